Source: an optimization exercise on an open RTL-to-GDS flow (aim: small area). Production flows keep margins and buffers that such runs may drop.
Function was checked by simulation only, so behaviour that the tests miss may differ from the original.
The runs stand in the order in which they began. Some may have run side by side, so a run need not build on the results above it, and the first need not be the original design.
Not every run is shown, and edits may drop behaviour that the tests do not exercise.
Power is estimated from default activity; no workload was simulated. The flow treats the clock pin as an ideal source, which a real chip does not have.

### constraint.sdc
create_clock -name core_clock -period 12.0 [get_ports {clk}]
set_input_delay 2.4000 -clock core_clock [delete_from_list [all_inputs] [get_ports {clk}]]
set_output_delay 2.4000 -clock core_clock [all_outputs]
set_load 0.01 [all_outputs]
### run.sh
#!/bin/bash
# synth_recipe.tcl (not shown) runs the flow's synth.tcl, then flattens the netlist and writes it again
# the make line also repeats each setting of config.mk as NAME=value (left out here)
make -C /OpenROAD-flow-scripts/flow DESIGN_CONFIG=/design/flow/config.mk WORK_HOME=/design/flow/orfs CLKGATE_MAP_FILE= SYNTH_SCRIPT=/design/flow/synth_recipe.tcl finish
### config.mk
export PLATFORM = sky130hd
export DESIGN_NAME = Uart8_Matrix10
export DESIGN_NICKNAME = Uart8_Matrix10
export VERILOG_FILES = /design/flow/design.v
export SDC_FILE = /design/flow/constraint.sdc
export NUM_CORES = 4
export LEC_CHECK = 0
export CAP_MARGIN = 20
export CORE_MARGIN = 2
export CORE_UTILIZATION = 45
export PLACE_DENSITY = 0.6
export SLEW_MARGIN = 20
### design.v
`timescale 1ns / 1ps
`timescale 1ns / 1ps
module Uart8Receiver (
    input  wire       clk,
    input  wire       rst,
    input  wire       tick,
    input  wire       in,
    output reg  [7:0] data,
    output reg        done,
    output reg        busy,
    output reg        err
);
    localparam [1:0] IDLE = 2'd0;
    localparam [1:0] DATA_BITS = 2'd1;
    localparam [1:0] STOP_BIT = 2'd2;
    reg [1:0] state;
    reg [2:0] inputSw;
    reg [6:0] cnt;    
    wire sampledBit = (inputSw[2] & inputSw[1]) |
                      (inputSw[1] & inputSw[0]) |
                      (inputSw[2] & inputSw[0]);
    always @(posedge clk) begin
        if (rst) begin
            state <= IDLE;
            inputSw <= 3'b111;
            done <= 1'b0;
            busy <= 1'b0;
            err <= 1'b0;
        end else if (tick) begin
            inputSw <= {inputSw[1:0], in};
            done <= 1'b0;
            case (state)
                IDLE: begin
                    if (!sampledBit) begin
                        if (cnt[2:0] == 3'd7) begin
                            state <= DATA_BITS;
                            busy <= 1'b1;
                            cnt <= 7'd0;
                        end else begin
                            cnt <= cnt + 7'd1;
                        end
                    end else begin
                        cnt <= 7'd0;
                    end
                end
                DATA_BITS: begin
                    if (cnt[3:0] == 4'hF)
                        data <= {sampledBit, data[7:1]};
                    if (cnt == 7'h7F)
                        state <= STOP_BIT;
                    cnt <= cnt + 7'd1;
                end
                default: begin  
                    if (cnt[3:0] == 4'hF) begin
                        state <= IDLE;
                        if (sampledBit) begin
                            done <= 1'b1;
                            busy <= 1'b0;
                        end else begin
                            err <= 1'b1;
                        end
                    end
                    cnt <= cnt + 7'd1;
                end
            endcase
        end
    end
endmodule
`timescale 1ns / 1ps
`timescale 1ns / 1ps
module Uart8_Matrix10 (
    input wire clk,
    input wire rst,
    input wire rx,
    input wire rxEn,
    output wire [7:0] out,
    output wire rxDone,
    output wire rxBusy,
    output wire rxErr,
    output wire tx,
    input wire txEn,
    output wire txDone,
    output wire txBusy,
    output reg [7:0] led
);
    localparam [2:0] RX_A = 3'd0, RX_B = 3'd1, WAIT = 3'd2, SUM = 3'd3, TX = 3'd4;
    reg [6:0] bc;
    always @(posedge clk) begin
        if (rst) bc <= 7'd0;
        else bc <= bc + 7'd1;
    end
    wire rxTick = (bc[2:0] == 3'd3);
    wire bitEnd = (bc == 7'd127);
    wire [7:0] rxData;
    Uart8Receiver rxInst (
        .clk(clk),
        .rst(rst),
        .tick(rxTick),
        .in(rx),
        .data(rxData),
        .done(rxDone),
        .busy(rxBusy),
        .err(rxErr)
    );
    wire rxRise = rxDone & (bc[2:0] == 3'd4);
    assign out = rxRise ? rxData : led;
    always @(posedge clk) begin
        if (rst) led <= 8'd0;
        else if (rxRise) led <= rxData;
    end
    reg [3:0] m, k;
    reg [2:0] ph;
    wire revEnd = (m == 4'd9) & (k == 4'd9);
    always @(posedge clk) begin
        if (rst) begin
            m <= 4'd0;
            k <= 4'd0;
            ph <= 3'd0;
        end else begin
        if (k == 4'd9) begin
            k <= 4'd0;
            m <= (m == 4'd9) ? 4'd0 : m + 4'd1;
        end else begin
            k <= k + 4'd1;
        end
        if (revEnd) ph <= ph + 3'd1;
        end
    end
    reg [2:0] st;
    reg pend;             
    reg [3:0] hi, lo;     
    reg [3:0] tbit;       
    reg [7:0] acc;
    wire wrA = (st == RX_A) & pend & (m == hi) & (k == lo);
    wire wrB = (st == RX_B) & pend & (m == lo) & (k == hi) & (ph == 3'd7);
    reg [799:0] ringA;
    reg [799:0] ringB;
    always @(posedge clk) begin
        ringA <= {wrA ? led : ringA[7:0], ringA[799:8]};
        ringB <= {wrB ? led : {ringB[6:0], ringB[7]}, ringB[799:8]};
    end
    wire [3:0] dd = lo - hi;
    wire wrap = lo < hi;
    wire [3:0] d = wrap ? dd + 4'd10 : dd;
    reg bbit;
    always @(*) begin
        case (d)
            4'd0: bbit = ringB[7];
            4'd1: bbit = ringB[87];
            4'd2: bbit = ringB[167];
            4'd3: bbit = ringB[247];
            4'd4: bbit = ringB[327];
            4'd5: bbit = ringB[407];
            4'd6: bbit = ringB[487];
            4'd7: bbit = ringB[567];
            4'd8: bbit = ringB[647];
            default: bbit = ringB[727];
        endcase
    end
    wire [2:0] pp = ph + {2'd0, wrap};    
    wire [7:0] term = ringA[7:0] & {8{bbit}};
    wire [7:0] base = (k != 4'd0) ? acc : (pp == 3'd0) ? 8'd0 : {acc[6:0], 1'b0};
    wire lastElem = (hi == 4'd9) & (lo == 4'd9);
    always @(posedge clk) begin
        if (rst) begin
            st <= RX_A;
            pend <= 1'b0;
            hi <= 4'd0;
            lo <= 4'd0;
        end else begin
            if (rxRise) pend <= 1'b1;
            case (st)
                RX_A, RX_B: begin
                    if (wrA | wrB) begin
                        pend <= 1'b0;
                        if (lo == 4'd9) begin
                            lo <= 4'd0;
                            hi <= (hi == 4'd9) ? 4'd0 : hi + 4'd1;
                        end else begin
                            lo <= lo + 4'd1;
                        end
                        if (lastElem) st <= st + 3'd1;
                    end
                end
                WAIT: begin
                    if (revEnd & (pp == 3'd7)) st <= SUM;
                end
                SUM: begin
                    if (m == hi) acc <= base + term;
                    if (revEnd & (pp == 3'd7)) begin
                        st <= TX;
                        tbit <= 4'd15;
                    end
                end
                default: begin  
                    if (bitEnd) begin
                        tbit <= tbit + 4'd1;
                        if (tbit != 4'd0 && tbit != 4'd15) acc <= {1'b0, acc[7:1]};
                        if (tbit == 4'd9) begin
                            if (lo == 4'd9) begin
                                lo <= 4'd0;
                                hi <= (hi == 4'd9) ? 4'd0 : hi + 4'd1;
                            end else begin
                                lo <= lo + 4'd1;
                            end
                            st <= lastElem ? RX_A : WAIT;
                        end
                    end
                end
            endcase
        end
    end
    assign txBusy = (st == TX) & (tbit != 4'd9);
    assign txDone = (st == TX) & (tbit == 4'd9);
    assign tx = (st != TX) | (tbit == 4'd9) | (tbit == 4'd15) | ((tbit != 4'd0) & acc[0]);
endmodule
==> reports/metrics.cfg, run 1 <==
[status]
outcome=timing/DRC/antenna clean

[clocking]
cts_sinks=1673
postCtsSetupBuffers=0
cts_tree=done
holdBufCountCts=0
root_buffer=clkbuf_16
numCtsBuffers=147
cts_resized=0
htreeDepth=4
path_clk_slew_ns=0.06
clk_latency_ns=0.71
cts_max_path_buffers=3

[worst_setup_path]
worstSetupPathType=reg2reg
worst-endpoint-arrival_ns=5.87
crit_fanout=10
cp.required_ns=12.46
cp-end-kind=register
start_kind=register

[timing]
tns_ns=0
skew_ns=0.0392
setup_violations=0
finalCritPeriodShare=0.451
tightest_slew_ns=0.846
fmax_mhz=185
finalHoldViolations=0
slew_viol_final=0
period_needed_ns=5.41
rsz0062_at_grt=false
slew_headroom=0.436

[grt]
grt_max_degree=53
grt.total_usage=0.108
grt_pass1_vias=14700
grt_first_pass_wirelength_um=74100
antenna_found_initial=2
grt_overflow=0

[finish]
syn2layout_area_growth_pct=17.7
fin_nets=2297
final_common_cell=dfxtp_1
layout_common_cells=dfxtp_1, clkbuf_16, nor2_1
drive_gt1_frac=0.120

[floorplan]
io-pin-count=27
die_y_um=290
num_rows=104
die_area_mm2=0.0842
core_mm2=0.0808
die_w_um=290
initial_core_util=0.456

[hold_path]
hp-class=reg2reg

[drt]
drt_iter0_markers=611
drt-pass1-iter-count=5
wirelength_um=43900
final_antenna_net_count=0
wl_per_cell_um=12.8
viasPerCell=4.09
vias=14000
drc=0

[run]
cap_violations=0

[synth]
syn_area_mm2=0.0368
synth_cell_types=70
syn_area_per_cell_um2=17.5
async_flop_share=0
netlist_instances=2105
synth_nets=2144
post-synth-top-area-fraction=0.895
synth_ff_type=dfxtp_1
yosysSeqAreaShare=0.917
ys_ff_latch=1673
synthTopCellsByArea=dfxtp_1, edfxtp_1, ha_1
ys.warnings.count=2
synth_edf_count=27
yosys.area.top_type=dfxtp_1

[place]
hpwl_um=22500
place_congestion=0.805
io_buffer_count=24

[worst max-delay path, stage by stage (launching register included)]
cell	delay, ns
dfxtp_1	0.51
inv_1	0.09
ha_1	0.22
fa_1	0.70
inv_2	0.17
ha_1	0.32
a21oi_1	0.05
a221o_1	0.42
nor4_1	0.43
nor4_2	0.14
mux2i_4	0.30
nor2b_1	0.10
ha_1	0.30
a21o_1	0.18
a21oi_1	0.25
o21ai_0	0.17
o41ai_1	0.38
xor2_1	0.24
nand2b_1	0.13
mux2i_1	0.08
[routing by layer]
| layer | vias up | wire length (um) | global-route usage |
|---|---|---|---|
| met5 | - | 0 | 0 |
| met4 | 0 | 1630 | 0.0586 |
| met3 | 132 | 2120 | 0.0326 |
| met2 | 249 | 17400 | 0.150 |
| met1 | 6635 | 22700 | 0.152 |
| li1 | 7023 | - | - |
[path summary, 6_finish.rpt]
path	start	end	slack (ns)	depth (start not counted)
worst max-delay path	lo[0]	acc[7]	6.59	19
worst min-delay path	ringA[740]	ringA[732]	0.30	0
worst min register to register	ringA[740]	ringA[732]	0.30	0
worst max register to register	lo[0]	acc[7]	6.59	19
[synthesized netlist by cell type, drive strengths merged (24+ instances only)]
master and n:
ha 32, dfxtp 1646, mux2 31, a21oi 35, nor2b 24, nor2 55, edfxtp 27, xor2 26
nand2 29, inv 29
[flip-flops by register name (all words and copies together) (netlist names), 2 cells and up]
name,flops
m,4
led,8
lo,4
rxInst.inputSw,3
k,4
tbit,4
acc,8
hi,4
ringA,800
ringB,800
rxInst.cnt,7
rxInst.state,2
ph,3
st,3
bc,7
rxInst.data,8
[through the flow]
step / utilization / instance area (um^2) / hold WS (ns) / instances / setup WS (ns)
2_1_floorplan: - / 36800 / 0.310 / 2105 / 7.27
3_3_place_gp: 0.474 / 38300 / 0.310 / 3169 / 6.93
3_5_place_dp: 0.474 / 38300 / 0.312 / 3169 / 6.72
4_1_cts: 0.537 / 43400 / 0.301 / 3432 / 6.69
5_1_grt: 0.537 / 43400 / 0.298 / 3432 / 6.33
6_report: 0.537 / 43400 / 0.297 / 3433 / 6.59
[cell type report]
class / instances / area (um^2)
fill: 6197 / 37400
antenna: 1 / 2.50
clock inverter: 56 / 837
tap: 1060 / 1330
inverter: 29 / 109
timing repair buffer: 25 / 243
sequential: 1673 / 33800
clock buffer: 207 / 4230
multi-input combinational: 382 / 2850
[kinds of logic after synthesis]
group                      count (synthesis)  share of synthesized area
adders and majority gates                 35                     0.0122
muxes                                     38                     0.0117
and+or+nand+nor                          187                     0.0282
buffers and inverters                     50                    0.00601
xor gates and xnor gates                  42                     0.0104
DFF                                     1673                      0.917
AOI/OAI and AO/OA                         80                     0.0148
Power of run 1 is not shown: the default activity estimate is doubtful for this run.
==> inputs of run 2 (changes only) <==
==> flow/run.sh (new file) <==
#!/bin/bash
# Standard layout, with a clock tree of clkbuf_8 buffers driving clusters of
# up to 16 registers and no dummy loads (the default tree uses clkbuf_16 on
# clusters of about five registers and pads it with dummy loads).
set -euo pipefail
export CTS_ARGS="-sink_clustering_enable -repair_clock_nets -dont_use_dummy_load -buf_list sky130_fd_sc_hd__clkbuf_8 -sink_clustering_size 16 -sink_clustering_max_diameter 80 -sink_buffer_max_cap_derate 1.0"
bash standard.sh > standard.log 2>&1
==> standard.sh (new file) <==
#!/bin/bash
# synth_recipe.tcl (not shown) runs the flow's synth.tcl, then flattens the netlist and writes it again
# the make line also repeats each setting of config.mk as NAME=value (left out here)
make -C /OpenROAD-flow-scripts/flow DESIGN_CONFIG=/design/flow/config.mk WORK_HOME=/design/flow/orfs CLKGATE_MAP_FILE= SYNTH_SCRIPT=/design/flow/synth_recipe.tcl "${@:-finish}"
--- a/config.mk
+++ b/config.mk
@@ -9,4 +9,4 @@
 export CORE_MARGIN = 2
-export CORE_UTILIZATION = 45
-export PLACE_DENSITY = 0.6
+export CORE_UTILIZATION = 65
+export PLACE_DENSITY = 0.75
 export SLEW_MARGIN = 20
removed: run.sh
==> reports/metrics.cfg, run 2 <==
[synth]
synth_adder_area_share=0.0122  ; unchanged
synth_edf_count=27  ; unchanged
synth_nets=2144  ; unchanged
yosysMostFrequentCell=dfxtp_1
synth_cell_types=70  ; unchanged
async_flop_share=0  ; unchanged
syn_area_per_cell_um2=17.5  ; unchanged
ys_ff_latch=1673  ; unchanged
synthTopCellsByArea=dfxtp_1, edfxtp_1, ha_1
yosys.area.top_type=dfxtp_1
synth_xor_area_frac=0.0104  ; unchanged
yosysSeqAreaShare=0.917  ; unchanged
synth_compound_area_frac=0.0148  ; unchanged
synth_ff_type=dfxtp_1
syn_area_mm2=0.0368  ; unchanged
synth_top_family_by_area=simple AND/OR/NAND/NOR gates
netlist_instances=2105  ; unchanged
synthTopCellsByCount=dfxtp_1, nor2_1, ha_1
synth-simple-area-share=0.0282  ; unchanged
synthMuxAreaShare=0.0117  ; unchanged
ys.warnings.count=2  ; unchanged
post-synth-top-area-fraction=0.895  ; unchanged

[drt]
wl_met3_um=1680  ; -21%
viasPerCell=4.51  ; +10%
route.met2.wl_um=17500  ; +0.41%
final_antenna_net_count=0  ; unchanged
wl_met1_um=21600  ; -5.0%
wl_per_cell_um=14.1  ; +10%
drt-pass1-iter-count=4  ; -1
wirelength_um=42000  ; -4.4%
vias=13500  ; -4.1%
drc=0  ; unchanged
top_layer=met4
drt_iter0_markers=646  ; +5.7%

[grt]
grt.total_usage=0.149  ; +0.0406
grt_first_pass_wirelength_um=70600  ; -4.7%
antenna_found_initial=0  ; -2
grt_max_degree=53  ; unchanged
grt_overflow=0  ; unchanged
grt_pass1_vias=14000  ; -4.9%

[timing]
finalCritPeriodShare=0.446  ; -0.00464
setup_ws_ns=6.64  ; +0.0557 ns
skew_ns=0.0662  ; +0.0270 ns
rsz0062_at_grt=false
fmax_mhz=187  ; +1.0%
slew_headroom=0.441  ; +0.00508
tns_ns=0  ; unchanged
setup_violations=0  ; unchanged
slew_viol_final=0  ; unchanged
finalHoldViolations=0  ; unchanged
tightest_slew_ns=0.839  ; -0.00762 ns
period_needed_ns=5.36  ; -0.0557 ns

[worst_setup_path]
start_kind=register
rr_startpoint=lo[0]
ff2ff_setup_slack_ns=6.64  ; +0.06 ns
r2r-end=acc[7]
crit_fanout=10  ; unchanged
cp-end-kind=register
critPathCapture=acc[7]
worst-endpoint-arrival_ns=5.74  ; -0.13 ns
r2r_cells=19  ; unchanged
crit_start=lo[0]
cp.required_ns=12.38  ; -0.08 ns
worstSetupPathType=reg2reg

[floorplan]
die_w_um=242  ; -17%
num_rows=87  ; -16%
die_area_mm2=0.0586  ; -30%
io-pin-count=27  ; unchanged
die_y_um=242  ; -17%
initial_core_util=0.656  ; +0.200
core_mm2=0.0562  ; -30%

[finish]
final_cell_count_no_fill=2982  ; -13%
layout_common_cells=dfxtp_1, clkbuf_8, nor2_1
regArea_mm2=0.0338  ; unchanged
multi_input_area_mm2=0.00285  ; -0.18%
syn2layout_area_growth_pct=7.25
fillers=3465  ; -44%
fin_nets=2266  ; -1.3%
reg.largest.list=ringA (800), ringB (800)
drive_gt1_frac=0.0755  ; -0.0446
final_common_cell=dfxtp_1

[status]
outcome=timing/DRC/antenna clean

[run]
cap_violations=0  ; unchanged

[place]
pre_cts_ws_ns=6.79  ; +0.0641 ns
place_congestion=0.785  ; -2.5%
dp.cells=2866  ; -9.6%
io_buffer_count=24  ; unchanged
hpwl_um=23300  ; +3.5%

[clocking]
postCtsSetupBuffers=0  ; unchanged
clk_latency_ns=0.70  ; about the same
htreeDepth=3  ; -1
cts_resized=0  ; unchanged
cts_max_path_buffers=3  ; unchanged
root_buffer=clkbuf_8
path_clk_slew_ns=0.09  ; +0.03 ns
holdBufCountCts=0  ; unchanged
cts_tree=done
cts_sinks=1673  ; unchanged
numCtsBuffers=115  ; -22%

[hold_path]
hp-class=reg2reg

run 2: per-layer routing:
layer	vias to the layer above	GRT usage
met5	-	0
met4	0	0.0610
met3	102	0.0380
met2	185	0.212
met1	6337	0.220
li1	6833	-
run 2: logic make-up (layout without fill, tap and decap cells):
group           after synthesis  after routing
fa+ha+maj                    35             35
flops                      1673           1673
buf+inv                      50            170
xor+xnor                     42             42
other cells                   0              1
compound gates               80             80
mux                          38             38
simple gates                187            187
run 2: how the worst min path moves through the flow:
stage          depth (start not counted)       start         end
3_3_place_gp                           0  ringB[366]  ringB[358]
2_1_floorplan                          0    ringA[8]    ringA[0]
4_1_cts                                0  ringB[524]  ringB[516]
5_1_grt                                0  ringB[524]  ringB[516]
6_report                               0  ringB[524]  ringB[516]
3_5_place_dp                           0  ringA[131]  ringA[123]
run 2: layout make-up:
type                    instances  area share
clock buffers                 115      0.0401
multi-input cells             382      0.0721
inverters                      29     0.00276
flip-flops and latches       1673       0.855
repair buffers                 26     0.00633
diodes                          1   0.0000633
well taps                     756      0.0239
run 2: per-stage QoR:
| step | utilization | hold slack, ns | cell area [um^2] |
|---|---|---|---|
| after floorplan | - | 0.310 | 36800 |
| after global placement | 0.675 | 0.310 | 37900 |
| after detailed placement | 0.675 | 0.312 | 37900 |
| after CTS | 0.703 | 0.275 | 39500 |
| after global routing | 0.703 | 0.268 | 39500 |
| final | 0.703 | 0.273 | 39500 |
run 2: worst max-delay path: stages (launching register included):
cell      delay, ns
dfxtp_1        0.58
inv_1          0.08
ha_1           0.22
fa_1           0.70
inv_2          0.16
ha_1           0.31
a21oi_1        0.04
a221o_1        0.42
nor4_1         0.37
nor4_2         0.12
mux2i_4        0.29
nor2b_1        0.09
ha_1           0.29
a21o_1         0.18
a21oi_1        0.23
o21ai_0        0.18
o41ai_1        0.36
xor2_1         0.21
nand2b_1       0.12
mux2i_1        0.08
Power of run 2 is not shown: the default activity estimate is doubtful for this run.
==> inputs of run 3 (changes only) <==
--- a/config.mk
+++ b/config.mk
@@ -9,4 +9,4 @@
 export CORE_MARGIN = 2
-export CORE_UTILIZATION = 65
-export PLACE_DENSITY = 0.75
+export CORE_UTILIZATION = 45
+export PLACE_DENSITY = 0.6
 export SLEW_MARGIN = 20
==> reports/metrics.cfg, run 3 <==
[synth]
yosysSeqAreaShare=0.917  ; unchanged
synth_adder_area_share=0.0122  ; unchanged
ys_ff_latch=1673  ; unchanged
synth-simple-area-share=0.0282  ; unchanged
post-synth-top-area-fraction=0.895  ; unchanged
synthTopCellsByCount=dfxtp_1, nor2_1, ha_1
synth_compound_area_frac=0.0148  ; unchanged
synth_edf_count=27  ; unchanged
yosys.area.top_type=dfxtp_1
synth_ff_type=dfxtp_1
synth_top_family_by_area=simple AND/OR/NAND/NOR gates
synthMuxAreaShare=0.0117  ; unchanged
yosysMostFrequentCell=dfxtp_1
synth_cell_types=70  ; unchanged
synth_xor_area_frac=0.0104  ; unchanged
synthTopCellsByArea=dfxtp_1, edfxtp_1, ha_1
netlist_instances=2105  ; unchanged
syn_area_mm2=0.0368  ; unchanged
synth_nets=2144  ; unchanged
async_flop_share=0  ; unchanged
ys.warnings.count=2  ; unchanged
syn_area_per_cell_um2=17.5  ; unchanged

[floorplan]
die_area_mm2=0.0842  ; +44%
initial_core_util=0.456  ; -0.200
core_mm2=0.0808  ; +44%
die_y_um=290  ; +20%
io-pin-count=27  ; unchanged
num_rows=104  ; +20%
die_w_um=290  ; +20%

[worst_setup_path]
crit_fanout=10  ; unchanged
ff2ff_setup_slack_ns=6.60  ; -0.04 ns
start_kind=register
crit_top_cell=ha_1
cp_cell_sequence=inv_1 -> ha_1 -> fa_1 -> inv_2 -> ha_1 -> a21oi_1 -> a221o_1 -> nor4_1 -> nor4_2 -> mux2i_4 -> nor2b_1 -> ha_1 -> a21o_1 -> a21oi_1 -> o21ai_0 -> o41ai_1 -> xor2_1 -> nand2b_1 -> mux2i_1
worst-endpoint-arrival_ns=5.82  ; +0.08 ns
cp-end-kind=register
cp.required_ns=12.42  ; +0.04 ns
r2r-end=acc[7]
rr_startpoint=lo[0]
r2r_cells=19  ; unchanged
worstSetupPathType=reg2reg
max_stage_delay_ns=0.69  ; about the same
cp_slowest_cell=fa_1

[clocking]
clk_latency_ns=0.72  ; +0.02 ns
holdBufCountCts=0  ; unchanged
cts_tree=done
postCtsSetupBuffers=0  ; unchanged
cts_sinks=1673  ; unchanged
htreeDepth=3  ; unchanged
root_buffer=clkbuf_8
cts_max_path_buffers=3  ; unchanged
path_clk_slew_ns=0.10  ; about the same
cts_resized=0  ; unchanged
numCtsBuffers=114  ; -0.87%

[drt]
vias=13600  ; +0.86%
wirelength_um=41500  ; -1.2%
viasPerCell=4.13  ; -8.4%
drt-pass1-iter-count=4  ; unchanged
drt_iter0_markers=551  ; -15%
wl_per_cell_um=12.6  ; -10%
final_antenna_net_count=0  ; unchanged
drc=0  ; unchanged

[grt]
antenna_found_initial=3  ; +3
grt_first_pass_wirelength_um=70000  ; -0.85%
grt-busiest-layer=met1
grt.total_usage=0.101  ; -0.0482
grt_overflow=0  ; unchanged
met3_usage=0.0240  ; -0.0140
grt_pass1_vias=14000  ; +0.021%
grtUsageMet1=0.148  ; -0.0718
use_met2=0.139  ; -0.0727
grt_max_degree=53  ; unchanged

[power]
power.total_uw=7910
p_per_area_mw_per_mm2=199
vdd_drop_max_uv=102
p_leak_uw=0.0157

[timing]
period_needed_ns=5.40  ; +0.0442 ns
skew_ns=0.0644  ; -0.00178 ns
tns_ns=0  ; unchanged
rsz0062_at_grt=false
setup_violations=0  ; unchanged
finalHoldViolations=0  ; unchanged
tightest_slew_ns=0.843  ; +0.00453 ns
fmax_mhz=185  ; -0.82%
slew_viol_final=0  ; unchanged
finalCritPeriodShare=0.450  ; +0.00369
slew_headroom=0.438  ; -0.00302

[finish]
layout_common_cells=dfxtp_1, clkbuf_8, nor2_1
fin_nets=2264  ; -0.088%
final_common_cell=dfxtp_1
syn2layout_area_growth_pct=8.24
reg.largest.list=ringA (800), ringB (800)
drive_gt1_frac=0.0751  ; -0.000382

[hold_path]
hp-start=ringA[787]
worstHoldPathCells=0  ; unchanged
hold_path_end=ringA[779]
hp-class=reg2reg

[place]
hpwl_um=22500  ; -3.4%
place_congestion=0.805  ; +2.6%
io_buffer_count=24  ; unchanged

[status]
outcome=timing/DRC/antenna clean

[run]
cap_violations=0  ; unchanged

==> run 3: cell counts after synthesis <==
Identical to the previous run, type by type.
==> run 3: area by class of cell <==
class                   count  area (um^2)
fillers                  6566        40900
clock buffers             114         1570
flip-flops and latches   1673        33800
multi-input cells         382         2850
diodes                      2         5.00
repair buffers             25          243
well taps                1060         1330
inverters                  29          109
==> run 3: kinds of logic after synthesis <==
family | Yosys count
flops | 1673
simple gates | 187
compound gates | 80
buf+inv | 50
xor+xnor | 42
mux | 38
fa+ha+maj | 35
==> run 3: stage by stage <==
step	setup WS (ns)	std cells	area, um^2	hold WS, ns	util
CTS	6.67	3283	39900	0.281	0.493
global route	6.33	3284	39900	0.287	0.493
global placement	6.93	3169	38300	0.310	0.474
floorplan	7.27	2105	36800	0.310	-
detailed placement	6.72	3169	38300	0.312	0.474
finish	6.60	3285	39900	0.285	0.493
==> run 3: worst max-delay path by stage <==
stage / cells past startpoint / start / endpoint / slack (ns)
after detailed placement: 19 / lo[0] / acc[7] / 6.72
after CTS: 19 / lo[0] / acc[7] / 6.67
after floorplan: 22 / lo[1] / acc[6] / 7.27
final: 19 / lo[0] / acc[7] / 6.60
after global placement: 19 / lo[0] / acc[7] / 6.93
after global routing: 19 / lo[0] / acc[7] / 6.33
==> run 3: per-layer routing <==
metal,vias to the layer above,routed length [um]
met2,187,16100
met1,6457,22200
met5,-,0
li1,6831,-
met3,98,1760
met4,0,1370
==> run 3: where the power goes <==
group | switching, uW | total (uW) | internal, uW
clock network | 1480 | 2330 | 848
registers | 3.08 | 5560 | 5560
logic | 14.5 | 24.2 | 9.78
total | 1500 | 7910 | 6420
==> run 3: worst max-delay path, delay by kind of cell, from the launching register on <==
kind | cells | cell delay [ns]
and+or+nand+nor | 4 | 0.78
muxes | 2 | 0.38
AOI/OAI and AO/OA | 6 | 1.45
buffers and inverters | 2 | 0.26
DFF | 1 | 0.53
xor gates and xnor gates | 1 | 0.24
adders and majority gates | 4 | 1.54
==> inputs of run 4 (changes only) <==
==> flow/run.sh (replaced) <==
#!/bin/bash
# Standard layout with a leaner clock tree: fewer, larger sink clusters
# and no dummy loads.
set -euo pipefail
export CTS_ARGS="-sink_clustering_enable -repair_clock_nets -dont_use_dummy_load -buf_list sky130_fd_sc_hd__clkbuf_8 -sink_clustering_size 22 -sink_clustering_max_diameter 60 -sink_buffer_max_cap_derate 1.0"
bash standard.sh > standard.log 2>&1
--- a/config.mk
+++ b/config.mk
@@ -7,6 +7,7 @@
 export LEC_CHECK = 0
+export ABC_AREA = 1
 export CAP_MARGIN = 20
 export CORE_MARGIN = 2
-export CORE_UTILIZATION = 45
-export PLACE_DENSITY = 0.6
+export CORE_UTILIZATION = 65
+export PLACE_DENSITY = 0.75
 export SLEW_MARGIN = 20
==> reports/metrics.cfg, run 4 <==
[drt]
drt_iter0_markers=740  ; +34%
drc=0  ; unchanged
wl_per_cell_um=14.1  ; +11%
wirelength_um=43800  ; +5.6%
viasPerCell=4.50  ; +8.8%
vias=14000  ; +3.2%
final_antenna_net_count=0  ; unchanged
drt-pass1-iter-count=5  ; +1

[worst_setup_path]
cp-end-kind=output pin
r2r-end=acc[6]
ff2ff_setup_slack_ns=7.59  ; +0.99 ns
start_kind=register
worstSetupPathType=reg2out
cp.required_ns=9.60  ; -2.82 ns
r2r_cells=25  ; +6
worst-endpoint-arrival_ns=2.97  ; -2.85 ns
crit_fanout=16  ; +6
rr_startpoint=lo[0]

[grt]
grt_pass1_vias=14200  ; +1.8%
antenna_found_initial=2  ; -1
grt_max_degree=30  ; -43%
grt_overflow=0  ; unchanged
grt_first_pass_wirelength_um=72900  ; +4.1%
grt.total_usage=0.156  ; +0.0546

[place]
io_buffer_count=24  ; unchanged
place_congestion=0.791  ; -1.8%
place_area_mm2=0.0379  ; -0.92%
pre_cts_ws_ns=7.35  ; +0.630 ns
hpwl_um=25200  ; +12%

[clocking]
cts_max_path_buffers=3  ; unchanged
cts_tree=done
clk_latency_ns=0.71  ; about the same
cts_sinks=1673  ; unchanged
numCtsBuffers=88  ; -23%
root_buffer=clkbuf_8
postCtsSetupBuffers=0  ; unchanged
htreeDepth=3  ; unchanged
cts_resized=0  ; unchanged
holdBufCountCts=0  ; unchanged
path_clk_slew_ns=0.12  ; +0.02 ns

[timing]
setup_violations=0  ; unchanged
rsz0062_at_grt=false
tns_ns=0  ; unchanged
setup_ws_ns=6.63  ; +0.0290 ns
skew_ns=0.0839  ; +0.0195 ns
slew_headroom=0.425  ; -0.0126
finalHoldViolations=0  ; unchanged
period_needed_ns=5.37  ; -0.0290 ns
tightest_slew_ns=0.859  ; +0.0157 ns
whs_ns=0.280  ; -0.00546 ns
finalCritPeriodShare=0.448  ; -0.00242
fmax_mhz=186  ; +0.54%
slew_viol_final=0  ; unchanged

[synth]
yosysSeqAreaShare=0.918  ; about the same
synthTopCellsByCount=dfxtp_1, nand2_1, inv_1
synthTopCellsByArea=dfxtp_1, edfxtp_1, nand2_1
ys.warnings.count=2  ; unchanged
synth_edf_count=27  ; unchanged
synth_cell_types=43  ; -39%
async_flop_share=0  ; unchanged
syn_area_per_cell_um2=16.3  ; -6.8%
synth_ff_type=dfxtp_1
netlist_instances=2257  ; +7.2%
post-synth-top-area-fraction=0.895  ; about the same
yosysMostFrequentCell=dfxtp_1
yosys.area.top_type=dfxtp_1
syn_area_mm2=0.0368  ; about the same
synth_nets=2296  ; +7.1%
ys_ff_latch=1673  ; unchanged

[finish]
stdcell_area_mm2=0.0392  ; -1.8%
layout_common_cells=dfxtp_1, nand2_1, inv_1
utilization=0.697  ; +0.204
fillers=3634  ; -45%
syn2layout_area_growth_pct=6.41
final_common_cell=dfxtp_1
drive_gt1_frac=0.0501  ; -0.0251
fin_nets=2398  ; +5.9%
multi_input_area_mm2=0.00255  ; -11%
regArea_mm2=0.0338  ; unchanged
reg.largest.list=ringA (800), ringB (800)

[floorplan]
num_rows=87  ; -16%
initial_core_util=0.655  ; +0.199
io-pin-count=27  ; unchanged
die_area_mm2=0.0585  ; -30%
core_mm2=0.0562  ; -30%
die_y_um=242  ; -17%
die_w_um=242  ; -17%

[hold_path]
hp-start=ringA[752]
hp-class=reg2reg
worstHoldPathCells=0  ; unchanged
hold_path_end=ringA[744]

[power]
vdd_drop_max_uv=157  ; +53%
p_per_area_mw_per_mm2=196  ; -1.1%
p_leak_uw=0.0158  ; +0.29%

[run]
cap_violations=0  ; unchanged

[status]
outcome=timing/DRC/antenna clean

==> run 4: changes by cell type after synthesis, sizes merged, moves of 7 or more <==
cell	previous run	this run
a211oi	1	10
nand2	29	129
nor2	55	78
mux2	31	0
inv	29	113
nand3	15	37
a21oi	35	47
nand2b	11	1
o21ai	11	46
xor2	26	13
nor2b	24	0
mux2i	7	0
nand4	5	18
==> run 4: routing by layer <==
layer / wire, um / share of wire / vias to the layer above / GRT usage
li1: - / - / 7158 / -
met1: 22800 / 0.52 / 6527 / 0.235
met2: 18000 / 0.41 / 218 / 0.224
met3: 1670 / 0.038 / 100 / 0.0332
met4: 1320 / 0.030 / 0 / 0.0557
met5: 0 / 0 / - / 0
==> run 4: critical path: stages (launching register included) <==
cell and delay [ns]:
dfxtp_1 0.38, inv_1 0.07, ha_1 0.19, nand3_1 0.40, inv_1 0.39, a21oi_1 0.28, clkdlybuf4s50_1 0.58
==> run 4: cell type report <==
| cell class | instances | area share |
|---|---|---|
| Sequential cell | 1673 | 0.862 |
| Multi-Input combinational cell | 456 | 0.0650 |
| Clock buffer | 88 | 0.0309 |
| Tap cell | 756 | 0.0242 |
| Inverter | 113 | 0.0108 |
| Timing Repair Buffer | 27 | 0.00671 |
| Antenna cell | 2 | 0.000128 |
==> run 4: how the worst max path moves through the flow <==
stage,end,slack [ns],cells after the start,startpoint
global placement,out[0],7.44,6,bc[0]
CTS,out[0],6.53,6,bc[0]
floorplan,rxInst.data[0],8.10,2,rst
global route,out[4],6.44,6,bc[0]
finish,out[4],6.63,6,bc[0]
detailed placement,out[0],7.35,6,bc[0]
==> run 4: logic make-up (layout without fill, tap and decap cells) <==
family | after synthesis | in the layout | synth area share
flip-flops | 1673 | 1673 | 0.918
AND/OR/NAND/NOR | 284 | 284 | 0.0344
buffers and inverters | 128 | 228 | 0.0133
AO/OA/AOI/OAI | 116 | 116 | 0.0176
adder cells (fa/ha/maj) | 34 | 34 | 0.0120
XOR/XNOR | 22 | 22 | 0.00524
other | 0 | 2 | 0
==> run 4: power by group <==
| group | leakage, uW | total [uW] | internal [uW] | switching (uW) |
|---|---|---|---|---|
| Clock | 0.000633 | 2090 | 667 | 1430 |
| Sequential | 0.0135 | 5570 | 5570 | 3.06 |
| Combinational | 0.00163 | 28.4 | 9.91 | 18.5 |
==> run 4: per-stage QoR <==
| step | total power (uW) | cells |
|---|---|---|
| final | 7690 | 3115 |
| after global routing | 7970 | 3114 |
| after CTS | 7780 | 3113 |
| after detailed placement | 5720 | 3025 |
| after global placement | 5720 | 3025 |
| after floorplan | 5720 | 2257 |
==> inputs of run 5 (changes only) <==
--- a/design.v
+++ b/design.v
@@ -7,3 +7,4 @@
     input  wire       in,
-    output reg  [7:0] data,
+    output wire       shift,  
+    output wire       sbit,   
     output reg        done,
@@ -21,2 +22,4 @@
                       (inputSw[2] & inputSw[0]);
+    assign shift = tick & (state == DATA_BITS) & (cnt[3:0] == 4'hF);
+    assign sbit = sampledBit;
     always @(posedge clk) begin
@@ -46,4 +49,2 @@
                 DATA_BITS: begin
-                    if (cnt[3:0] == 4'hF)
-                        data <= {sampledBit, data[7:1]};
                     if (cnt == 7'h7F)
@@ -93,3 +94,3 @@
     wire bitEnd = (bc == 7'd127);
-    wire [7:0] rxData;
+    wire rxShift, rxBit;
     Uart8Receiver rxInst (
@@ -99,3 +100,4 @@
         .in(rx),
-        .data(rxData),
+        .shift(rxShift),
+        .sbit(rxBit),
         .done(rxDone),
@@ -104,7 +106,8 @@
     );
+    reg [7:0] acc;        
     wire rxRise = rxDone & (bc[2:0] == 3'd4);
-    assign out = rxRise ? rxData : led;
+    assign out = rxRise ? acc : led;
     always @(posedge clk) begin
         if (rst) led <= 8'd0;
-        else if (rxRise) led <= rxData;
+        else if (rxRise) led <= acc;
     end
@@ -132,3 +135,2 @@
     reg [3:0] tbit;       
-    reg [7:0] acc;
     wire wrA = (st == RX_A) & pend & (m == hi) & (k == lo);
@@ -171,2 +173,3 @@
             if (rxRise) pend <= 1'b1;
+            if (rxShift) acc <= {rxBit, acc[7:1]};
             case (st)
==> flow/run.sh (replaced) <==
#!/bin/bash
# Standard layout, with a clock tree of clkbuf_8 buffers driving clusters of
# up to 16 registers and no dummy loads (the default tree uses clkbuf_16 on
# clusters of about five registers and pads it with dummy loads).
set -euo pipefail
export CTS_ARGS="-sink_clustering_enable -repair_clock_nets -dont_use_dummy_load -buf_list sky130_fd_sc_hd__clkbuf_8 -sink_clustering_size 16 -sink_clustering_max_diameter 80 -sink_buffer_max_cap_derate 1.0"
bash standard.sh > standard.log 2>&1
--- a/config.mk
+++ b/config.mk
@@ -10,4 +10,4 @@
 export CORE_MARGIN = 2
-export CORE_UTILIZATION = 65
-export PLACE_DENSITY = 0.75
+export CORE_UTILIZATION = 45
+export PLACE_DENSITY = 0.6
 export SLEW_MARGIN = 20
==> reports/metrics.cfg, run 5 <==
[drt]
drc=0  ; unchanged
viasPerCell=4.13  ; -8.2%
wirelength_um=43200  ; -1.3%
drt_iter0_markers=669  ; -9.6%
drt-pass1-iter-count=5  ; unchanged
wl_per_cell_um=12.6  ; -10%
final_antenna_net_count=0  ; unchanged
vias=14100  ; +1.0%

[worst_setup_path]
worst-endpoint-arrival_ns=3.15  ; +0.18 ns
worstSetupPathType=reg2out
cp_slowest_cell=clkdlybuf4s50_1
r2r_cells=23  ; -8.0%
r2r-end=acc[7]
worst-path-buf-inv=3  ; unchanged
cp_cell_sequence=inv_1 -> ha_1 -> nand3_1 -> clkinv_1 -> a21oi_1 -> clkdlybuf4s50_1
start_kind=register
crit_family=buffers and inverters
max_stage_delay_ns=0.57  ; about the same
rr_startpoint=lo[0]
ff2ff_setup_slack_ns=7.32  ; -0.27 ns
crit_fanout=17  ; +1
cp.required_ns=9.60  ; about the same
cp-end-kind=output pin

[synth]
synth_edf_count=19  ; -30%
synth_cell_types=49  ; +14%
yosysMostFrequentCell=dfxtp_1
yosysSeqAreaShare=0.914  ; -0.00308
ys.warnings.count=2  ; unchanged
post-synth-top-area-fraction=0.899  ; +0.00339
netlist_instances=2242  ; -0.66%
async_flop_share=0  ; unchanged
synthTopCellsByCount=dfxtp_1, inv_1, nand2_1
synthTopCellsByArea=dfxtp_1, edfxtp_1, ha_1
ys_ff_latch=1665  ; -0.48%
yosys.area.top_type=dfxtp_1
syn_area_mm2=0.0367  ; -0.38%
syn_area_per_cell_um2=16.4  ; +0.29%
synth_ff_type=dfxtp_1
synth_nets=2281  ; -0.65%

[clocking]
clk_latency_ns=0.71  ; about the same
cts_tree=done
htreeDepth=3  ; unchanged
root_buffer=clkbuf_8
numCtsBuffers=114  ; +30%
postCtsSetupBuffers=0  ; unchanged
cts_sinks=1665  ; -0.48%
cts_max_path_buffers=3  ; unchanged
path_clk_slew_ns=0.09  ; -0.03 ns
cts_resized=0  ; unchanged
holdBufCountCts=0  ; unchanged

[hold_path]
worstHoldPathCells=0  ; unchanged
hp-class=reg2reg
hold_path_end=ringB[637]
hp-start=ringB[645]

[power]
vdd_drop_max_uv=122  ; -23%
p_leak_uw=0.0159  ; +0.75%
power.total_uw=7910  ; +2.8%
p_per_area_mw_per_mm2=199  ; +1.3%

[finish]
regArea_mm2=0.0335  ; -0.71%
layout_common_cells=dfxtp_1, clkbuf_8, inv_1
multi_input_area_mm2=0.00265  ; +4.0%
syn2layout_area_growth_pct=8.39
drive_gt1_frac=0.0617  ; +0.0116
fillers=6585  ; +81%
final_common_cell=dfxtp_1
fin_nets=2407  ; +0.38%
reg.largest.list=ringA (800), ringB (800)

[floorplan]
num_rows=104  ; +20%
core_mm2=0.0805  ; +43%
die_area_mm2=0.0838  ; +43%
die_w_um=289  ; +20%
die_y_um=289  ; +20%
initial_core_util=0.455  ; -0.200
io-pin-count=27  ; unchanged

[timing]
tns_ns=0  ; unchanged
slew_headroom=0.321  ; -0.105
fmax_mhz=180  ; -3.2%
tightest_slew_ns=1.01  ; +0.152 ns
finalCritPeriodShare=0.462  ; +0.0146
rsz0062_at_grt=false
slew_viol_final=0  ; unchanged
skew_ns=0.0655  ; -0.0184 ns
finalHoldViolations=0  ; unchanged
setup_violations=0  ; unchanged
period_needed_ns=5.55  ; +0.175 ns

[place]
io_buffer_count=24  ; unchanged
hpwl_um=24100  ; -4.2%
place_congestion=0.780  ; -1.3%

[grt]
grt.total_usage=0.108  ; -0.0477
use_met2=0.145  ; -0.0783
antenna_found_initial=2  ; unchanged
grt_max_degree=29  ; -3.3%
grtUsageMet1=0.164  ; -0.0717
grt_first_pass_wirelength_um=72800  ; -0.11%
grt-busiest-layer=met1
met3_usage=0.0246  ; -0.00867
grt_overflow=0  ; unchanged
grt_pass1_vias=14300  ; +0.84%

[run]
cap_violations=0  ; unchanged

[status]
outcome=timing/DRC/antenna clean

==> run 5: cell types whose count changed after synthesis, sizes merged, moves of 3 or more <==
cell | previous run | this run
edfxtp | 27 | 19
nand2 | 129 | 103
nand3 | 37 | 47
nand4 | 18 | 8
nor2 | 78 | 71
o211ai | 1 | 6
o21ai | 46 | 56
o31ai | 2 | 5
==> run 5: cells by family (layout without fill, tap and decap cells) <==
family	Yosys count	after routing	synth area share
simple gates	250	250	0.0319
fa+ha+maj	34	34	0.0120
other cells	0	1	0
compound gates	143	143	0.0228
flops	1665	1665	0.914
xor+xnor	23	23	0.00550
buf+inv	127	251	0.0133
==> run 5: power breakdown <==
| part | internal (uW) | switching [uW] |
|---|---|---|
| clock | 849 | 1470 |
| combinational | 15.9 | 29.5 |
| sequential | 5530 | 4.51 |
| total | 6400 | 1510 |
==> run 5: layout make-up <==
type,instances,share of cell area
inverters,112,0.0106
clock buffers,114,0.0395
repair buffers,25,0.00623
diodes,1,0.0000630
well taps,1060,0.0334
flip-flops and latches,1665,0.844
multi-input cells,450,0.0666
==> run 5: worst max path at each step <==
stage | startpoint | endpoint | slack [ns] | depth (start not counted)
after floorplan | lo[0] | acc[6] | 8.12 | 25
after global placement | rst | tbit[2] | 7.23 | 5
after global routing | bc[0] | out[6] | 6.19 | 6
after CTS | bc[0] | out[3] | 6.39 | 6
final | bc[0] | out[3] | 6.45 | 6
after detailed placement | rst | tbit[2] | 7.16 | 5
==> run 5: per-layer routing <==
metal / wire (um) / vias up
met4: 1230 / 0
met5: 0 / -
met2: 16600 / 226
met3: 2070 / 106
met1: 23400 / 6622
li1: - / 7192
==> run 5: through the flow <==
step           hold WS, ns  cell area [um^2]  worst slack, ns  std cells   util
3_5_place_dp         0.312             38200             7.16       3312  0.474
2_1_floorplan        0.310             36700             8.12       2242      -
6_report             0.279             39700             6.45       3427  0.493
3_3_place_gp         0.310             38200             7.23       3312  0.474
5_1_grt              0.278             39700             6.19       3427  0.493
4_1_cts              0.280             39700             6.39       3426  0.493
==> inputs of run 6 (changes only) <==
--- a/design.v
+++ b/design.v
@@ -7,2 +7,4 @@
     input  wire       in,
+    input  wire       txRun,   
+    input  wire       txStep,  
     output wire       shift,  
@@ -11,3 +13,4 @@
     output reg        busy,
-    output reg        err
+    output reg        err,
+    output wire [3:0] txBit   
 );
@@ -24,2 +27,3 @@
     assign sbit = sampledBit;
+    assign txBit = cnt[3:0];
     always @(posedge clk) begin
@@ -44,2 +48,4 @@
                         end
+                    end else if (txRun) begin
+                        if (txStep) cnt <= cnt + 7'd1;
                     end else begin
@@ -93,4 +99,6 @@
     wire rxTick = (bc[2:0] == 3'd3);
-    wire bitEnd = (bc == 7'd127);
+    wire bitEnd = (bc == 7'd123);    
     wire rxShift, rxBit;
+    wire [3:0] tbit;      
+    reg [2:0] st;
     Uart8Receiver rxInst (
@@ -100,2 +108,5 @@
         .in(rx),
+        .txRun(st == TX),
+        .txStep(bc[6:3] == 4'hF),
+        .txBit(tbit),
         .shift(rxShift),
@@ -131,6 +142,4 @@
     end
-    reg [2:0] st;
     reg pend;             
     reg [3:0] hi, lo;     
-    reg [3:0] tbit;       
     wire wrA = (st == RX_A) & pend & (m == hi) & (k == lo);
@@ -163,3 +172,3 @@
     wire [7:0] term = ringA[7:0] & {8{bbit}};
-    wire [7:0] base = (k != 4'd0) ? acc : (pp == 3'd0) ? 8'd0 : {acc[6:0], 1'b0};
+    wire [7:0] base = (k != 4'd0) ? acc : {acc[6:0], 1'b0};
     wire lastElem = (hi == 4'd9) & (lo == 4'd9);
@@ -192,6 +201,3 @@
                     if (m == hi) acc <= base + term;
-                    if (revEnd & (pp == 3'd7)) begin
-                        st <= TX;
-                        tbit <= 4'd15;
-                    end
+                    if (revEnd & (pp == 3'd7)) st <= TX;
                 end
@@ -199,5 +205,4 @@
                     if (bitEnd) begin
-                        tbit <= tbit + 4'd1;
-                        if (tbit != 4'd0 && tbit != 4'd15) acc <= {1'b0, acc[7:1]};
-                        if (tbit == 4'd9) begin
+                        if (tbit >= 4'd2 && tbit <= 4'd9) acc <= {1'b0, acc[7:1]};
+                        if (tbit == 4'd10) begin
                             if (lo == 4'd9) begin
@@ -215,5 +220,5 @@
     end
-    assign txBusy = (st == TX) & (tbit != 4'd9);
-    assign txDone = (st == TX) & (tbit == 4'd9);
-    assign tx = (st != TX) | (tbit == 4'd9) | (tbit == 4'd15) | ((tbit != 4'd0) & acc[0]);
+    assign txBusy = (st == TX) & (tbit != 4'd10);
+    assign txDone = (st == TX) & (tbit == 4'd10);
+    assign tx = (st != TX) | (tbit == 4'd10) | (tbit == 4'd0) | ((tbit != 4'd1) & acc[0]);
 endmodule
==> reports/metrics.cfg, run 6 <==
[timing]
fmax_mhz=186  ; +3.3%
finalCritPeriodShare=0.447  ; -0.0150
rsz0062_at_grt=false
skew_ns=0.0566  ; -0.00895 ns
tightest_slew_ns=1.03  ; +0.0144 ns
slew_headroom=0.311  ; -0.00965
period_needed_ns=5.37  ; -0.179 ns
setup_violations=0  ; unchanged
finalHoldViolations=0  ; unchanged
slew_viol_final=0  ; unchanged
tns_ns=0  ; unchanged

[drt]
drt-pass1-iter-count=5  ; unchanged
drt_iter0_markers=720  ; +7.6%
wirelength_um=42500  ; -1.6%
drc=0  ; unchanged
final_antenna_net_count=0  ; unchanged
viasPerCell=4.10  ; -0.60%
vias=14100  ; -0.28%
wl_per_cell_um=12.4  ; -1.9%

[grt]
antenna_found_initial=1  ; -1
grt.total_usage=0.107  ; -0.000989
grt_overflow=0  ; unchanged
grt_pass1_vias=14700  ; +2.1%
grt_first_pass_wirelength_um=72900  ; +0.12%
grt_max_degree=32  ; +10%

[run]
cap_violations=0  ; unchanged

[worst_setup_path]
cp.depth=6  ; unchanged
worstSetupPathType=reg2out
worst-endpoint-arrival_ns=2.97  ; -0.18 ns
r2r_cells=23  ; unchanged
start_kind=register
crit_family=buffers and inverters
cp_slowest_cell=clkdlybuf4s50_1
cp-end-kind=output pin
cp.required_ns=9.60  ; about the same
max_stage_delay_ns=0.59  ; +0.02 ns
cp_cell_sequence=inv_1 -> ha_1 -> nand3_1 -> clkinv_1 -> a21oi_1 -> clkdlybuf4s50_1
worst-path-buf-inv=3  ; unchanged
crit_fanout=17  ; unchanged
rr_startpoint=lo[0]
crit_start=bc[0]

[synth]
synth_top_family_by_area=simple AND/OR/NAND/NOR gates
yosysSeqAreaShare=0.915  ; +0.00100
post-synth-top-area-fraction=0.903  ; +0.00422
yosysMostFrequentCell=dfxtp_1
ys_ff_latch=1661  ; -0.24%
synth-simple-area-share=0.0359  ; +0.00396
synth_compound_area_frac=0.0205  ; -0.00229
syn_area_mm2=0.0365  ; -0.47%
yosys.area.top_type=dfxtp_1
synthMuxAreaShare=0  ; unchanged
ys.warnings.count=2  ; unchanged
async_flop_share=0  ; unchanged
netlist_instances=2247  ; +0.22%
synth_nets=2287  ; +0.26%
synth_xor_area_frac=0.00288  ; -0.00261
synth_adder_area_share=0.0124  ; +0.000399
synth_ff_type=dfxtp_1
synthTopCellsByArea=dfxtp_1, nand2_1, edfxtp_1
synth_edf_count=15  ; -4
synthTopCellsByCount=dfxtp_1, nand2_1, inv_1
syn_area_per_cell_um2=16.2  ; -0.69%
synth_cell_types=48  ; -2.0%

[clocking]
htreeDepth=3  ; unchanged
root_buffer=clkbuf_8
postCtsSetupBuffers=0  ; unchanged
cts_sinks=1661  ; -0.24%
numCtsBuffers=114  ; unchanged
cts_max_path_buffers=3  ; unchanged
holdBufCountCts=0  ; unchanged
clk_latency_ns=0.71  ; about the same
cts_tree=done
path_clk_slew_ns=0.09  ; about the same
cts_resized=0  ; unchanged

[status]
outcome=timing/DRC/antenna clean

[finish]
stdcell_area_mm2=0.0396  ; -0.31%
syn2layout_area_growth_pct=8.56
final_common_cell=dfxtp_1
layout_common_cells=dfxtp_1, nand2_1, clkbuf_8
fin_nets=2419  ; +0.50%
drive_gt1_frac=0.0597  ; -0.00197
reg.largest.list=ringA (800), ringB (800)
utilization=0.493  ; -0.000757

[power]
power.total_uw=7880  ; -0.27%
p_leak_uw=0.0158  ; -0.16%
vdd_drop_max_uv=97.2  ; -20%
p_per_area_mw_per_mm2=199  ; about the same

[place]
hpwl_um=23400  ; -3.0%
place_congestion=0.766  ; -1.8%
io_buffer_count=24  ; unchanged
place_area_mm2=0.0380  ; -0.40%

[floorplan]
die_w_um=289  ; -0.23%
initial_core_util=0.454  ; -0.00140
die_y_um=289  ; -0.23%
die_area_mm2=0.0834  ; -0.46%
num_rows=104  ; unchanged
core_mm2=0.0804  ; -0.16%
io-pin-count=27  ; unchanged

[hold_path]
worstHoldPathCells=0  ; unchanged
hp-class=reg2reg
hp-start=ringB[606]

## run 6: cell count changes after synthesis, moves of 4 or more
cell	before	now
nand2_1	97	127
o21ai_0	55	42
xor2_1	14	6
nand4_1	7	14
nor2_1	69	76
clkbuf_1	10	4
nand3_1	44	38
a22oi_1	0	5
a21oi_1	45	49
edfxtp_1	19	15
o21ai_1	1	5
o31ai_1	5	1
## run 6: final timing paths
| check | end | slack, ns |
|---|---|---|
| worst max-delay path | out[1] | 6.63 |
| worst max register to register | acc[6] | 7.36 |
| worst min register to register | ringB[598] | 0.30 |
| worst min-delay path | ringB[598] | 0.30 |
## run 6: cell families (layout without fill, tap and decap cells)
kind of cell | after synthesis | count (layout)
other | 0 | 1
AND/OR/NAND/NOR | 287 | 287
adder cells (fa/ha/maj) | 35 | 35
AO/OA/AOI/OAI | 130 | 130
buffers and inverters | 122 | 252
XOR/XNOR | 12 | 12
flip-flops | 1661 | 1661
## run 6: area by class of cell
cell class	count	area [um^2]
fillers	6749	40800
flip-flops and latches	1661	33400
multi-input cells	464	2620
clock buffers	114	1570
well taps	1060	1330
inverters	112	420
repair buffers	26	275
diodes	1	2.50
## run 6: per-layer routing
layer | up-vias | share of wire | global-route usage
met1 | 6596 | 0.54 | 0.160
met2 | 221 | 0.38 | 0.146
met5 | - | 0 | 0
met3 | 86 | 0.053 | 0.0287
met4 | 0 | 0.024 | 0.0425
li1 | 7203 | - | -
## run 6: worst reg2reg max path: stages, from the launching register on
cell and delay, ns:
dfxtp_1 0.41, inv_1 0.15, ha_1 0.23, fa_1 0.54, inv_1 0.09, ha_1 0.29, o21ai_0 0.31, nand2_1 0.13
nor2_1 0.10, nor2_1 0.05, nand2_1 0.05, nand2_1 0.13, inv_1 0.24, nor2_1 0.07, ha_1 0.22, fa_1 0.41
a21oi_1 0.17, o21ai_0 0.13, nand2_1 0.11, nand2_1 0.07, a21oi_1 0.15, xor2_1 0.11, o21ai_0 0.15, o211ai_1 0.10
## run 6: metrics by stage
stage	worst slack, ns	hold WS [ns]	cells
floorplan	8.07	0.310	2247
global placement	7.35	0.310	3322
detailed placement	7.29	0.312	3322
CTS	6.51	0.297	3436
global route	6.35	0.298	3438
finish	6.63	0.297	3438
## run 6: power by group
part	leakage, uW	internal [uW]	switching, uW
logic	0.00164	13.6	26.4
clock network	0.000820	849	1470
registers	0.0134	5520	4.54
==> inputs of run 7 (changes only) <==
==> flow/run.sh (replaced) <==
#!/bin/bash
# Standard layout with a leaner clock tree: fewer, larger sink clusters
# and no dummy loads.
set -euo pipefail
export CTS_ARGS="-sink_clustering_enable -repair_clock_nets -dont_use_dummy_load -buf_list sky130_fd_sc_hd__clkbuf_8 -sink_clustering_size 18 -sink_clustering_max_diameter 70 -sink_buffer_max_cap_derate 1.0"
bash standard.sh > standard.log 2>&1
==> reports/metrics.cfg, run 7 <==
[status]
outcome=timing/DRC/antenna clean

[synth]
syn_area_mm2=0.0365  ; unchanged
netlist_instances=2247  ; unchanged
yosys.area.top_type=dfxtp_1
ys.warnings.count=2  ; unchanged
synth_nets=2287  ; unchanged
syn_area_per_cell_um2=16.2  ; unchanged
yosysMostFrequentCell=dfxtp_1
yosysSeqAreaShare=0.915  ; unchanged
synthTopCellsByArea=dfxtp_1, nand2_1, edfxtp_1
ys_ff_latch=1661  ; unchanged
synth_edf_count=15  ; unchanged
synth_ff_type=dfxtp_1
synth_cell_types=48  ; unchanged
post-synth-top-area-fraction=0.903  ; unchanged
async_flop_share=0  ; unchanged
synthTopCellsByCount=dfxtp_1, nand2_1, inv_1

[clocking]
cts_sinks=1661  ; unchanged
path_clk_slew_ns=0.11  ; +0.02 ns
clk_latency_ns=0.71  ; about the same
root_buffer=clkbuf_8
postCtsSetupBuffers=0  ; unchanged
htreeDepth=3  ; unchanged
numCtsBuffers=104  ; -8.8%
cts_tree=done
cts_max_path_buffers=3  ; unchanged
holdBufCountCts=0  ; unchanged
cts_resized=0  ; unchanged

[worst_setup_path]
start_kind=register
crit_start=bc[0]
cp_slowest_cell=clkdlybuf4s50_1
crit_family=buffers and inverters
crit_fanout=17  ; unchanged
cp_cell_sequence=inv_1 -> ha_1 -> nand3_1 -> clkinv_1 -> a21oi_1 -> clkdlybuf4s50_1
critPathCapture=out[1]
max_stage_delay_ns=0.59  ; about the same
ff2ff_setup_slack_ns=7.30  ; -0.06 ns
rr_startpoint=lo[0]
worst-path-buf-inv=3  ; unchanged
worstSetupPathType=reg2out
r2r-end=acc[6]
cp.depth=6  ; unchanged
cp.required_ns=9.60  ; about the same
worst-endpoint-arrival_ns=2.99  ; +0.02 ns
cp-end-kind=output pin
r2r_cells=23  ; unchanged

[grt]
antenna_found_initial=1  ; unchanged
grt_first_pass_wirelength_um=72300  ; -0.87%
grt_overflow=0  ; unchanged
grt_pass1_vias=14500  ; -1.2%
grt_max_degree=32  ; unchanged
grt.total_usage=0.106  ; -0.000650

[drt]
final_antenna_net_count=0  ; unchanged
top_layer=met4
viasPerCell=4.08  ; -0.47%
wl_per_cell_um=12.4  ; +0.15%
drt_iter0_markers=646  ; -10%
drt-pass1-iter-count=5  ; unchanged
wl_met3_um=2140  ; -5.1%
vias=14000  ; -0.76%
route.met2.wl_um=16000  ; -1.8%
drc=0  ; unchanged
wirelength_um=42500  ; -0.14%
wl_met1_um=23100  ; +0.78%

[floorplan]
die_area_mm2=0.0834  ; unchanged
io-pin-count=27  ; unchanged
initial_core_util=0.454  ; unchanged
die_w_um=289  ; unchanged
num_rows=104  ; unchanged
core_mm2=0.0804  ; unchanged
die_y_um=289  ; unchanged

[power]
p_per_area_mw_per_mm2=198  ; -0.67%
vdd_drop_max_uv=106  ; +9.1%
p_leak_uw=0.0158  ; -0.45%
power.total_uw=7800  ; -1.0%

[finish]
syn2layout_area_growth_pct=8.18
reg.largest.list=ringA (800), ringB (800)
final_cell_count_no_fill=3428  ; -0.29%
drive_gt1_frac=0.0558  ; -0.00397
final_common_cell=dfxtp_1
fin_nets=2409  ; -0.41%
layout_common_cells=dfxtp_1, nand2_1, clkbuf_8

[timing]
period_needed_ns=5.39  ; +0.0239 ns
fmax_mhz=186  ; -0.44%
rsz0062_at_grt=false
setup_violations=0  ; unchanged
tns_ns=0  ; unchanged
finalHoldViolations=0  ; unchanged
skew_ns=0.0564  ; -0.000135 ns
whs_ns=0.259  ; -0.0383 ns
slew_headroom=0.299  ; -0.0118
finalCritPeriodShare=0.449  ; +0.00199
slew_viol_final=0  ; unchanged
tightest_slew_ns=1.04  ; +0.0176 ns

[place]
place_congestion=0.766  ; unchanged
hpwl_um=23400  ; unchanged
dp.cells=3322  ; unchanged
io_buffer_count=24  ; unchanged

[run]
cap_violations=0  ; unchanged

[hold_path]
hp-class=reg2reg

## run 7: cell counts after synthesis
Identical to the previous run, type by type.
## run 7: layout make-up
type	count	area, um^2
inverters	112	420
flip-flops and latches	1661	33400
multi-input cells	464	2620
fillers	6747	40900
repair buffers	26	275
diodes	1	2.50
clock buffers	104	1430
well taps	1060	1330
## run 7: metal layers
layer / global-route usage / vias to the layer above
li1: - / 7185
met1: 0.160 / 6505
met2: 0.144 / 215
met3: 0.0258 / 94
met4: 0.0482 / 0
met5: 0 / -
## run 7: stage by stage
step	worst slack (ns)	instance area [um^2]	utilization
after floorplan	8.07	36500	-
after global placement	7.35	38000	0.473
after detailed placement	7.29	38000	0.473
after CTS	6.46	39400	0.490
after global routing	6.31	39500	0.491
final	6.61	39500	0.491
## run 7: worst min-delay path by stage
stage / from / end / depth (start not counted)
finish: ringA[358] / ringA[350] / 0
global route: ringA[358] / ringA[350] / 0
CTS: ringA[358] / ringA[350] / 0
detailed placement: ringA[217] / ringA[209] / 0
global placement: ringA[788] / ringA[780] / 0
floorplan: ringA[8] / ringA[0] / 0
## run 7: cell families after synthesis
group / share of synthesized area
compound gates: 0.0205
xor+xnor: 0.00288
fa+ha+maj: 0.0124
buf+inv: 0.0129
flops: 0.915
simple gates: 0.0359
## run 7: report_power, final
part	internal [uW]	leakage, uW	switching, uW	total [uW]
sequential	5520	0.0134	4.52	5520
combinational	13.6	0.00164	26.3	39.9
clock	779	0.000748	1460	2240
==> inputs of run 8 (changes only) <==
==> flow/run.sh (replaced) <==
#!/bin/bash
# Standard layout with a leaner clock tree: clkbuf_8 buffers on clusters of
# up to 16 registers and no dummy loads (the default tree uses clkbuf_16 on
# clusters of about five registers and pads it with dummy loads). Every port
# still gets its own buffer, a buf_1 instead of a clkdlybuf4s50_1.
set -euo pipefail
export CTS_ARGS="-sink_clustering_enable -repair_clock_nets -dont_use_dummy_load -buf_list sky130_fd_sc_hd__clkbuf_8 -sink_clustering_size 16 -sink_clustering_max_diameter 80 -sink_buffer_max_cap_derate 1.0"
export BUFFER_PORTS_ARGS="-buffer_cell sky130_fd_sc_hd__buf_1"
bash standard.sh > standard.log 2>&1
==> reports/metrics.cfg, run 8 <==
[finish]
layout_common_cells=dfxtp_1, nand2_1, clkbuf_8
fin_nets=2417  ; +0.33%
reg.largest.list=ringA (800), ringB (800)
drive_gt1_frac=0.0594  ; +0.00360
regArea_mm2=0.0334  ; unchanged
fillers=6760  ; +0.19%
syn2layout_area_growth_pct=8.03
final_common_cell=dfxtp_1
multi_input_area_mm2=0.00262  ; unchanged
utilization=0.490  ; -0.000669
final_cell_count_no_fill=3436  ; +0.23%

[drt]
wl_met3_um=2260  ; +5.7%
drc=0  ; unchanged
wl_per_cell_um=12.3  ; -0.59%
wirelength_um=42300  ; -0.36%
route.met2.wl_um=16200  ; +0.91%
top_layer=met4
wl_met1_um=22700  ; -1.7%
viasPerCell=4.12  ; +0.78%
final_antenna_net_count=0  ; unchanged
drt_iter0_markers=597  ; -7.6%
vias=14100  ; +1.0%
drt-pass1-iter-count=5  ; unchanged

[grt]
grt_max_degree=32  ; unchanged
grt_overflow=0  ; unchanged
antenna_found_initial=1  ; unchanged
grt.total_usage=0.106  ; about the same
grt_pass1_vias=14500  ; +0.28%
grt_first_pass_wirelength_um=72500  ; +0.26%

[timing]
slew_viol_final=0  ; unchanged
tightest_slew_ns=1.03  ; -0.0115 ns
fmax_mhz=204  ; +10%
finalHoldViolations=0  ; unchanged
finalCritPeriodShare=0.408  ; -0.0409
setup_violations=0  ; unchanged
rsz0062_at_grt=false
skew_ns=0.0793  ; +0.0229 ns
period_needed_ns=4.90  ; -0.491 ns
slew_headroom=0.307  ; +0.00773
tns_ns=0  ; unchanged

[synth]
netlist_instances=2247  ; unchanged
syn_area_per_cell_um2=16.2  ; unchanged
async_flop_share=0  ; unchanged
ys_ff_latch=1661  ; unchanged
ys.warnings.count=2  ; unchanged
synth_nets=2287  ; unchanged
yosysSeqAreaShare=0.915  ; unchanged
syn_area_mm2=0.0365  ; unchanged
yosys.area.top_type=dfxtp_1
post-synth-top-area-fraction=0.903  ; unchanged
synth_edf_count=15  ; unchanged
synthTopCellsByCount=dfxtp_1, nand2_1, inv_1
synth_cell_types=48  ; unchanged
synth_ff_type=dfxtp_1
yosysMostFrequentCell=dfxtp_1
synthTopCellsByArea=dfxtp_1, nand2_1, edfxtp_1

[clocking]
postCtsSetupBuffers=0  ; unchanged
htreeDepth=3  ; unchanged
cts_max_path_buffers=3  ; unchanged
numCtsBuffers=113  ; +8.7%
cts_tree=done
root_buffer=clkbuf_8
cts_resized=0  ; unchanged
clk_latency_ns=0.72  ; about the same
holdBufCountCts=0  ; unchanged
path_clk_slew_ns=0.09  ; -0.02 ns
cts_sinks=1661  ; unchanged

[worst_setup_path]
cp-end-kind=output pin
start_kind=register
worst-endpoint-arrival_ns=2.50  ; -0.49 ns
worstSetupPathType=reg2out
crit_fanout=17  ; unchanged
ff2ff_setup_slack_ns=7.34  ; +0.04 ns
cp.required_ns=9.60  ; about the same

[run]
cap_violations=0  ; unchanged

[place]
io_buffer_count=24  ; unchanged
place_congestion=0.807  ; +5.3%
dp.cells=3322  ; unchanged
hpwl_um=23200  ; -0.61%

[power]
p_leak_uw=0.0158  ; about the same
p_per_area_mw_per_mm2=200  ; +1.0%
vdd_drop_max_uv=94.0  ; -11%

[hold_path]
hp-class=reg2reg

[floorplan]
initial_core_util=0.454  ; unchanged
die_area_mm2=0.0834  ; unchanged
io-pin-count=27  ; unchanged
die_w_um=289  ; unchanged
core_mm2=0.0804  ; unchanged
num_rows=104  ; unchanged
die_y_um=289  ; unchanged

[status]
outcome=timing/DRC/antenna clean

==> run 8: worst paths after layout <==
path / startpoint / endpoint / cells past startpoint
worst max-delay path: bc[0] / out[1] / 6
worst min-delay path: ringB[738] / ringB[730] / 0
worst max register to register: lo[0] / acc[6] / 23
worst min register to register: ringB[738] / ringB[730] / 0
==> run 8: final cells by class <==
| type | instances | share of cell area |
|---|---|---|
| antenna | 1 | 0.0000635 |
| clock buffer | 113 | 0.0395 |
| inverter | 112 | 0.0107 |
| multi-input combinational | 464 | 0.0663 |
| sequential | 1661 | 0.847 |
| tap | 1060 | 0.0336 |
| timing repair buffer | 25 | 0.00248 |
==> run 8: worst max-delay path, stage by stage (launching register included) <==
cell	delay (ns)
dfxtp_1	0.36
inv_1	0.06
ha_1	0.19
nand3_1	0.26
clkinv_1	0.46
a21oi_1	0.32
buf_1	0.19
==> run 8: layer usage <==
metal  track usage  vias up
met5             0        -
met4        0.0478        0
met3        0.0258       97
met2         0.145      245
met1         0.159     6607
li1              -     7192
==> run 8: cell families after synthesis <==
family,after synthesis,share of synthesized area
compound gates,130,0.0205
xor+xnor,12,0.00288
fa+ha+maj,35,0.0124
buf+inv,122,0.0129
flops,1661,0.915
simple gates,287,0.0359
==> run 8: power by group <==
group / switching (uW) / total (uW) / internal (uW)
Combinational: 25.4 / 37.6 / 12.2
Sequential: 4.55 / 5520 / 5520
Clock: 1470 / 2310 / 842
==> run 8: per-stage QoR <==
stage          power [uW]  setup slack (ns)  area [um^2]  hold WS [ns]
3_3_place_gp         5690              7.46        37900         0.310
6_report             7870              7.10        39400         0.256
5_1_grt              8210              6.80        39400         0.247
4_1_cts              8000              6.97        39400         0.237
3_5_place_dp         5690              7.37        37900         0.312
2_1_floorplan        5680              8.07        36500         0.310
==> inputs of run 9 (changes only) <==
--- a/config.mk
+++ b/config.mk
@@ -8,3 +8,3 @@
 export ABC_AREA = 1
-export CAP_MARGIN = 20
+export CAP_MARGIN = 0
 export CORE_MARGIN = 2
@@ -12,2 +12,2 @@
 export PLACE_DENSITY = 0.6
-export SLEW_MARGIN = 20
+export SLEW_MARGIN = 0
==> reports/metrics.cfg, run 9 <==
[drt]
viasPerCell=4.12  ; about the same
drc=0  ; unchanged
drt-pass1-iter-count=5  ; unchanged
drt_iter0_markers=597  ; unchanged
wirelength_um=42300  ; about the same
wl_per_cell_um=12.3  ; about the same
final_antenna_net_count=0  ; unchanged
vias=14100  ; +0.0071%

[worst_setup_path]
cp-end-kind=output pin
cp.required_ns=9.60  ; about the same
worst-endpoint-arrival_ns=2.50  ; about the same
start_kind=register
cp_cell_sequence=inv_1 -> ha_1 -> nand3_1 -> clkinv_1 -> a21oi_1 -> buf_1
crit_fanout=17  ; unchanged
crit_start=bc[0]
worstSetupPathType=reg2out
cp_slowest_cell=clkinv_1
rr_startpoint=lo[0]
max_stage_delay_ns=0.46  ; about the same

[synth]
ys.warnings.count=2  ; unchanged
synth-simple-area-share=0.0359  ; unchanged
netlist_instances=2247  ; unchanged
synth_ff_type=dfxtp_1
yosysSeqAreaShare=0.915  ; unchanged
syn_area_per_cell_um2=16.2  ; unchanged
syn_area_mm2=0.0365  ; unchanged
yosysMostFrequentCell=dfxtp_1
synth_edf_count=15  ; unchanged
synth_compound_area_frac=0.0205  ; unchanged
synth_xor_area_frac=0.00288  ; unchanged
synthTopCellsByArea=dfxtp_1, nand2_1, edfxtp_1
synth_top_family_by_area=simple AND/OR/NAND/NOR gates
synthTopCellsByCount=dfxtp_1, nand2_1, inv_1
synth_nets=2287  ; unchanged
post-synth-top-area-fraction=0.903  ; unchanged
yosys.area.top_type=dfxtp_1
ys_ff_latch=1661  ; unchanged
synthMuxAreaShare=0  ; unchanged
synth_adder_area_share=0.0124  ; unchanged
async_flop_share=0  ; unchanged
synth_cell_types=48  ; unchanged

[place]
dp.cells=3322  ; unchanged
io_buffer_count=24  ; unchanged
place_congestion=0.807  ; unchanged
hpwl_um=23200  ; unchanged

[clocking]
holdBufCountCts=0  ; unchanged
htreeDepth=3  ; unchanged
cts_resized=0  ; unchanged
path_clk_slew_ns=0.09  ; about the same
numCtsBuffers=113  ; unchanged
cts_tree=done
root_buffer=clkbuf_8
cts_max_path_buffers=3  ; unchanged
clk_latency_ns=0.72  ; about the same
cts_sinks=1661  ; unchanged
postCtsSetupBuffers=0  ; unchanged

[timing]
tns_ns=0  ; unchanged
slew_viol_final=0  ; unchanged
fmax_mhz=204  ; about the same
finalHoldViolations=0  ; unchanged
setup_violations=0  ; unchanged
rsz0062_at_grt=false
skew_ns=0.0791  ; -0.000211 ns
tightest_slew_ns=1.15  ; +0.115 ns
slew_headroom=0.235  ; -0.0722
whs_ns=0.256  ; +0.000212 ns
finalCritPeriodShare=0.408  ; about the same
period_needed_ns=4.90  ; -0.000330 ns

[power]
swShare=0.190  ; about the same
p_leak_uw=0.0158  ; about the same
internal-power_uw=6370  ; about the same
seqPwrFrac=0.702  ; about the same
vdd_drop_max_uv=94.0  ; unchanged
p_per_area_mw_per_mm2=200  ; about the same
power_frac_clock=0.294  ; about the same
p_switching_uw=1500  ; about the same
pwr-share-comb=0.005  ; about the same

[status]
outcome=timing/DRC/antenna clean

[finish]
fin_nets=2417  ; unchanged
drive_gt1_frac=0.0589  ; -0.000421
final_common_cell=dfxtp_1
reg.largest.list=ringA (800), ringB (800)
final_cell_count_no_fill=3436  ; unchanged
fillers=6760  ; unchanged
syn2layout_area_growth_pct=8.03  ; unchanged
layout_common_cells=dfxtp_1, nand2_1, clkbuf_8

[floorplan]
io-pin-count=27  ; unchanged
num_rows=104  ; unchanged
die_area_mm2=0.0834  ; unchanged
core_mm2=0.0804  ; unchanged
initial_core_util=0.454  ; unchanged
die_y_um=289  ; unchanged
die_w_um=289  ; unchanged

[grt]
grt_first_pass_wirelength_um=72500  ; unchanged
antenna_found_initial=1  ; unchanged
grt_overflow=0  ; unchanged
grt_max_degree=32  ; unchanged
grt_pass1_vias=14500  ; unchanged
grt.total_usage=0.106  ; unchanged

[hold_path]
hp-class=reg2reg
hp-start=ringB[738]

[run]
cap_violations=0  ; unchanged

==> run 9: cell counts after synthesis <==
No cell type changed its count.
==> run 9: cell families after synthesis <==
logic type	Yosys count
xor+xnor	12
flops	1661
compound gates	130
buf+inv	122
simple gates	287
fa+ha+maj	35
==> run 9: critical path, delay by kind of cell (launching register included) <==
kind,cells,cell delay (ns)
buffers and inverters,3,0.71
AND/OR/NAND/NOR,1,0.26
adder cells (fa/ha/maj),1,0.19
flip-flops,1,0.36
AO/OA/AOI/OAI,1,0.32
==> run 9: per-layer routing <==
layer  track usage  part of all wire  vias up
li1              -                 -     7192
met1         0.159              0.54     6606
met2         0.145              0.38      247
met3        0.0258             0.053       97
met4        0.0478             0.028        0
met5             0                 0        -
==> run 9: power by group through the flow <==
stage / Sequential (uW) / Clock [uW] / Combinational, uW
2_1_floorplan: 5650 / 0 / 28.0
3_3_place_gp: 5650 / 0 / 36.8
5_1_grt: 5530 / 2640 / 43.2
6_report: 5520 / 2310 / 37.6
3_5_place_dp: 5650 / 0 / 37.5
4_1_cts: 5520 / 2440 / 37.9
==> run 9: final timing paths <==
check | end | slack (ns) | cells past startpoint
max | out[1] | 7.10 | 6
min | ringB[730] | 0.26 | 0
max reg2reg | acc[6] | 7.34 | 23
min reg2reg | ringB[730] | 0.26 | 0
==> run 9: per-stage QoR <==
step / cell area (um^2) / total power (uW) / utilization / setup WS [ns]
6_report: 39400 / 7870 / 0.490 / 7.10
5_1_grt: 39400 / 8210 / 0.490 / 6.80
4_1_cts: 39400 / 8000 / 0.490 / 6.97
3_5_place_dp: 37900 / 5690 / 0.471 / 7.37
3_3_place_gp: 37900 / 5690 / 0.471 / 7.46
2_1_floorplan: 36500 / 5680 / - / 8.07
==> run 9: area by class of cell <==
| type | count | area [um^2] | share of cell area |
|---|---|---|---|
| repair buffers | 25 | 97.6 | 0.00248 |
| diodes | 1 | 2.50 | 0.0000635 |
| clock buffers | 113 | 1560 | 0.0395 |
| flip-flops and latches | 1661 | 33400 | 0.847 |
| multi-input cells | 464 | 2620 | 0.0663 |
| inverters | 112 | 420 | 0.0107 |
| well taps | 1060 | 1330 | 0.0336 |
==> inputs of run 10 (changes only) <==
==> flow/run.sh (replaced) <==
#!/bin/bash
# Standard layout with a leaner clock tree: clkbuf_16 buffers on clusters of
# up to 36 registers and no dummy loads (the default tree uses clkbuf_16 on
# clusters of about five registers and pads it with dummy loads). Every port
# still gets its own buffer, a buf_1 instead of a clkdlybuf4s50_1.
set -euo pipefail
export CTS_ARGS="-sink_clustering_enable -repair_clock_nets -dont_use_dummy_load -buf_list sky130_fd_sc_hd__clkbuf_16 -sink_clustering_size 36 -sink_clustering_max_diameter 80 -sink_buffer_max_cap_derate 1.0"
export BUFFER_PORTS_ARGS="-buffer_cell sky130_fd_sc_hd__buf_1"
bash standard.sh > standard.log 2>&1
--- a/config.mk
+++ b/config.mk
@@ -8,3 +8,3 @@
 export ABC_AREA = 1
-export CAP_MARGIN = 0
+export CAP_MARGIN = 20
 export CORE_MARGIN = 2
@@ -12,2 +12,2 @@
 export PLACE_DENSITY = 0.6
-export SLEW_MARGIN = 0
+export SLEW_MARGIN = 20
==> reports/metrics.cfg, run 10 <==
[timing]
slew_headroom=0.303  ; +0.0682
whs_ns=0.236  ; -0.0203 ns
slew_viol_final=0  ; unchanged
period_needed_ns=4.84  ; -0.0629 ns
skew_ns=0.0898  ; +0.0107 ns
fmax_mhz=207  ; +1.3%
setup_violations=0  ; unchanged
finalHoldViolations=0  ; unchanged
tightest_slew_ns=1.04  ; -0.109 ns
tns_ns=0  ; unchanged
finalCritPeriodShare=0.403  ; -0.00524
rsz0062_at_grt=false

[drt]
wirelength_um=41600  ; -1.6%
final_antenna_net_count=0  ; unchanged
vias=13800  ; -2.7%
viasPerCell=4.08  ; -0.98%
wl_per_cell_um=12.3  ; +0.16%
drc=0  ; unchanged
drt_iter0_markers=691  ; +16%
drt-pass1-iter-count=5  ; unchanged

[finish]
layout_common_cells=dfxtp_1, nand2_1, inv_1
drive_gt1_frac=0.0354  ; -0.0235
fin_nets=2358  ; -2.4%
reg.largest.list=ringA (800), ringB (800)
antenna_cells=0  ; -1
fillers=6751  ; -0.13%
syn2layout_area_growth_pct=7.47
final_common_cell=dfxtp_1

[grt]
grt_first_pass_wirelength_um=70200  ; -3.1%
grt_max_degree=37  ; +16%
met3_usage=0.0209  ; -0.00490
grt-busiest-layer=met1
grt_overflow=0  ; unchanged
antenna_found_initial=0  ; -1
grt_pass1_vias=13800  ; -5.0%
grtUsageMet1=0.158  ; -0.00102
use_met2=0.142  ; -0.00275
grt.total_usage=0.102  ; -0.00391

[clocking]
numCtsBuffers=54  ; -52%
htreeDepth=2  ; -1
root_buffer=clkbuf_16
postCtsSetupBuffers=0  ; unchanged
holdBufCountCts=0  ; unchanged
path_clk_slew_ns=0.11  ; +0.02 ns
clk_latency_ns=0.65  ; -0.07 ns
cts_tree=done
cts_resized=0  ; unchanged
cts_sinks=1661  ; unchanged
cts_max_path_buffers=3  ; unchanged

[synth]
yosysSeqAreaShare=0.915  ; unchanged
synth_ff_type=dfxtp_1
async_flop_share=0  ; unchanged
synth_cell_types=48  ; unchanged
netlist_instances=2247  ; unchanged
ys.warnings.count=2  ; unchanged
synth_nets=2287  ; unchanged
yosysMostFrequentCell=dfxtp_1
synthTopCellsByArea=dfxtp_1, nand2_1, edfxtp_1
syn_area_per_cell_um2=16.2  ; unchanged
synthTopCellsByCount=dfxtp_1, nand2_1, inv_1
ys_ff_latch=1661  ; unchanged
synth_edf_count=15  ; unchanged
post-synth-top-area-fraction=0.903  ; unchanged
syn_area_mm2=0.0365  ; unchanged
yosys.area.top_type=dfxtp_1

[run]
cap_violations=0  ; unchanged

[floorplan]
io-pin-count=27  ; unchanged
die_area_mm2=0.0834  ; unchanged
core_mm2=0.0804  ; unchanged
initial_core_util=0.454  ; unchanged
die_w_um=289  ; unchanged
die_y_um=289  ; unchanged
num_rows=104  ; unchanged

[place]
hpwl_um=23200  ; unchanged
place_congestion=0.807  ; unchanged
io_buffer_count=24  ; unchanged

[worst_setup_path]
crit_fanout=17  ; unchanged
worst-endpoint-arrival_ns=2.44  ; -0.06 ns
cp-end-kind=output pin
worstSetupPathType=reg2out
start_kind=register
cp.required_ns=9.60  ; about the same

[power]
p_per_area_mw_per_mm2=199  ; -0.31%
power.total_uw=7810  ; -0.83%
p_leak_uw=0.0156  ; -0.94%
vdd_drop_max_uv=146  ; +56%

[hold_path]
hp-class=reg2reg

[status]
outcome=timing/DRC/antenna clean

run 10: final timing paths:
kind                                  from         end  slack, ns  cells past startpoint
worst min register to register  ringB[793]  ringB[785]       0.24                      0
worst max-delay path                 bc[0]      out[1]       7.16                      6
worst min-delay path            ringB[793]  ringB[785]       0.24                      0
worst max register to register       lo[0]      acc[6]       7.38                     23
run 10: area by class of cell:
cell class / count / area, um^2 / area share
Tap cell: 1060 / 1330 / 0.0338
Multi-Input combinational cell: 464 / 2620 / 0.0667
Inverter: 112 / 420 / 0.0107
Sequential cell: 1661 / 33400 / 0.852
Timing Repair Buffer: 25 / 97.6 / 0.00249
Clock buffer: 54 / 1350 / 0.0345
run 10: through the flow:
stage	util	area (um^2)	setup WS [ns]	instances
after floorplan	-	36500	8.07	2247
after global placement	0.471	37900	7.46	3322
after detailed placement	0.471	37900	7.37	3322
after CTS	0.488	39200	7.09	3376
after global routing	0.488	39200	6.87	3376
final	0.488	39200	7.16	3376
run 10: per-layer routing:
layer  vias up  wire, um  part of all wire
met5         -         0                 0
met4         0      1130             0.027
met3        77      1850             0.044
met2       178     15800              0.38
met1      6412     22800              0.55
li1       7092         -                 -
run 10: power breakdown:
group          internal (uW)  leakage (uW)  switching [uW]
Combinational           12.2       0.00157            25.4
Sequential              5520        0.0134            4.62
Clock                    816      0.000665            1430
run 10: cell families after synthesis:
| logic type | after synthesis | share of synthesized area |
|---|---|---|
| AND/OR/NAND/NOR | 287 | 0.0359 |
| flip-flops | 1661 | 0.915 |
| XOR/XNOR | 12 | 0.00288 |
| buffers and inverters | 122 | 0.0129 |
| adder cells (fa/ha/maj) | 35 | 0.0124 |
| AO/OA/AOI/OAI | 130 | 0.0205 |
run 10: worst max-delay path: stages (launching register included):
cell and delay (ns):
dfxtp_1 0.35, inv_1 0.06, ha_1 0.19, nand3_1 0.25, clkinv_1 0.47, a21oi_1 0.34, buf_1 0.19
==> inputs of run 11 (changes only) <==
==> flow/run.sh (replaced) <==
#!/bin/bash
# Standard layout with a leaner clock tree: clkbuf_8 buffers on clusters of
# up to 20 registers and no dummy loads (the default tree uses clkbuf_16 on
# clusters of about five registers and pads it with dummy loads). Every port
# still gets its own buffer, a buf_1 instead of a clkdlybuf4s50_1.
set -euo pipefail
export CTS_ARGS="-sink_clustering_enable -repair_clock_nets -dont_use_dummy_load -buf_list sky130_fd_sc_hd__clkbuf_8 -sink_clustering_size 20 -sink_clustering_max_diameter 70 -sink_buffer_max_cap_derate 1.0"
export BUFFER_PORTS_ARGS="-buffer_cell sky130_fd_sc_hd__buf_1"
bash standard.sh > standard.log 2>&1
==> reports/metrics.cfg, run 11 <==
[drt]
final_antenna_net_count=0  ; unchanged
vias=14000  ; +1.9%
drt_iter0_markers=625  ; -9.6%
wl_per_cell_um=12.3  ; -0.21%
drt-pass1-iter-count=5  ; unchanged
wirelength_um=42100  ; +1.0%
drc=0  ; unchanged
viasPerCell=4.10  ; +0.63%

[timing]
skew_ns=0.0874  ; -0.00244 ns
tns_ns=0  ; unchanged
finalCritPeriodShare=0.408  ; +0.00490
setup_violations=0  ; unchanged
period_needed_ns=4.90  ; +0.0589 ns
whs_ns=0.259  ; +0.0233 ns
slew_viol_final=0  ; unchanged
rsz0062_at_grt=false
tightest_slew_ns=1.02  ; -0.0147 ns
slew_headroom=0.313  ; +0.00989
finalHoldViolations=0  ; unchanged
fmax_mhz=204  ; -1.2%

[grt]
grt_pass1_vias=14300  ; +3.7%
grt_max_degree=32  ; -14%
antenna_found_initial=1  ; +1
grt_overflow=0  ; unchanged
grt.total_usage=0.106  ; +0.00321
grt_first_pass_wirelength_um=71800  ; +2.3%

[synth]
yosysSeqAreaShare=0.915  ; unchanged
synth-simple-area-share=0.0359  ; unchanged
ys_ff_latch=1661  ; unchanged
yosys.area.top_type=dfxtp_1
async_flop_share=0  ; unchanged
netlist_instances=2247  ; unchanged
post-synth-top-area-fraction=0.903  ; unchanged
synth_cell_types=48  ; unchanged
synth_edf_count=15  ; unchanged
yosysMostFrequentCell=dfxtp_1
synth_compound_area_frac=0.0205  ; unchanged
ys.warnings.count=2  ; unchanged
synth_nets=2287  ; unchanged
synthTopCellsByCount=dfxtp_1, nand2_1, inv_1
synth_xor_area_frac=0.00288  ; unchanged
synthMuxAreaShare=0  ; unchanged
synth_ff_type=dfxtp_1
synth_top_family_by_area=simple AND/OR/NAND/NOR gates
syn_area_mm2=0.0365  ; unchanged
synthTopCellsByArea=dfxtp_1, nand2_1, edfxtp_1
synth_adder_area_share=0.0124  ; unchanged
syn_area_per_cell_um2=16.2  ; unchanged

[power]
p_leak_uw=0.0156  ; +0.11%
p_per_area_mw_per_mm2=197  ; -1.0%
vdd_drop_max_uv=114  ; -22%

[finish]
stdcell_area_mm2=0.0392  ; -0.11%
syn2layout_area_growth_pct=7.36
layout_common_cells=dfxtp_1, nand2_1, inv_1
drive_gt1_frac=0.0522  ; +0.0168
fin_nets=2399  ; +1.7%
fillers=6785  ; +0.50%
final_common_cell=dfxtp_1
reg.largest.list=ringA (800), ringB (800)
multi_input_area_mm2=0.00262  ; unchanged
regArea_mm2=0.0334  ; unchanged

[clocking]
cts_resized=0  ; unchanged
root_buffer=clkbuf_8
postCtsSetupBuffers=0  ; unchanged
cts_sinks=1661  ; unchanged
clk_latency_ns=0.73  ; +0.08 ns
holdBufCountCts=0  ; unchanged
cts_tree=done
cts_max_path_buffers=3  ; unchanged
htreeDepth=3  ; +1
numCtsBuffers=95  ; +76%
path_clk_slew_ns=0.10  ; about the same

[place]
hpwl_um=23200  ; unchanged
place_area_mm2=0.0379  ; unchanged
place_congestion=0.807  ; unchanged
io_buffer_count=24  ; unchanged

[floorplan]
die_y_um=289  ; unchanged
initial_core_util=0.454  ; unchanged
core_mm2=0.0804  ; unchanged
num_rows=104  ; unchanged
die_w_um=289  ; unchanged
die_area_mm2=0.0834  ; unchanged
io-pin-count=27  ; unchanged

[worst_setup_path]
start_kind=register
max_stage_delay_ns=0.47  ; about the same
worstSetupPathType=reg2out
crit_fanout=17  ; unchanged
cp-end-kind=output pin
cp_cell_sequence=inv_1 -> ha_1 -> nand3_1 -> clkinv_1 -> a21oi_1 -> buf_1
worst-endpoint-arrival_ns=2.50  ; +0.06 ns
crit_family=buffers and inverters
worst-path-buf-inv=3  ; unchanged
cp.required_ns=9.60  ; about the same
cp_slowest_cell=clkinv_1

[hold_path]
hp-class=reg2reg

[status]
outcome=timing/DRC/antenna clean

[run]
cap_violations=0  ; unchanged

run 11: changes by cell type in the layout (fill, tap and decap cells not counted), sizes merged:
cell / before / now
clkbuf: 54 / 95
diode: 0 / 1
run 11: routing by layer:
| metal | up-vias | global-route usage | wire length [um] |
|---|---|---|---|
| met2 | 228 | 0.143 | 16000 |
| met1 | 6539 | 0.159 | 22700 |
| met5 | - | 0 | 0 |
| met4 | 0 | 0.0456 | 1150 |
| li1 | 7162 | - | - |
| met3 | 89 | 0.0254 | 2210 |
run 11: logic make-up after synthesis:
kind of cell | after synthesis
xor+xnor | 12
flops | 1661
buf+inv | 122
fa+ha+maj | 35
compound gates | 130
simple gates | 287
run 11: metrics by stage:
stage                     std cells  utilization  total power [uW]  setup slack, ns
after global placement         3322        0.471              5690             7.46
after detailed placement       3322        0.471              5690             7.37
after CTS                      3417        0.487              7840             6.98
after floorplan                2247            -              5680             8.07
after global routing           3418        0.487              8040             6.82
final                          3418        0.487              7720             7.10
run 11: final timing paths:
path,from,endpoint,slack (ns),cells after the start
worst max register to register,lo[0],acc[6],7.34,23
worst min register to register,ringA[600],ringA[592],0.26,0
worst min-delay path,ringA[600],ringA[592],0.26,0
worst max-delay path,bc[0],out[1],7.10,6
run 11: final cells by class:
| class | instances | area share |
|---|---|---|
| repair buffers | 25 | 0.00249 |
| well taps | 1060 | 0.0339 |
| flip-flops and latches | 1661 | 0.853 |
| inverters | 112 | 0.0107 |
| clock buffers | 95 | 0.0334 |
| diodes | 1 | 0.0000639 |
| multi-input cells | 464 | 0.0668 |
run 11: report_power, final:
group / switching, uW / total (uW) / internal [uW]
Sequential: 4.56 / 5530 / 5520
Combinational: 25.4 / 37.6 / 12.2
Clock: 1440 / 2160 / 715
==> inputs of run 12 (changes only) <==
==> flow/run.sh (replaced) <==
#!/bin/bash
# Standard layout with a leaner clock tree: clkbuf_8 buffers on clusters of
# up to 18 registers and no dummy loads (the default tree uses clkbuf_16 on
# clusters of about five registers and pads it with dummy loads). Every port
# still gets its own buffer, a buf_1 instead of a clkdlybuf4s50_1.
set -euo pipefail
export CTS_ARGS="-sink_clustering_enable -repair_clock_nets -dont_use_dummy_load -buf_list sky130_fd_sc_hd__clkbuf_8 -sink_clustering_size 18 -sink_clustering_max_diameter 70 -sink_buffer_max_cap_derate 1.0"
export BUFFER_PORTS_ARGS="-buffer_cell sky130_fd_sc_hd__buf_1"
bash standard.sh > standard.log 2>&1
==> reports/metrics.cfg, run 12 <==
[clocking]
cts_sinks=1661  ; unchanged
cts_resized=0  ; unchanged
numCtsBuffers=103  ; +8.4%
postCtsSetupBuffers=0  ; unchanged
htreeDepth=3  ; unchanged
cts_tree=done
clk_latency_ns=0.73  ; about the same
cts_max_path_buffers=3  ; unchanged
holdBufCountCts=0  ; unchanged
root_buffer=clkbuf_8
path_clk_slew_ns=0.10  ; about the same

[timing]
tns_ns=0  ; unchanged
slew_viol_final=0  ; unchanged
tightest_slew_ns=1.04  ; +0.0179 ns
finalCritPeriodShare=0.412  ; +0.00435
setup_violations=0  ; unchanged
slew_headroom=0.301  ; -0.0120
skew_ns=0.0736  ; -0.0138 ns
finalHoldViolations=0  ; unchanged
fmax_mhz=202  ; -1.1%
rsz0062_at_grt=false
period_needed_ns=4.95  ; +0.0522 ns
whs_ns=0.281  ; +0.0216 ns

[worst_setup_path]
max_stage_delay_ns=0.47  ; about the same
ff2ff_setup_slack_ns=7.32  ; -0.02 ns
cp-end-kind=output pin
rr_startpoint=lo[0]
worst-endpoint-arrival_ns=2.55  ; +0.05 ns
worst-path-buf-inv=3  ; unchanged
critPathCapture=out[1]
cp_slowest_cell=clkinv_1
crit_start=bc[0]
cp_cell_sequence=inv_1 -> ha_1 -> nand3_1 -> clkinv_1 -> a21oi_1 -> buf_1
crit_family=buffers and inverters
cp.depth=6  ; unchanged
crit_fanout=17  ; unchanged
cp.required_ns=9.60  ; about the same
r2r_cells=23  ; unchanged
worstSetupPathType=reg2out
start_kind=register
r2r-end=acc[6]

[finish]
layout_common_cells=dfxtp_1, nand2_1, inv_1, clkbuf_8, nor2_1
fillers=6779  ; -0.088%
final_common_cell=dfxtp_1
reg.largest.list=ringA (800), ringB (800)
utilization=0.488  ; +0.00137
regArea_mm2=0.0334  ; unchanged
multi_input_area_mm2=0.00262  ; unchanged
drive_gt1_frac=0.0554  ; +0.00321
syn2layout_area_growth_pct=7.66
fin_nets=2407  ; +0.33%

[drt]
vias=14100  ; +0.36%
drt-pass1-iter-count=5  ; unchanged
wirelength_um=42200  ; +0.43%
viasPerCell=4.11  ; +0.12%
drc=0  ; unchanged
final_antenna_net_count=0  ; unchanged
wl_per_cell_um=12.3  ; +0.20%
drt_iter0_markers=647  ; +3.5%

[synth]
synthTopCellsByArea=dfxtp_1, nand2_1, edfxtp_1
post-synth-top-area-fraction=0.903  ; unchanged
syn_area_mm2=0.0365  ; unchanged
synth_edf_count=15  ; unchanged
syn_area_per_cell_um2=16.2  ; unchanged
yosysSeqAreaShare=0.915  ; unchanged
synth_nets=2287  ; unchanged
netlist_instances=2247  ; unchanged
ys.warnings.count=2  ; unchanged
yosysMostFrequentCell=dfxtp_1
synth_cell_types=48  ; unchanged
async_flop_share=0  ; unchanged
synthTopCellsByCount=dfxtp_1, nand2_1, inv_1
ys_ff_latch=1661  ; unchanged
yosys.area.top_type=dfxtp_1
synth_ff_type=dfxtp_1

[grt]
antenna_found_initial=1  ; unchanged
grt-busiest-layer=met1
grt_pass1_vias=14400  ; +0.55%
met3_usage=0.0237  ; -0.00166
grt.total_usage=0.106  ; about the same
grt_first_pass_wirelength_um=72000  ; +0.24%
use_met2=0.144  ; +0.000179
grtUsageMet1=0.159  ; -0.000321
grt_max_degree=32  ; unchanged
grt_overflow=0  ; unchanged

[power]
p_per_area_mw_per_mm2=198  ; +0.60%
p_leak_uw=0.0157  ; +0.37%
vdd_drop_max_uv=90.5  ; -21%
power.total_uw=7790  ; +0.89%

[place]
hpwl_um=23200  ; unchanged
place_congestion=0.807  ; unchanged
io_buffer_count=24  ; unchanged

[floorplan]
initial_core_util=0.454  ; unchanged
die_w_um=289  ; unchanged
core_mm2=0.0804  ; unchanged
io-pin-count=27  ; unchanged
num_rows=104  ; unchanged
die_area_mm2=0.0834  ; unchanged
die_y_um=289  ; unchanged

[hold_path]
worstHoldPathCells=0  ; unchanged
hp-class=reg2reg

[run]
cap_violations=0  ; unchanged

[status]
outcome=timing/DRC/antenna clean

run 12: changes by cell type in the layout (fill, tap and decap cells not counted):
cell | previous run | this run
clkbuf_8 | 95 | 103
run 12: worst min-delay path by stage:
| stage | from | end |
|---|---|---|
| after detailed placement | ringA[124] | ringA[116] |
| after floorplan | ringA[8] | ringA[0] |
| after global routing | ringA[666] | ringA[658] |
| final | ringA[666] | ringA[658] |
| after global placement | ringB[714] | ringB[706] |
| after CTS | ringA[144] | ringA[136] |
run 12: metal layers:
metal	wire, um	vias to the layer above
met3	2190	103
met5	0	-
met1	22700	6543
met2	16100	243
li1	-	7179
met4	1280	0
run 12: cell type report:
type,instances,area share
inverter,112,0.0107
sequential,1661,0.850
multi-input combinational,464,0.0666
clock buffer,103,0.0361
tap,1060,0.0338
timing repair buffer,25,0.00248
antenna,1,0.0000637
run 12: kinds of logic (layout without fill, tap and decap cells):
family / Yosys count / after routing / synth area share
xor+xnor: 12 / 12 / 0.00288
fa+ha+maj: 35 / 35 / 0.0124
buf+inv: 122 / 240 / 0.0129
flops: 1661 / 1661 / 0.915
compound gates: 130 / 130 / 0.0205
other cells: 0 / 1 / 0
simple gates: 287 / 287 / 0.0359
run 12: power breakdown:
| part | total (uW) | leakage [uW] | internal (uW) | switching [uW] |
|---|---|---|---|---|
| Sequential | 5520 | 0.0134 | 5520 | 4.63 |
| Clock | 2230 | 0.000741 | 772 | 1450 |
| Combinational | 37.7 | 0.00157 | 12.2 | 25.5 |
run 12: stage by stage:
stage / cells / worst slack [ns] / area (um^2)
2_1_floorplan: 2247 / 8.07 / 36500
3_3_place_gp: 3322 / 7.46 / 37900
3_5_place_dp: 3322 / 7.37 / 37900
4_1_cts: 3425 / 6.95 / 39300
5_1_grt: 3426 / 6.80 / 39300
6_report: 3426 / 7.05 / 39300
==> inputs of run 13 (changes only) <==
==> flow/run.sh (replaced) <==
#!/bin/bash
# Standard layout with a leaner clock tree: clkbuf_8 buffers on clusters of
# up to 20 registers and no dummy loads (the default tree uses clkbuf_16 on
# clusters of about five registers and pads it with dummy loads). Every port
# still gets its own buffer, a buf_1 instead of a clkdlybuf4s50_1.
set -euo pipefail
export CTS_ARGS="-sink_clustering_enable -repair_clock_nets -dont_use_dummy_load -buf_list sky130_fd_sc_hd__clkbuf_8 -sink_clustering_size 20 -sink_clustering_max_diameter 70 -sink_buffer_max_cap_derate 1.0"
export BUFFER_PORTS_ARGS="-buffer_cell sky130_fd_sc_hd__buf_1"
bash standard.sh > standard.log 2>&1
--- a/config.mk
+++ b/config.mk
@@ -10,4 +10,4 @@
 export CORE_MARGIN = 2
-export CORE_UTILIZATION = 45
-export PLACE_DENSITY = 0.6
+export CORE_UTILIZATION = 55
+export PLACE_DENSITY = 0.75
 export SLEW_MARGIN = 20
==> reports/metrics.cfg, run 13 <==
[synth]
synth_ff_type=dfxtp_1
synthTopCellsByCount=dfxtp_1, nand2_1, inv_1
async_flop_share=0  ; unchanged
netlist_instances=2247  ; unchanged
syn_area_mm2=0.0365  ; unchanged
post-synth-top-area-fraction=0.903  ; unchanged
yosys.area.top_type=dfxtp_1
synth_cell_types=48  ; unchanged
synth_edf_count=15  ; unchanged
synthTopCellsByArea=dfxtp_1, nand2_1, edfxtp_1
ys.warnings.count=2  ; unchanged
synth_nets=2287  ; unchanged
syn_area_per_cell_um2=16.2  ; unchanged
ys_ff_latch=1661  ; unchanged
yosysMostFrequentCell=dfxtp_1
yosysSeqAreaShare=0.915  ; unchanged

[clocking]
numCtsBuffers=95  ; -7.8%
postCtsSetupBuffers=0  ; unchanged
cts_max_path_buffers=3  ; unchanged
cts_resized=0  ; unchanged
cts_tree=done
holdBufCountCts=0  ; unchanged
path_clk_slew_ns=0.12  ; +0.02 ns
htreeDepth=3  ; unchanged
clk_latency_ns=0.70  ; -0.03 ns
root_buffer=clkbuf_8
cts_sinks=1661  ; unchanged

[drt]
route.met2.wl_um=19000  ; +18%
drc=0  ; unchanged
top_layer=met4
drt_iter0_markers=743  ; +15%
drt-pass1-iter-count=5  ; unchanged
viasPerCell=4.33  ; +5.3%
wl_per_cell_um=13.9  ; +13%
wl_met3_um=1740  ; -21%
final_antenna_net_count=0  ; unchanged
wl_met1_um=22900  ; +0.90%
wirelength_um=44800  ; +6.1%
vias=13900  ; -0.91%

[floorplan]
initial_core_util=0.555  ; +0.101
num_rows=94  ; -9.6%
die_area_mm2=0.0684  ; -18%
core_mm2=0.0657  ; -18%
io-pin-count=27  ; unchanged
die_w_um=262  ; -9.4%
die_y_um=262  ; -9.4%

[timing]
finalCritPeriodShare=0.451  ; +0.0385
skew_ns=0.0861  ; +0.0125 ns
fmax_mhz=185  ; -8.5%
setup_violations=0  ; unchanged
tightest_slew_ns=0.932  ; -0.109 ns
slew_viol_final=0  ; unchanged
finalHoldViolations=0  ; unchanged
rsz0062_at_grt=false
whs_ns=0.283  ; +0.00252 ns
period_needed_ns=5.41  ; +0.462 ns
slew_headroom=0.374  ; +0.0731
tns_ns=0  ; unchanged

[worst_setup_path]
start_kind=register
cp-end-kind=output pin
r2r-end=acc[6]
worst-endpoint-arrival_ns=3.01  ; +0.46 ns
cp.required_ns=9.60  ; about the same
worstSetupPathType=reg2out
ff2ff_setup_slack_ns=7.37  ; +0.05 ns
rr_startpoint=lo[0]
crit_start=bc[0]
r2r_cells=23  ; unchanged
crit_fanout=17  ; unchanged

[power]
vdd_drop_max_uv=141  ; +55%
p_per_area_mw_per_mm2=199  ; +0.14%
p_leak_uw=0.0157  ; -0.28%

[grt]
grt.total_usage=0.136  ; +0.0307
grt_first_pass_wirelength_um=74600  ; +3.6%
antenna_found_initial=1  ; unchanged
grt_overflow=0  ; unchanged
grt_pass1_vias=14500  ; +0.98%
grt_max_degree=32  ; unchanged

[finish]
fin_nets=2400  ; -0.29%
regArea_mm2=0.0334  ; unchanged
layout_common_cells=dfxtp_1, nand2_1, inv_1
final_common_cell=dfxtp_1
fillers=4630  ; -32%
multi_input_area_mm2=0.00262  ; unchanged
reg.largest.list=ringA (800), ringB (800)
drive_gt1_frac=0.0522  ; -0.00323
syn2layout_area_growth_pct=6.76

[hold_path]
hp-class=reg2reg
hold_path_end=ringB[293]
hp-start=ringB[301]
worstHoldPathCells=0  ; unchanged

[place]
io_buffer_count=24  ; unchanged
place_congestion=0.782  ; -3.1%
hpwl_um=25100  ; +8.0%

[status]
outcome=timing/DRC/antenna clean

[run]
cap_violations=0  ; unchanged

[run 13: power by group]
| group | internal (uW) | switching, uW | leakage (uW) |
|---|---|---|---|
| sequential | 5520 | 4.50 | 0.0134 |
| combinational | 13.2 | 26.1 | 0.00158 |
| clock | 716 | 1450 | 0.000683 |
| total | 6250 | 1480 | 0.0157 |
[run 13: worst max-delay path by stage]
stage	to	slack [ns]	cells past startpoint
after CTS	out[7]	6.50	6
final	out[7]	6.59	6
after detailed placement	out[7]	7.30	6
after global placement	out[7]	7.33	6
after floorplan	acc[6]	8.07	23
after global routing	out[7]	6.37	6
[run 13: final cells by class]
cell class,count,share of cell area
well taps,864,0.0278
diodes,1,0.0000642
inverters,112,0.0108
multi-input cells,464,0.0671
clock buffers,95,0.0336
repair buffers,26,0.00321
flip-flops and latches,1661,0.857
[run 13: logic make-up after synthesis]
group                    after synthesis  share of synthesized area
XOR/XNOR                              12                    0.00288
adder cells (fa/ha/maj)               35                     0.0124
buffers and inverters                122                     0.0129
flip-flops                          1661                      0.915
AO/OA/AOI/OAI                        130                     0.0205
AND/OR/NAND/NOR                      287                     0.0359
[run 13: metal layers]
| layer | vias to the layer above | GRT usage |
|---|---|---|
| met5 | - | 0 |
| met4 | 0 | 0.0521 |
| met3 | 87 | 0.0292 |
| met2 | 193 | 0.204 |
| met1 | 6497 | 0.196 |
| li1 | 7163 | - |
[run 13: metrics by stage]
step	power, uW	cells	setup WS, ns	area (um^2)	util
after floorplan	5680	2247	8.07	36500	-
final	7730	3223	6.59	39000	0.592
after global placement	5690	3126	7.33	37600	0.572
after detailed placement	5690	3126	7.30	37600	0.572
after CTS	7820	3221	6.50	38900	0.592
after global routing	8010	3223	6.37	39000	0.592
[run 13: worst max-delay path, stage by stage (launching register included)]
cell and delay [ns]:
dfxtp_1 0.37, inv_1 0.07, ha_1 0.19, nand3_1 0.34, clkinv_1 0.60, a21oi_1 0.54, buf_1 0.20
==> inputs of run 14 (changes only) <==
--- a/config.mk
+++ b/config.mk
@@ -7,7 +7,6 @@
 export LEC_CHECK = 0
-export ABC_AREA = 1
 export CAP_MARGIN = 20
 export CORE_MARGIN = 2
-export CORE_UTILIZATION = 55
-export PLACE_DENSITY = 0.75
+export CORE_UTILIZATION = 45
+export PLACE_DENSITY = 0.6
 export SLEW_MARGIN = 20
==> reports/metrics.cfg, run 14 <==
[drt]
drt-pass1-iter-count=5  ; unchanged
wirelength_um=41900  ; -6.6%
wl_per_cell_um=12.8  ; -7.8%
viasPerCell=4.13  ; -4.5%
vias=13500  ; -3.2%
drt_iter0_markers=718  ; -3.4%
final_antenna_net_count=0  ; unchanged
drc=0  ; unchanged

[clocking]
cts_sinks=1661  ; unchanged
holdBufCountCts=0  ; unchanged
postCtsSetupBuffers=0  ; unchanged
cts_tree=done
htreeDepth=3  ; unchanged
numCtsBuffers=94  ; -1.1%
cts_max_path_buffers=3  ; unchanged
cts_resized=0  ; unchanged
clk_latency_ns=0.71  ; about the same
path_clk_slew_ns=0.11  ; about the same
root_buffer=clkbuf_8

[timing]
tns_ns=0  ; unchanged
rsz0062_at_grt=false
finalHoldViolations=0  ; unchanged
fmax_mhz=167  ; -9.9%
skew_ns=0.0755  ; -0.0107 ns
slew_viol_final=0  ; unchanged
finalCritPeriodShare=0.500  ; +0.0493
slew_headroom=0.334  ; -0.0396
tightest_slew_ns=0.986  ; +0.0536 ns
setup_violations=0  ; unchanged
period_needed_ns=6.00  ; +0.592 ns
setup_ws_ns=6.00  ; -0.592 ns

[synth]
netlist_instances=2111  ; -6.1%
ys.warnings.count=2  ; unchanged
yosys.area.top_type=dfxtp_1
synth_nets=2151  ; -5.9%
yosysMostFrequentCell=dfxtp_1
synthTopCellsByArea=dfxtp_1, edfxtp_1, ha_1
syn_area_per_cell_um2=17.3  ; +6.7%
synth_edf_count=15  ; unchanged
ys_ff_latch=1661  ; unchanged
synth_ff_type=dfxtp_1
synthTopCellsByCount=dfxtp_1, nor2_1, nand2_1
syn_area_mm2=0.0366  ; +0.25%
synth_cell_types=68  ; +42%
yosysSeqAreaShare=0.913  ; -0.00225
async_flop_share=0  ; unchanged
post-synth-top-area-fraction=0.901  ; -0.00222

[grt]
antenna_found_initial=1  ; unchanged
grt_first_pass_wirelength_um=70400  ; -5.6%
grt_overflow=0  ; unchanged
grt_max_degree=38  ; +19%
grt.total_usage=0.104  ; -0.0320
grt_pass1_vias=13600  ; -6.1%

[finish]
drive_gt1_frac=0.0653  ; +0.0131
fin_nets=2247  ; -6.4%
layout_common_cells=dfxtp_1, clkbuf_8, nor2_1
syn2layout_area_growth_pct=6.97
reg.largest.list=ringA (800), ringB (800)
utilization=0.486  ; -0.107
final_common_cell=dfxtp_1
final_cell_count_no_fill=3266  ; +1.3%
fillers=6611  ; +43%

[place]
hpwl_um=23000  ; -8.2%
pre_cts_ws_ns=6.00  ; -1.30 ns
io_buffer_count=24  ; unchanged
dp.cells=3171  ; +1.4%
place_congestion=0.757  ; -3.2%

[floorplan]
die_w_um=289  ; +11%
num_rows=104  ; +11%
die_y_um=289  ; +11%
die_area_mm2=0.0836  ; +22%
io-pin-count=27  ; unchanged
core_mm2=0.0805  ; +23%
initial_core_util=0.454  ; -0.101

[worst_setup_path]
worstSetupPathType=reg2reg
cp.required_ns=12.43  ; +2.83 ns
cp-end-kind=register
crit_fanout=11  ; -6
worst-endpoint-arrival_ns=6.43  ; +3.42 ns
start_kind=register

[power]
p_per_area_mw_per_mm2=197  ; -0.78%
p_leak_uw=0.0153  ; -2.5%
vdd_drop_max_uv=117  ; -17%
power.total_uw=7710  ; -0.34%

[status]
outcome=timing/DRC/antenna clean

[hold_path]
hp-class=reg2reg

[run]
cap_violations=0  ; unchanged

==> run 14: worst max-delay path, stage by stage, from the launching register on <==
cell and delay, ns:
dfxtp_1 0.44, inv_1 0.13, ha_1 0.23, fa_1 0.72, clkinv_1 0.33, ha_1 0.39
a211oi_1 0.21, a21oi_1 0.09, and2_1 0.18, nor4b_1 0.34, nor4_1 0.14, a21oi_1 0.54
nor2b_1 0.11, ha_1 0.37, a21o_1 0.17, a21oi_1 0.29, a32oi_1 0.18, xnor2_1 0.25
nor2_1 0.08, and3_1 0.18, or4_1 0.45
==> run 14: worst paths after layout <==
kind | start | end | slack, ns | cells after the start
setup reg to reg | lo[0] | acc[7] | 6.00 | 20
setup / recovery | lo[0] | acc[7] | 6.00 | 20
hold reg to reg | ringB[467] | ringB[459] | 0.26 | 0
hold / removal | ringB[467] | ringB[459] | 0.26 | 0
==> run 14: power by group <==
part / leakage [uW] / switching, uW / total, uW / internal [uW]
sequential: 0.0134 / 6.63 / 5530 / 5520
clock: 0.000676 / 1440 / 2150 / 709
combinational: 0.00120 / 18.0 / 32.5 / 14.5
total: 0.0153 / 1460 / 7710 / 6240
==> run 14: cell type report <==
type / instances / area (um^2) / share of cell area
Antenna cell: 1 / 2.50 / 0.0000640
Inverter: 29 / 109 / 0.00278
Timing Repair Buffer: 25 / 98.8 / 0.00253
Tap cell: 1060 / 1330 / 0.0339
Sequential cell: 1661 / 33400 / 0.854
Clock buffer: 94 / 1290 / 0.0331
Multi-Input combinational cell: 396 / 2900 / 0.0740
==> run 14: kinds of logic (layout without fill, tap and decap cells) <==
family | count (synthesis) | in the layout | share of synthesized area
AO/OA/AOI/OAI | 94 | 94 | 0.0182
XOR/XNOR | 38 | 38 | 0.00971
adder cells (fa/ha/maj) | 35 | 35 | 0.0124
buffers and inverters | 54 | 148 | 0.00797
flip-flops | 1661 | 1661 | 0.913
multiplexers | 41 | 41 | 0.0122
other | 0 | 1 | 0
AND/OR/NAND/NOR | 188 | 188 | 0.0264
==> run 14: stage by stage <==
step / hold WS, ns / cell area (um^2)
floorplan: 0.310 / 36600
global placement: 0.310 / 37800
detailed placement: 0.312 / 37800
CTS: 0.258 / 39100
global route: 0.247 / 39100
finish: 0.257 / 39100
==> run 14: layer usage <==
layer / track usage / wire length (um) / vias up
met5: 0 / 0 / -
met4: 0.0432 / 1380 / 0
met3: 0.0272 / 2060 / 106
met2: 0.138 / 15500 / 199
met1: 0.160 / 22900 / 6378
li1: - / - / 6810

-- re-timing with driven ports --
No port has a modelled driver above. Below, the same layouts with a new extraction and two added sets of constraints.
Step 1: set_driving_cell puts a clkbuf_16 on clk and a buf_2 on each other input, an assumption about the parent block.
Step 2, shift: input delay + t, output delay - t, t = (earliest + latest rising clock arrival at the registers) / 2. This alone moves slack from input paths to output paths.
a / b / c = no drivers / after step 1 / after step 2; a / b = the first two.
run	shift t [ns]	slack for setup (ns)	hold slack, ns	latest minus earliest clock arrival (ns)	pins driven straight from the clock port
run 1	0.754	6.589 / 6.589 / 6.589	0.297 / 0.297 / 0.297	0.045 / 0.046	1
run 2	0.728	6.645 / 6.645 / 6.645	0.273 / 0.273 / 0.273	0.075 / 0.075	1
run 3	0.744	6.600 / 6.600 / 6.600	0.285 / 0.285 / 0.285	0.077 / 0.077	1
run 4	0.718	6.629 / 6.572 / 7.290	0.280 / 0.280 / 0.280	0.095 / 0.095	1
run 5	0.738	6.454 / 6.403 / 7.135	0.279 / 0.279 / 0.279	0.090 / 0.090	1
run 6	0.746	6.634 / 6.575 / 7.321	0.297 / 0.297 / 0.297	0.072 / 0.072	1
run 7	0.728	6.610 / 6.556 / 7.284	0.259 / 0.259 / 0.259	0.112 / 0.112	1
run 8	0.733	7.101 / 7.047 / 7.336	0.256 / 0.256 / 0.256	0.086 / 0.086	1
run 9	0.733	7.101 / 7.047 / 7.336	0.256 / 0.256 / 0.256	0.085 / 0.086	1
run 10	0.666	7.164 / 7.107 / 7.376	0.236 / 0.236 / 0.236	0.092 / 0.093	1
run 11	0.731	7.105 / 7.052 / 7.339	0.259 / 0.259 / 0.259	0.096 / 0.097	1
run 12	0.742	7.053 / 6.999 / 7.316	0.281 / 0.281 / 0.281	0.075 / 0.075	1
run 13	0.720	6.591 / 6.533 / 7.253	0.283 / 0.283 / 0.283	0.094 / 0.094	1
run 14	0.723	5.999 / 5.999 / 5.999	0.257 / 0.257 / 0.257	0.093 / 0.092	1
After both steps setup and hold are still met in every run listed.
